What follows belongs to an exercise in optimizing a design on an open flow for small area; a production flow would make more cautious choices.
In this exercise RTL edits were held to simulation tests only and were not proved equivalent to the original.
Runs are listed by start time; runs that overlapped did not see each other's results, and the first one shown may already differ from the original design.
Some runs may be left out. An edit can pass the tests and still lose a function that they never use.
Power is estimated from default activity; no workload was simulated.

**config.mk**
```make
export PLATFORM = sky130hd
export DESIGN_NAME = k580vi53
export DESIGN_NICKNAME = k580vi53
export VERILOG_FILES = /design/flow/design.v
export SDC_FILE = /design/flow/constraint.sdc
export NUM_CORES = 4
export LEC_CHECK = 0
export CAP_MARGIN = 20
export CORE_MARGIN = 2
export CORE_UTILIZATION = 40
export SLEW_MARGIN = 20
```
**constraint.sdc**
```tcl
create_clock -name core_clock -period 10.0 [get_ports {clk_sys}]
set_input_delay 2.0000 -clock core_clock [delete_from_list [all_inputs] [get_ports {clk_sys}]]
set_output_delay 2.0000 -clock core_clock [all_outputs]
set_load 0.01 [all_outputs]
```
**design.v**
```verilog
module k580vi53
(
	input        reset,
	input        clk_sys,
	input  [1:0] addr,
	input  [7:0] din,
	output [7:0] dout,
	input        wr,
	input        rd,
	input  [2:0] clk_timer,
	input  [2:0] gate,
	output [2:0] out,
	output [2:0] sound_active
);
wire	[7:0] dout0;
wire	[7:0]	dout1;
wire	[7:0]	dout2;
assign dout = (rd) ? dout0 & dout1 & dout2 : 8'hff;
timer t0(reset, clk_sys, clk_timer[0], din, dout0, wr && (addr == 3) && (din[7:6] == 0), wr && (addr == 0), rd && (addr == 0), gate[0], out[0], sound_active[0]);
timer t1(reset, clk_sys, clk_timer[1], din, dout1, wr && (addr == 3) && (din[7:6] == 1), wr && (addr == 1), rd && (addr == 1), gate[1], out[1], sound_active[1]);
timer t2(reset, clk_sys, clk_timer[2], din, dout2, wr && (addr == 3) && (din[7:6] == 2), wr && (addr == 2), rd && (addr == 2), gate[2], out[2], sound_active[2]);
endmodule
module timer
(
	input        reset,
	input        clk_sys,
	input	       clk_timer,
	input	 [7:0] din,
	output [7:0] dout,
	input	       wr_cw,
	input	       wr,
	input	       rd,
	input	       gate,
	output reg   out,
	output reg   sound_active
);
reg  [7:0] q;
reg  [7:0] cw;
reg [15:0] counter;
reg [15:0] ld_count;
reg  [7:0] load;
reg        pause;
reg        stop1;
assign dout = q;
	reg [15:0] l_counter;
	reg msbw, msbr;  
	reg latched;
	reg old_wr_cw, old_wr, old_rd;
always @(posedge clk_sys) begin
	old_wr_cw <= wr_cw;
	old_wr <= wr;
	old_rd <= rd;
	if(!old_wr_cw && wr_cw) begin
		msbw <=0;
		msbr <=0;
		if(!din[5:4]) begin
			if(!latched) begin 
				latched <=1;
				l_counter <= counter;
			end
		end else begin
			cw <= din;
			latched <=0;
			stop1 <=1;
			pause<=1;
		end
	end
	if(!old_wr && wr) begin
		case(cw[5:4]) 
			1: begin  
					ld_count[7:0]  <= check(din);
					ld_count[15:8] <= 0;
					stop1  <=0;
					load  <=load + 1'd1;
					pause <=0;
				end
			2: begin  
					ld_count[7:0]  <= 0;
					ld_count[15:8] <= check(din);
					stop1  <=0;
					load  <=load + 1'd1;
					pause <=0;
				end
			default: begin  
					if(msbw) ld_count[15:8] <= check(din);
						else  ld_count[7:0]  <= check(din);
					msbw  <= ~msbw;
					pause <= ~msbw;
					if(msbw) begin
						stop1  <=0;
						load  <=load + 1'd1;
					end
				end
		endcase
	end
	if(!old_rd && rd) begin
		casex({latched, msbr, cw[5:4]})
			4'b0X01: q <=counter[7:0];
			4'b0X10: q <=counter[15:8];
			4'b0011: q <=counter[7:0];
			4'b0111: q <=counter[15:8];
			4'b1X01: begin q <=l_counter[7:0];  latched <=0; end
			4'b1X10: begin q <=l_counter[15:8]; latched <=0; end
			4'b1011: q <=l_counter[7:0];
			4'b1111: begin q <=l_counter[15:8]; latched <=0; end
		endcase
		msbr <= ~msbr;
	end
	if(!rd || reset) q <= 255;
	if(reset) begin
		stop1 <=1;
		ld_count  <=0;
		cw <= 0;
		old_wr_cw <= 0;
		old_wr <= 0;
		old_rd <= 0;
		msbw <= 0;
		msbr <= 0;
		latched <= 0;
		l_counter <= 0;
		load <= 0;
		pause <= 0;
	end
end
function [15:0] minus1;
	input [15:0] value;
	begin
		if(!cw[0]) minus1 = value-1'd1;
		else begin
			minus1 = value;
			if(!minus1[3:0]) begin
				minus1[3:0] = 9;
				if(!minus1[7:4]) begin
					minus1[7:4] = 9;
					if(!minus1[11:8]) begin
						minus1[11:8] = 9;
						if(!minus1[15:12]) begin
							minus1[15:12] = 9;
						end else minus1[15:12] = minus1[15:12]-1'd1;
					end else minus1[11:8] = minus1[11:8]-1'd1;
				end else minus1[7:4] = minus1[7:4]-1'd1;
			end else minus1[3:0] = minus1[3:0]-1'd1;
		end
	end
endfunction
function [7:0] check;
	input [7:0] value;
	begin
		if(!cw[0]) check = value;
		else begin
			check[3:0] = (value[3:0]>9) ? 4'd9 : value[3:0];
			check[7:4] = (value[7:4]>9) ? 4'd9 : value[7:4];
		end;
	end
endfunction
reg  stop2;
wire stop = stop1 | stop2;
	reg  [7:0] old_load;
	reg        old_gate;
	reg start, count_en, m3state;
	reg  [7:0] stop_delay;
	reg        old_clk;
always @(posedge clk_sys) begin
	old_clk <= clk_timer;
	if(old_clk & ~clk_timer) begin
		stop2 <= stop1;
		old_load <= load;
		old_gate <= gate;
		start <= stop;
		sound_active <= (!cw[3:1] || (cw[2:1] == 2'b11)) && !stop;
		casex(cw[3:1])
			3'b000: 	if(stop) begin out <=0; count_en <=0; end
						else begin
							if(start || (old_load != load)) begin
								counter <= ld_count;
								out <=0;
								count_en <=1;
							end else if(!pause && gate) begin
								counter <= minus1(counter);
								if(counter == 1) begin 
									out <=1;
									count_en <=0;
								end
							end
						end
			3'b001: 	if(stop) begin out <=1; count_en <=0; end
						else begin
							if(!old_gate & gate) begin
								counter <= ld_count;
								out <=0;
								count_en <=1;
							end else begin
								counter <= minus1(counter);
								if((counter == 1) && count_en) begin 
									out <=1;
									count_en <=0;
								end
							end
						end
			3'bX10: 	if(stop || !gate) out <=1;
						else begin
							if(start || (!old_gate & gate) || (counter <= 1)) begin
								counter <=ld_count;
								out <=1;
							end else begin
								counter <= minus1(counter);
								if(counter == 2) out <=0;
							end
						end
			3'bX11: 	if(stop || !gate) begin out <=1; m3state <=1; end
						else begin
							if(start || (!old_gate & gate) || (counter <= 2)) begin
								counter <=ld_count;
								out <= m3state;
								m3state <= ~m3state;
							end else begin 
								counter <= !counter[0] ? minus1(minus1(counter)) : out ? minus1(counter) : minus1(minus1(minus1(counter)));
							end
						end
			3'b100: 	if(stop) begin out <=1; count_en <=0; end
						else begin
							out <=1;
							if(start) begin 
								counter  <=ld_count;
								count_en <=1;
							end else if(gate) begin
								counter <= minus1(counter);
								if((counter == 1) && count_en) begin 
									out <=0;
									count_en <=0;
								end
							end
						end
			3'b101: 	if(stop) begin out <=1; count_en <=0; end
						else begin
							out <=1;
							if(!old_gate & gate) begin
								counter <=ld_count;
								out <=1;
								count_en <=1;
							end else begin
								counter <= minus1(counter);
								if((counter == 1) && count_en) begin 
									out <=0;
									count_en <=0;
								end
							end
						end
		endcase
	end
	if(reset) begin
		old_clk <= 0;
		stop2 <= 1;
		old_load <= 0;
		old_gate <= 0;
		start <= 0;
		sound_active <= 0;
		counter <= 0;
		out <= 0;
		count_en <= 0;
		m3state <= 0;
	end
end
endmodule
```
**run.sh**
```bash
#!/bin/bash
# synth_recipe.tcl (not shown) runs the flow's synth.tcl, then flattens the netlist and writes it again
# the make line also repeats each setting of config.mk as NAME=value (left out here)
make -C /OpenROAD-flow-scripts/flow DESIGN_CONFIG=/design/flow/config.mk WORK_HOME=/design/flow/orfs CLKGATE_MAP_FILE= SYNTH_SCRIPT=/design/flow/synth_recipe.tcl finish
```
==> metrics.cfg, run 1 <==
[run_status]
status=finished clean

[yosys]
synth_area_mm2=0.0196
synth_cell_types=95
synth_top_area_share_pct=28.8
async_flop_share_pct=0
synth_nets=2762
synth_top_cells_by_count=395 x nand2_1, 282 x dfxtp_1, 263 x nor2_1
ys_seq_area_share_pct=28.8
ys_ff_latch=282
ys_warn_count=1
synth_flop_cell=dfxtp_1
netlist.top_cell.by_area=dfxtp_1
synth_cells=2704
yosysMostFrequentCell=nand2_1
netlist_top_cells_area=dfxtp_1 29%, nand2_1 7.6%, a21oi_1 6.1%
syn_avg_cell_area_um2=7.24
synth_edf_count=0

[cts]
cts_buffers=31
clock_sinks=282
cts_root_buf=clkbuf_16
clk_latency_ns=0.59
cts_tree=done
cts_resized=0
post_cts_buffers=0
clockBufferDepth=3
cts-hold-fix-buffers=0
clkTransAtPathRegs_ns=0.07
htreeDepth=1

[hold_path]
hold_class=reg -> reg

[power]
max-vdd-ir-drop_v=0.000119
finalPower_mw=2.49
leakage_nw=7.22
p_per_area_mw_per_mm2=118

[floorplanning]
die_area_mm2=0.0507
die_x_um=225
core_area_mm2=0.0486
start_util_pct=40.3
ios=34
die_h_um=225
num_rows=81

[cells_and_area]
final_cell_area_mm2=0.0211
layout-drive-gt1-share_pct=5.67
utilization_pct=43.4
insertedDiodeCount=0
nNetsFinal=2648
syn2layout_area_growth_pct=7.83
fin_cells=3234

[timing]
hold_slack_ns=0.454
min_period_ns=5.34
fin_skew_ns=0.0246
setup_viol=0
period_share_pct=53.4
fin_ws_ns=4.66
hold_viol=0
relSlewSlack_pct=27.8
slew_viol_final=0
fmax_mhz=187
worst_slew_pin_slew_ns=1.07
rsz0062_at_grt=no
setup_tns_ns=0

[routing]
avgRoutedWirePerCell_um=19.8
first_iter_violations=1765
routed_wl_um=64000
detail-route-antenna-nets=0
viasPerCell=6.17
drc=0
drt_first_pass_iters=6
route.vias.total=20000

[placed_design]
hpwlAfterDp_um=46200
io_buffers=33
dp_cells=3179
place_congestion=0.943
dp_slack_ns=4.71
placedInstanceArea_mm2=0.0201

[grt]
globalRouteOverflowTotal=0
grt_max_degree=89
grt_pass1_wl_um=102000
grt.total_usage_pct=24.5
antenna_found_initial=0
grt_pass1_vias=18300

[worst_setup_path]
critPathRequiredTime_ns=10.45
cp_max_fo=35
critPathLaunchType=register
end_kind=register
arrival_ns=5.79
setup.worst_path.class=reg -> reg

[flow_run]
cap_violations=0

==> sequential cells by signal, indices dropped and copies added, names as in the netlist, 6 cells and up <==
signal	cells
t0.counter	16
t0.cw	6
t0.l_counter	16
t0.ld_count	16
t0.load	8
t0.old_load	8
t0.q	8
t1.counter	16
t1.cw	6
t1.l_counter	16
t1.ld_count	16
t1.load	8
t1.old_load	8
t1.q	8
t2.counter	16
t2.cw	6
t2.l_counter	16
t2.ld_count	16
t2.load	8
t2.old_load	8
t2.q	8
==> routing by layer <==
metal | vias up | wire [µm] | global-route usage (%)
met5 | - | 0 | 0
met3 | 99 | 3730 | 2.23
met4 | 0 | 1500 | 7.09
li1 | 9595 | - | -
met1 | 9563 | 28800 | 33.5
met2 | 709 | 30000 | 41.1
==> layout make-up <==
class	count	area, µm²
Fill cell	4929	27500
Multi-Input combinational cell	2151	12900
Sequential cell	282	5650
Clock buffer	42	887
Tap cell	622	778
Timing Repair Buffer	61	544
Inverter	63	236
Clock inverter	13	130
==> where the power goes <==
part | internal, mW | total (mW) | switching (mW) | leakage [nW]
clock network | 0.669 | 1.15 | 0.482 | 0.498
logic | 0.0592 | 0.185 | 0.126 | 4.44
registers | 1.13 | 1.15 | 0.0155 | 2.28
total | 1.86 | 2.49 | 0.623 | 7.22
==> logic make-up after synthesis <==
family / share of synthesized area (%)
flip-flops: 28.8
buffers and inverters: 5.42
AND/OR/NAND/NOR: 28.7
multiplexers: 4.28
adder cells (fa/ha/maj): 2.43
XOR/XNOR: 4.68
AO/OA/AOI/OAI: 25.6
==> cells in the final DEF (no fill, tap or decap), drive strengths merged, types with 15 or more instances in the layout <==
cell type	count
a211oi	38
a21oi	239
a221oi	47
a311oi	16
a31oi	33
and2	29
and3	15
buf	28
clkbuf	43
clkdlybuf4s50	32
dfxtp	282
ha	38
inv	60
mux2i	71
nand2	395
nand2b	34
nand3	99
nand4	42
nor2	263
nor2b	28
nor3	106
nor4	34
o211ai	54
o21ai	141
o22ai	16
or2	21
or3	24
xnor2	62
xor2	41
==> worst paths after layout <==
kind	slack [ns]	end	cells past startpoint	from
worst max-delay path	4.66	t2.counter[13]	14	t2.counter[0]
worst min-delay path	0.45	t1.ld_count[9]	2	t1.ld_count[9]
worst max register to register	4.66	t2.counter[13]	14	t2.counter[0]
worst min register to register	0.45	t1.ld_count[9]	2	t1.ld_count[9]
==> worst max-delay path, cell delays in order (launching register included) <==
cell      delay (ns)
dfxtp_1         0.31
buf_4           0.35
inv_1           0.33
ha_1            0.48
and2_1          0.28
o311a_1         0.40
or4_4           0.57
or4_1           0.48
o31ai_1         0.15
nand3_1         0.20
nor4b_2         0.84
nand2_1         0.17
o211a_1         0.27
o31ai_1         0.25
a211oi_1        0.12
==> run 2: changes to the inputs <==
==> design.v (replaced) <==
module k580vi53
(
	input        reset,
	input        clk_sys,
	input  [1:0] addr,
	input  [7:0] din,
	output [7:0] dout,
	input        wr,
	input        rd,
	input  [2:0] clk_timer,
	input  [2:0] gate,
	output [2:0] out,
	output [2:0] sound_active
);
reg       old_wr, old_rd;
reg [1:0] old_addr, old_sel;
always @(posedge clk_sys) begin
	old_wr   <= wr & ~reset;
	old_rd   <= rd & ~reset;
	old_addr <= addr;
	old_sel  <= din[7:6];
end
wire old_wr_cw = old_wr && (old_addr == 3);
wire [2:0] cw_edge, wr_edge, rd_edge, rd_sel;
wire [7:0] val0, val1, val2;
genvar i;
generate
	for(i = 0; i < 3; i = i + 1) begin : ch
		assign cw_edge[i] = wr && (addr == 3) && (din[7:6] == i) && !(old_wr_cw && (old_sel == i));
		assign wr_edge[i] = wr && (addr == i) && !(old_wr && (old_addr == i));
		assign rd_edge[i] = rd && (addr == i) && !(old_rd && (old_addr == i));
	end
endgenerate
timer t0(reset, clk_sys, clk_timer[0], din, val0, rd_sel[0], cw_edge[0], wr_edge[0], rd_edge[0], gate[0], out[0], sound_active[0]);
timer t1(reset, clk_sys, clk_timer[1], din, val1, rd_sel[1], cw_edge[1], wr_edge[1], rd_edge[1], gate[1], out[1], sound_active[1]);
timer t2(reset, clk_sys, clk_timer[2], din, val2, rd_sel[2], cw_edge[2], wr_edge[2], rd_edge[2], gate[2], out[2], sound_active[2]);
reg [7:0] q;
assign dout = q;
always @(posedge clk_sys) begin
	if(reset || !rd || addr == 3) q <= 8'hff;
	else if(rd_edge[0]) q <= rd_sel[0] ? val0 : 8'hff;
	else if(rd_edge[1]) q <= rd_sel[1] ? val1 : 8'hff;
	else if(rd_edge[2]) q <= rd_sel[2] ? val2 : 8'hff;
end
endmodule
module timer
(
	input        reset,
	input        clk_sys,
	input        clk_timer,
	input  [7:0] din,
	output [7:0] val,
	output       val_ok,
	input        cw_edge,
	input        wr_edge,
	input        rd_edge,
	input        gate,
	output reg   out,
	output reg   sound_active
);
reg  [5:0] cw;
reg [15:0] counter;
reg [15:0] ld_count;
reg [15:0] l_counter;
reg  [7:0] ldiff;
reg        pause;
reg        stop1, stop2;
reg        msbw, msbr;
reg        latched;
wire [1:0] rw   = cw[5:4];
wire [2:0] mode = cw[3:1];
wire       bcd  = cw[0];
wire [7:0] chk;
assign chk[3:0] = (bcd && din[3:0] > 9) ? 4'd9 : din[3:0];
assign chk[7:4] = (bcd && din[7:4] > 9) ? 4'd9 : din[7:4];
wire ld_inc = wr_edge && ((rw[1] ^ rw[0]) || msbw);
wire [15:0] rsrc = latched ? l_counter : counter;
wire        rhi  = (rw == 2) || ((rw == 3) && msbr);
assign val    = rhi ? rsrc[15:8] : rsrc[7:0];
assign val_ok = (rw != 0);
always @(posedge clk_sys) begin
	if(cw_edge) begin
		msbw <= 0;
		msbr <= 0;
		if(!din[5:4]) begin
			if(!latched) begin
				latched   <= 1;
				l_counter <= counter;
			end
		end else begin
			cw      <= din[5:0];
			latched <= 0;
			stop1   <= 1;
			pause   <= 1;
		end
	end
	if(wr_edge) begin
		case(rw)
			1: begin
					ld_count <= {8'd0, chk};
					stop1 <= 0;
					pause <= 0;
				end
			2: begin
					ld_count <= {chk, 8'd0};
					stop1 <= 0;
					pause <= 0;
				end
			default: begin
					if(msbw) ld_count[15:8] <= chk;
						else  ld_count[7:0]  <= chk;
					msbw  <= ~msbw;
					pause <= ~msbw;
					if(msbw) stop1 <= 0;
				end
		endcase
	end
	if(rd_edge) begin
		if(latched && rw != 0 && (rw != 3 || msbr)) latched <= 0;
		msbr <= ~msbr;
	end
	if(reset) begin
		stop1   <= 1;
		cw      <= 0;
		msbw    <= 0;
		msbr    <= 0;
		latched <= 0;
		pause   <= 0;
	end
end
wire        m3   = (mode[1:0] == 2'b11);
wire  [1:0] k    = (m3 && counter[0]) ? (out ? 2'd1 : 2'd3) : (m3 ? 2'd2 : 2'd1);
wire  [4:0] lo   = {1'b0, counter[3:0]} - {3'b0, k};
wire  [3:0] d0   = (bcd && lo[4]) ? lo[3:0] - 4'd6 : lo[3:0];
wire        b1   = lo[4];
wire        b2   = b1 && (counter[7:4] == 0);
wire        b3   = b2 && (counter[11:8] == 0);
wire  [3:0] d1   = !b1 ? counter[7:4]   : (counter[7:4]   == 0) ? (bcd ? 4'd9 : 4'd15) : counter[7:4]   - 1'd1;
wire  [3:0] d2   = !b2 ? counter[11:8]  : (counter[11:8]  == 0) ? (bcd ? 4'd9 : 4'd15) : counter[11:8]  - 1'd1;
wire  [3:0] d3   = !b3 ? counter[15:12] : (counter[15:12] == 0) ? (bcd ? 4'd9 : 4'd15) : counter[15:12] - 1'd1;
wire [15:0] dec  = {d3, d2, d1, d0};
wire hi_zero = (counter[15:2] == 0);
wire c_eq1 = hi_zero && (counter[1:0] == 1);
wire c_eq2 = hi_zero && (counter[1:0] == 2);
wire c_le1 = hi_zero && !counter[1];
wire c_le2 = hi_zero && (counter[1:0] != 3);
wire stop = stop1 | stop2;
reg old_gate;
reg start, count_en, m3state;
reg old_clk;
wire tedge = old_clk & ~clk_timer;
wire grise = !old_gate & gate;
always @(posedge clk_sys) begin
	old_clk <= clk_timer;
	if(tedge) begin
		stop2 <= stop1;
		old_gate <= gate;
		start <= stop;
		sound_active <= (!mode || (mode[1:0] == 2'b11)) && !stop;
		casex(mode)
			3'b000: 	if(stop) begin out <=0; count_en <=0; end
						else begin
							if(start || ldiff != 0) begin
								counter <= ld_count;
								out <=0;
								count_en <=1;
							end else if(!pause && gate) begin
								counter <= dec;
								if(c_eq1) begin
									out <=1;
									count_en <=0;
								end
							end
						end
			3'b001: 	if(stop) begin out <=1; count_en <=0; end
						else begin
							if(grise) begin
								counter <= ld_count;
								out <=0;
								count_en <=1;
							end else begin
								counter <= dec;
								if(c_eq1 && count_en) begin
									out <=1;
									count_en <=0;
								end
							end
						end
			3'bX10: 	if(stop || !gate) out <=1;
						else begin
							if(start || grise || c_le1) begin
								counter <=ld_count;
								out <=1;
							end else begin
								counter <= dec;
								if(c_eq2) out <=0;
							end
						end
			3'bX11: 	if(stop || !gate) begin out <=1; m3state <=1; end
						else begin
							if(start || grise || c_le2) begin
								counter <=ld_count;
								out <= m3state;
								m3state <= ~m3state;
							end else begin
								counter <= dec;
							end
						end
			3'b100: 	if(stop) begin out <=1; count_en <=0; end
						else begin
							out <=1;
							if(start) begin
								counter  <=ld_count;
								count_en <=1;
							end else if(gate) begin
								counter <= dec;
								if(c_eq1 && count_en) begin
									out <=0;
									count_en <=0;
								end
							end
						end
			3'b101: 	if(stop) begin out <=1; count_en <=0; end
						else begin
							out <=1;
							if(grise) begin
								counter <=ld_count;
								count_en <=1;
							end else begin
								counter <= dec;
								if(c_eq1 && count_en) begin
									out <=0;
									count_en <=0;
								end
							end
						end
		endcase
	end
	ldiff <= (tedge ? 8'd0 : ldiff) + ld_inc;
	if(reset) begin
		old_clk <= 0;
		stop2 <= 1;
		old_gate <= 0;
		start <= 0;
		sound_active <= 0;
		counter <= 0;
		out <= 0;
		count_en <= 0;
		m3state <= 0;
		ldiff <= 0;
	end
end
endmodule
==> run 2 against run 1 <==
Still clean on timing, DRC and antenna. Setup slack gained 0.82 ns. Clock skew grew 0.0089 ns. First-iteration DRC count shrank 58%. Sequential power shrank 9.6%. Die area shrank 31%. Power shrank 11%. Critical path depth shrank 7. Area after synthesis shrank 31%. Register-to-register slack gained 2.1 ns. Combinational power shrank 34%. Final area shrank 29%. Largest power group is now clock.
==> metrics.cfg, run 2 <==
[run_status]
status=finished clean

[routing]
route.vias.total=11000
drt_first_pass_iters=5
first_iter_violations=739
drc=0
detail-route-antenna-nets=0
avgRoutedWirePerCell_um=17.3
routed_wl_um=34000
viasPerCell=5.57

[power]
max-vdd-ir-drop_v=0.000148
leakage_nw=5.50
p_per_area_mw_per_mm2=148

[timing]
fmax_mhz=221
setup_tns_ns=0
fin_skew_ns=0.0335
worst_slew_pin_slew_ns=1.08
setup_viol=0
min_period_ns=4.52
hold_viol=0
relSlewSlack_pct=27.6
rsz0062_at_grt=no
period_share_pct=45.2
slew_viol_final=0

[floorplanning]
die_area_mm2=0.0350
die_x_um=187
start_util_pct=40.3
core_area_mm2=0.0333
num_rows=67
die_h_um=187
ios=34

[yosys]
synth-simple-area-share_pct=22.8
yosysMostFrequentCell=nor2_1
synth_flop_cell=dfxtp_1
synth_top_area_share_pct=21.5
syn_avg_cell_area_um2=8.85
synth_top_family_by_area=simple AND/OR/NAND/NOR gates
synth_cells=1516
synth.area.mux_share_pct=6.74
netlist.top_cell.by_area=edfxtp_1
synth_cell_types=85
ys_warn_count=2
synth_top_cells_by_count=178 x nor2_1, 172 x nand2_1, 143 x dfxtp_1
synth_fa_ha_area_share_pct=4.27
netlist_top_cells_area=edfxtp_1 21%, dfxtp_1 21%, nor2_1 5.0%
ys_ff_latch=239
synth_nets=1580
synth_xor_area_share_pct=1.44
synth-compound-area-share_pct=17.2
async_flop_share_pct=0
synth_area_mm2=0.0134
ys_seq_area_share_pct=42.8
synth_edf_count=96

[cts]
post_cts_buffers=0
cts-hold-fix-buffers=0
cts_tree=done
clk_latency_ns=0.56
cts_buffers=28
clkTransAtPathRegs_ns=0.06
cts_resized=0
clock_sinks=239
clockBufferDepth=3
cts_root_buf=clkbuf_16
htreeDepth=1

[grt]
grt_pass1_wl_um=55000
grt_pass1_vias=10400
grt.total_usage_pct=19.1
globalRouteOverflowTotal=0
grt_max_degree=43
antenna_found_initial=0

[worst_setup_path]
startpoint=clk_timer[0]
r2r-start=t0.cw[1]
setup.worst_path.class=in -> reg
arrival_ns=4.99
end_kind=register
critPathRequiredTime_ns=10.47
rr_worst_depth=9
critPathLaunchType=input port
cp_max_fo=26
ff2ff_setup_slack_ns=6.75

[placed_design]
place_congestion=0.848
hpwlAfterDp_um=24300
dp_cells=1916
io_buffers=33

[cells_and_area]
final_cell_mix=177 x nor2_1, 172 x nand2_1, 143 x dfxtp_1, 96 x edfxtp_1, 87 x a21oi_1
fin_cells=1969
layout-drive-gt1-share_pct=8.95
final_common_cell=nor2_1
nNetsFinal=1562
syn2layout_area_growth_pct=11.8
n_fill_cell=3260

[hold_path]
hold_path_startpoint=t2.count_en
worstHoldPathCells=2
hold_class=reg -> reg

[flow_run]
cap_violations=0

## run 2: layout make-up
cell class / instances / area (µm²) / area share (%)
well taps: 448 / 561 / 3.74
repair buffers: 45 / 418 / 2.79
clock inverters: 15 / 195 / 1.30
flip-flops and latches: 239 / 5750 / 38.3
multi-input cells: 1119 / 7060 / 47.1
clock buffers: 37 / 776 / 5.17
diodes: 1 / 2.50 / 0.0167
inverters: 65 / 244 / 1.63
## run 2: cell families after synthesis
| kind of cell | Yosys count |
|---|---|
| compound gates | 346 |
| xor+xnor | 22 |
| fa+ha+maj | 44 |
| buf+inv | 158 |
| flops | 239 |
| mux | 86 |
| simple gates | 621 |
## run 2: metrics by stage
step	instance area [µm²]	worst slack, ns	hold slack [ns]	utilization (%)	total power, mW
floorplan	13400	5.87	0.445	-	1.14
global placement	14000	5.03	0.460	42.1	1.18
CTS	15000	5.53	0.483	45.1	2.25
finish	15000	5.48	0.477	45.1	2.22
global route	15000	5.05	0.506	45.1	2.30
detailed placement	14000	4.96	0.472	42.1	1.18
## run 2: per-layer routing
layer  track usage, %  share of wire (%)  vias to the layer above
li1                 -                  -                     5451
met4             6.32                3.1                        0
met5                0                  0                        -
met3             2.57                4.5                       51
met1             26.4                 46                     5230
met2             30.8                 46                      241
## run 2: worst max-delay path: stages
cell,delay [ns]
clkdlybuf4s50_1,0.45
nor4b_1,0.56
o21ai_0,0.22
a31oi_1,0.42
o21a_1,0.77
nand2_1,0.26
o32ai_1,0.31
## run 2: path summary, 6_finish.rpt
| kind | endpoint |
|---|---|
| max | t0.counter[5] |
| min reg2reg | t2.count_en |
| min | t2.count_en |
| max reg2reg | t0.counter[9] |
## run 2: where the power goes
group	total (mW)	internal [mW]	switching, mW	leakage (nW)
logic	0.123	0.0438	0.0790	2.96
registers	1.04	1.02	0.0123	2.07
clock network	1.06	0.650	0.412	0.469
==> run 3: changes to the inputs <==
--- a/design.v
+++ b/design.v
@@ -124,7 +124,5 @@
 		cw      <= 0;
 		msbw    <= 0;
-		msbr    <= 0;
 		latched <= 0;
-		pause   <= 0;
 	end
 end
@@ -241,6 +239,4 @@
 		old_clk <= 0;
 		stop2 <= 1;
-		old_gate <= 0;
-		start <= 0;
 		sound_active <= 0;
 		counter <= 0;
@@ -248,5 +244,4 @@
 		count_en <= 0;
 		m3state <= 0;
-		ldiff <= 0;
 	end
 end
==> flow/run.sh (new file) <==
#!/bin/bash
# Own layout flow: the standard synthesis, then the combinational logic
# between the (unchanged) registers is re-mapped by ABC for area, then the
# standard ORFS layout with a lighter clock tree and small port buffers.
set -euo pipefail
W=$PWD
F=$W/flow
R=$W/orfs/results/$FLOW_PLATFORM/k580vi53/base
O=$W/orfs/objects/$FLOW_PLATFORM/k580vi53/base
YOSYS=$(command -v yosys || echo /OpenROAD-flow-scripts/tools/install/yosys/bin/yosys)

# 1. standard synthesis (registers, their names and cell types come from here)
bash standard.sh synth > $W/log_synth_standard.log 2>&1
cp $R/1_2_yosys.v $W/netlist_standard.v

# 2. re-map the logic between the registers for area
export RESYN_LIB=$FLOW_HOME/platforms/$FLOW_PLATFORM/lib/sky130_fd_sc_hd__tt_025C_1v80.lib
export RESYN_DONT_USE="$(sed -n '/DONT_USE_CELLS/,/^$/p' $FLOW_HOME/platforms/$FLOW_PLATFORM/config.mk | grep -o 'sky130_fd_sc_hd__[a-z0-9_]*' | tr '\n' ' ')"
export RESYN_IN=$W/netlist_standard.v
export RESYN_OUT=$W/netlist_resyn.v
export RESYN_SCRIPT=$F/resyn.abc
export RESYN_CONSTR=$O/abc.constr
export RESYN_TOP=$FLOW_TOP
$YOSYS -c $F/resyn.tcl > $W/log_resyn.log 2>&1
cp $W/netlist_resyn.v $R/1_2_yosys.v
rm -f $R/1_synth.odb $R/1_synth.sdc

# 3. layout
export CTS_ARGS="-sink_clustering_enable -repair_clock_nets -dont_use_dummy_load -buf_list sky130_fd_sc_hd__clkbuf_4"
export BUFFER_PORTS_ARGS="-buffer_cell sky130_fd_sc_hd__buf_1"
bash standard.sh finish > $W/log_layout.log 2>&1
==> flow/resyn.abc (new file) <==
strash
&get -n
&deepsyn -T 60
&put
dch -f
map -a
mfs2 -a
strash
dch -f
map -a
==> flow/resyn.tcl (new file) <==
yosys -import
read_liberty -ignore_miss_func $::env(RESYN_LIB)
read_verilog $::env(RESYN_IN)
hierarchy -top $::env(RESYN_TOP)
# sequential cells stay as they are; everything else becomes plain logic
set seqs [list]
foreach c {dfxtp_1 dfxtp_2 dfxtp_4 edfxtp_1 dfrtp_1 dfrtp_2 dfrtp_4 dfstp_1 dfxbp_1 edfxbp_1 sdfxtp_1 sdfxbp_1 dfbbp_1 dfrbp_1 dfsbp_1 dlxtp_1 dlxtn_1} {
  lappend seqs sky130_fd_sc_hd__$c
}
blackbox {*}$seqs
flatten
opt_clean -purge
setundef -zero
set du [list]
foreach c $::env(RESYN_DONT_USE) { lappend du -dont_use $c }
abc -liberty $::env(RESYN_LIB) {*}$du -script $::env(RESYN_SCRIPT) -constr $::env(RESYN_CONSTR) -D 10000
opt_clean -purge
hilomap -singleton -hicell sky130_fd_sc_hd__conb_1 HI -locell sky130_fd_sc_hd__conb_1 LO
splitnets
opt_clean -purge
stat -liberty $::env(RESYN_LIB)
select $::env(RESYN_TOP)
write_verilog -noattr -noexpr -nohex -nodec -selected $::env(RESYN_OUT)
==> standard.sh (new file) <==
#!/bin/bash
# synth_recipe.tcl (not shown) runs the flow's synth.tcl, then flattens the netlist and writes it again
# the make line also repeats each setting of config.mk as NAME=value (left out here)
make -C /OpenROAD-flow-scripts/flow DESIGN_CONFIG=/design/flow/config.mk WORK_HOME=/design/flow/orfs CLKGATE_MAP_FILE= SYNTH_SCRIPT=/design/flow/synth_recipe.tcl "${@:-finish}"
removed: run.sh
==> run 3 against run 2 <==
First-iteration DRC count down 8.4%. Global-route usage up 1.1 points. Power down 19%. Core utilization down 0.079 points. Sequential cell count is the same. Combinational power is 26% lower. Die area fell by 21%. Still clean. Largest power group is now registers. Hold slack worse by 0.047 ns. Clock skew is 0.023 ns higher.
==> metrics.cfg, run 3 <==
[cells_and_area]
syn2layout_area_growth_pct=10.5
final_cell_area_mm2=0.0117
final_common_cell=nand2_1
nNetsFinal=1407
n_fill_cell=2630
layout-drive-gt1-share_pct=6.93
utilization_pct=45.0
final_cell_mix=235 x nand2_1, 215 x nor2_1, 183 x clkinv_1, 132 x o21ai_0, 130 x dfxtp_1
fin_cells=1721

[worst_setup_path]
cp_max_fo=7
timing.rr.end=t0.counter[14]
path_common_cell=clkinv_1
cp_num_buf_inv=5
arrival_ns=5.23
end_kind=register
critPathLaunchType=input port
critPathRequiredTime_ns=10.54
path_cells=buf_1 > clkinv_1 > a211oi_1 > o21ai_0 > a21oi_1 > nand2_1 > nor2_1 > clkinv_1 > nor2_1 > clkinv_1 > nor3_1 > nand3_1 > nor3_1 > nand4_1 > clkinv_1 > nor2_1 > o21ai_0 > nand2_1
max_stage_delay_ns=0.33
setup.worst_path.class=in -> reg
crit_family=simple AND/OR/NAND/NOR gates
crit_slowest_cell=a211oi_1
r2r-start=t0.stop1
ff2ff_setup_slack_ns=6.21
rr_worst_depth=18

[yosys]
ys_warn_count=2
synth_area_mm2=0.0106
syn_avg_cell_area_um2=8.28
synth_nets=1298
synth_cells=1278

[timing]
hold_viol=0
hold_slack_ns=0.430
setup_tns_ns=0
rsz0062_at_grt=no
fin_skew_ns=0.0561
min_period_ns=4.69
relSlewSlack_pct=27.9
slew_viol_final=0
worst_slew_pin_slew_ns=1.08
fmax_mhz=213
period_share_pct=46.9
setup_viol=0
fin_ws_ns=5.31

[hold_path]
holdPathEnd=t0.counter[3]
hold_path_startpoint=t0.ld_count[3]
hold_class=reg -> reg
worstHoldPathCells=2

[floorplanning]
die_h_um=167
core_area_mm2=0.0260
die_x_um=167
start_util_pct=40.7
die_area_mm2=0.0278
ios=34
num_rows=59

[grt]
globalRouteOverflowTotal=0
grt_pass1_wl_um=45300
grt.total_usage_pct=20.2
grt_max_degree=33
grt_pass1_vias=8767
antenna_found_initial=3

[placed_design]
hpwlAfterDp_um=20300
dp_cells=1652
dp_slack_ns=4.80
io_buffers=33
place_congestion=0.904
placedInstanceArea_mm2=0.0112

[routing]
detail-route-antenna-nets=0
route.vias.total=9090
first_iter_violations=677
viasPerCell=5.28
routed_wl_um=27900
avgRoutedWirePerCell_um=16.2
drc=0
drt_first_pass_iters=8

[cts]
htreeDepth=3
cts-hold-fix-buffers=0
clockBufferDepth=3
cts_root_buf=clkbuf_4
clock_sinks=239
cts_buffers=67
cts_tree=done
clk_latency_ns=0.66
post_cts_buffers=0
clkTransAtPathRegs_ns=0.05
cts_resized=0

[power]
internal_power_mw=1.37
switchingPower_mw=0.434
p_per_area_mw_per_mm2=154
max-vdd-ir-drop_v=0.0000934
clockPowerShare_pct=36.4
comb_power_share_pct=5.0
p_seq_share_pct=58.5
finalPower_mw=1.81
leakage_nw=4.25
swShare_pct=24.0

[flow_run]
cap_violations=0

[run_status]
status=finished clean

## run 3: power by group through the flow
stage | Clock (mW) | Sequential (mW) | Combinational, mW
2_1_floorplan | 0 | 1.07 | 0.0569
3_3_place_gp | 0 | 1.08 | 0.0897
3_5_place_dp | 0 | 1.08 | 0.0908
4_1_cts | 0.681 | 1.06 | 0.0910
5_1_grt | 0.726 | 1.06 | 0.102
6_report | 0.658 | 1.06 | 0.0912
## run 3: tightest hold or removal path: stages, from the launching register on
cell and delay (ns):
edfxtp_1 0.31, nand2_1 0.05, nand2_1 0.05
## run 3: metal layers
metal	share of wire [%]	GRT usage [%]	up-vias
li1	-	-	4606
met1	47	28.1	4091
met2	43	30.9	314
met3	6.4	4.25	75
met4	3.1	8.28	4
met5	0.097	0	-
## run 3: how the worst max path moves through the flow
stage / cells after the start / endpoint / start / slack, ns
after global routing: 19 / t2.counter[15] / clk_timer[2] / 4.90
after CTS: 20 / t2.counter[15] / clk_timer[2] / 5.50
final: 18 / t0.counter[14] / gate[0] / 5.31
after floorplan: 17 / t2.counter[14] / clk_timer[2] / 5.48
after detailed placement: 18 / t2.counter[14] / clk_timer[2] / 4.80
after global placement: 19 / t0.ldiff[7] / wr / 4.91
## run 3: area by class of cell
| type | count | area, µm² | share of cell area, % |
|---|---|---|---|
| flip-flops and latches | 239 | 5870 | 50.2 |
| inverters | 183 | 687 | 5.87 |
| multi-input cells | 856 | 4040 | 34.5 |
| repair buffers | 40 | 178 | 1.52 |
| diodes | 1 | 2.50 | 0.0214 |
| well taps | 335 | 419 | 3.58 |
| clock buffers | 67 | 503 | 4.30 |
==> run 4: changes to the inputs <==
--- a/design.v
+++ b/design.v
@@ -62,4 +62,5 @@
 reg [15:0] counter;
 reg [15:0] ld_count;
+wire [15:0] ld_val = {ld_count[15:8] & {8{rw != 1}}, ld_count[7:0] & {8{rw != 2}}};
 reg [15:0] l_counter;
 reg  [7:0] ldiff;
@@ -98,10 +99,10 @@
 		case(rw)
 			1: begin
-					ld_count <= {8'd0, chk};
+					ld_count[7:0] <= chk;
 					stop1 <= 0;
 					pause <= 0;
 				end
 			2: begin
-					ld_count <= {chk, 8'd0};
+					ld_count[15:8] <= chk;
 					stop1 <= 0;
 					pause <= 0;
@@ -160,5 +161,5 @@
 						else begin
 							if(start || ldiff != 0) begin
-								counter <= ld_count;
+								counter <= ld_val;
 								out <=0;
 								count_en <=1;
@@ -174,5 +175,5 @@
 						else begin
 							if(grise) begin
-								counter <= ld_count;
+								counter <= ld_val;
 								out <=0;
 								count_en <=1;
@@ -188,5 +189,5 @@
 						else begin
 							if(start || grise || c_le1) begin
-								counter <=ld_count;
+								counter <=ld_val;
 								out <=1;
 							end else begin
@@ -198,5 +199,5 @@
 						else begin
 							if(start || grise || c_le2) begin
-								counter <=ld_count;
+								counter <=ld_val;
 								out <= m3state;
 								m3state <= ~m3state;
@@ -209,5 +210,5 @@
 							out <=1;
 							if(start) begin
-								counter  <=ld_count;
+								counter  <=ld_val;
 								count_en <=1;
 							end else if(gate) begin
@@ -223,5 +224,5 @@
 							out <=1;
 							if(grise) begin
-								counter <=ld_count;
+								counter <=ld_val;
 								count_en <=1;
 							end else begin
--- a/flow/run.sh
+++ b/flow/run.sh
@@ -27,5 +27,5 @@
 
 # 3. layout
-export CTS_ARGS="-sink_clustering_enable -repair_clock_nets -dont_use_dummy_load -buf_list sky130_fd_sc_hd__clkbuf_4"
+export CTS_ARGS="-sink_clustering_enable -repair_clock_nets -dont_use_dummy_load -buf_list sky130_fd_sc_hd__clkbuf_8 -sink_clustering_size 16 -sink_clustering_max_diameter 70"
 export BUFFER_PORTS_ARGS="-buffer_cell sky130_fd_sc_hd__buf_1"
 bash standard.sh finish > $W/log_layout.log 2>&1
==> run 4 against run 3 <==
Critical path depth is 1 higher. Clock skew is 0.028 ns lower. Core utilization is 1.1 points lower. Final cell count is 4.9% lower. Register-to-register slack better by 0.17 ns. Global-route usage is 1.5 points lower. Routed wire length is 5.9% lower. Non-clock buffer count is 2 lower. Area after synthesis is 0.63% lower. First-iteration DRC count is 31% higher.
==> metrics.cfg, run 4 <==
[hold_path]
hold_path_startpoint=t0.ld_count[3]
worstHoldPathCells=2
hold_class=reg -> reg
holdPathEnd=t0.counter[3]

[cts]
cts_resized=0
cts_tree=done
clk_latency_ns=0.54
cts-hold-fix-buffers=0
cts_root_buf=clkbuf_8
clock_sinks=239
cts_buffers=19
clockBufferDepth=3
post_cts_buffers=0
htreeDepth=1
clkTransAtPathRegs_ns=0.11

[power]
p_seq_share_pct=64.8
clockPowerShare_pct=29.4
comb_power_share_pct=5.8
swShare_pct=24.1
switchingPower_mw=0.394
max-vdd-ir-drop_v=0.000104
internal_power_mw=1.24
p_per_area_mw_per_mm2=144
leakage_nw=3.92
finalPower_mw=1.64

[routing]
drc=0
route.vias.total=8689
routed_wl_um=26300
viasPerCell=5.31
detail-route-antenna-nets=0
first_iter_violations=885
avgRoutedWirePerCell_um=16.1
drt_first_pass_iters=5

[cells_and_area]
nNetsFinal=1323
final_common_cell=clkinv_1
syn2layout_area_growth_pct=8.07
insertedDiodeCount=0
final_cell_mix=197 x clkinv_1, 193 x nand2_1, 179 x nor2_1, 131 x dfxtp_1, 129 x o21ai_0
layout-drive-gt1-share_pct=2.84
n_fill_cell=2584

[timing]
fin_skew_ns=0.0279
setup_tns_ns=0
min_period_ns=4.69
worst_slew_pin_slew_ns=1.06
hold_viol=0
setup_viol=0
rsz0062_at_grt=no
relSlewSlack_pct=28.5
period_share_pct=46.9
slew_viol_final=0
fmax_mhz=213

[grt]
grt_pass1_wl_um=42300
globalRouteOverflowTotal=0
antenna_found_initial=0
grt_max_degree=33
grt_pass1_vias=8045
grt.total_usage_pct=18.8

[floorplanning]
start_util_pct=40.6
num_rows=59
die_area_mm2=0.0276
ios=34
die_x_um=166
die_h_um=166
core_area_mm2=0.0259

[worst_setup_path]
setup.worst_path.class=in -> reg
critPathLaunchType=input port
critPathRequiredTime_ns=10.47
max_stage_delay_ns=0.31
rr_worst_depth=20
path_cells=buf_1 > clkinv_1 > or2_2 > a21oi_1 > clkinv_1 > nor2_1 > clkinv_1 > nor2_1 > clkinv_1 > nor2_1 > nand2_1 > nor2_1 > clkinv_1 > nor2_1 > and2_2 > nand2_1 > a311oi_1 > o21ai_0 > o21ai_0
r2r-start=t2.stop1
cp_num_buf_inv=6
timing.rr.end=t2.counter[14]
end_kind=register
crit_family=simple AND/OR/NAND/NOR gates
cp_max_fo=5
arrival_ns=5.16
crit_slowest_cell=or2_2
ff2ff_setup_slack_ns=6.38

[run_status]
status=finished clean

[yosys]
ys_warn_count=2
synth_cells=1244
synth_nets=1264
syn_avg_cell_area_um2=8.45
synth_area_mm2=0.0105

[placed_design]
io_buffers=33
place_congestion=0.922
hpwlAfterDp_um=19600

[flow_run]
cap_violations=0

[run 4: how the worst max path moves through the flow]
stage / slack, ns / to / cells after the start / from
finish: 5.31 / t2.counter[14] / 19 / gate[2]
global route: 4.88 / t2.counter[14] / 21 / clk_timer[2]
CTS: 5.39 / t2.counter[14] / 21 / clk_timer[2]
detailed placement: 4.83 / t2.counter[14] / 21 / clk_timer[2]
global placement: 4.96 / t2.counter[14] / 21 / clk_timer[2]
floorplan: 5.41 / t2.counter[14] / 20 / clk_timer[2]
[run 4: tightest hold or removal path: cells and delay by family, from the launching register on]
| kind | cells | cell delay [ns] |
|---|---|---|
| flip-flops | 1 | 0.33 |
| AND/OR/NAND/NOR | 2 | 0.09 |
[run 4: stage by stage]
stage | utilization (%) | setup WS [ns] | cell area [µm²] | hold WS, ns | std cells
6_report | 43.9 | 5.31 | 11400 | 0.444 | 1636
5_1_grt | 43.9 | 4.88 | 11400 | 0.473 | 1636
4_1_cts | 43.8 | 5.39 | 11400 | 0.453 | 1636
3_5_place_dp | 42.8 | 4.83 | 11100 | 0.426 | 1617
3_3_place_gp | 42.8 | 4.96 | 11100 | 0.430 | 1617
2_1_floorplan | - | 5.41 | 10500 | 0.412 | 1244
[run 4: cell type report]
type / count / area, µm² / share of cell area (%)
multi-input cells: 808 / 3920 / 34.5
flip-flops and latches: 239 / 5870 / 51.6
clock buffers: 19 / 262 / 2.30
repair buffers: 38 / 163 / 1.43
well taps: 335 / 419 / 3.69
inverters: 197 / 739 / 6.51
[run 4: metal layers]
metal  GRT usage [%]  vias to the layer above  part of all wire, %
li1                -                     4397                    -
met1            26.7                     4024                   47
met2            29.5                      216                   44
met3            2.69                       52                  5.4
met4            6.39                        0                  3.5
met5               0                        -                    0
[run 4: power groups by stage]
stage               clock network (mW)  registers (mW)  logic [mW]
finish                           0.482            1.06      0.0947
global route                     0.526            1.06       0.107
CTS                              0.494            1.06      0.0947
detailed placement                   0            1.08      0.0942
global placement                     0            1.08      0.0931
floorplan                            0            1.08      0.0608
==> run 5: changes to the inputs <==
--- a/design.v
+++ b/design.v
@@ -22,24 +22,32 @@
 end
 wire old_wr_cw = old_wr && (old_addr == 3);
-wire [2:0] cw_edge, wr_edge, rd_edge, rd_sel;
-wire [7:0] val0, val1, val2;
+wire [2:0] cw_edge, wr_edge;
+wire [2:0] asel;
+wire [15:0] cnt0, cnt1, cnt2, lat0, lat1, lat2;
+wire  [4:0] rs0, rs1, rs2;
 genvar i;
 generate
 	for(i = 0; i < 3; i = i + 1) begin : ch
+		assign asel[i]    = (addr == i);
 		assign cw_edge[i] = wr && (addr == 3) && (din[7:6] == i) && !(old_wr_cw && (old_sel == i));
-		assign wr_edge[i] = wr && (addr == i) && !(old_wr && (old_addr == i));
-		assign rd_edge[i] = rd && (addr == i) && !(old_rd && (old_addr == i));
+		assign wr_edge[i] = wr && asel[i] && !(old_wr && (old_addr == i));
 	end
 endgenerate
-timer t0(reset, clk_sys, clk_timer[0], din, val0, rd_sel[0], cw_edge[0], wr_edge[0], rd_edge[0], gate[0], out[0], sound_active[0]);
-timer t1(reset, clk_sys, clk_timer[1], din, val1, rd_sel[1], cw_edge[1], wr_edge[1], rd_edge[1], gate[1], out[1], sound_active[1]);
-timer t2(reset, clk_sys, clk_timer[2], din, val2, rd_sel[2], cw_edge[2], wr_edge[2], rd_edge[2], gate[2], out[2], sound_active[2]);
+wire rd_edge = rd && !(old_rd && (old_addr == addr));
+timer t0(reset, clk_sys, clk_timer[0], din, cnt0, lat0, rs0, cw_edge[0], wr_edge[0], rd_edge && asel[0], gate[0], out[0], sound_active[0]);
+timer t1(reset, clk_sys, clk_timer[1], din, cnt1, lat1, rs1, cw_edge[1], wr_edge[1], rd_edge && asel[1], gate[1], out[1], sound_active[1]);
+timer t2(reset, clk_sys, clk_timer[2], din, cnt2, lat2, rs2, cw_edge[2], wr_edge[2], rd_edge && asel[2], gate[2], out[2], sound_active[2]);
+wire [4:0] s0 = rs0 & {5{asel[0]}};
+wire [4:0] s1 = rs1 & {5{asel[1]}};
+wire [4:0] s2 = rs2 & {5{asel[2]}};
+wire [7:0] rv =
+	({8{s0[0]}} & cnt0[7:0]) | ({8{s0[1]}} & cnt0[15:8]) | ({8{s0[2]}} & lat0[7:0]) | ({8{s0[3]}} & lat0[15:8]) | {8{s0[4]}} |
+	({8{s1[0]}} & cnt1[7:0]) | ({8{s1[1]}} & cnt1[15:8]) | ({8{s1[2]}} & lat1[7:0]) | ({8{s1[3]}} & lat1[15:8]) | {8{s1[4]}} |
+	({8{s2[0]}} & cnt2[7:0]) | ({8{s2[1]}} & cnt2[15:8]) | ({8{s2[2]}} & lat2[7:0]) | ({8{s2[3]}} & lat2[15:8]) | {8{s2[4]}};
 reg [7:0] q;
 assign dout = q;
 always @(posedge clk_sys) begin
 	if(reset || !rd || addr == 3) q <= 8'hff;
-	else if(rd_edge[0]) q <= rd_sel[0] ? val0 : 8'hff;
-	else if(rd_edge[1]) q <= rd_sel[1] ? val1 : 8'hff;
-	else if(rd_edge[2]) q <= rd_sel[2] ? val2 : 8'hff;
+	else if(rd_edge) q <= rv;
 end
 endmodule
@@ -50,6 +58,7 @@
 	input        clk_timer,
 	input  [7:0] din,
-	output [7:0] val,
-	output       val_ok,
+	output [15:0] cnt,
+	output [15:0] lat,
+	output  [4:0] rsel,
 	input        cw_edge,
 	input        wr_edge,
@@ -76,8 +85,9 @@
 assign chk[7:4] = (bcd && din[7:4] > 9) ? 4'd9 : din[7:4];
 wire ld_inc = wr_edge && ((rw[1] ^ rw[0]) || msbw);
-wire [15:0] rsrc = latched ? l_counter : counter;
 wire        rhi  = (rw == 2) || ((rw == 3) && msbr);
-assign val    = rhi ? rsrc[15:8] : rsrc[7:0];
-assign val_ok = (rw != 0);
+wire        rok  = (rw != 0);
+assign cnt  = counter;
+assign lat  = l_counter;
+assign rsel = {!rok, rok && latched && rhi, rok && latched && !rhi, rok && !latched && rhi, rok && !latched && !rhi};
 always @(posedge clk_sys) begin
 	if(cw_edge) begin
==> flow/resyn.abc (replaced) <==
strash
&get -n
&deepsyn -T 60
&st
&dch -f
&nf -p -R 1000 -C 32 -F 8
&put
==> run 5 against run 4 <==
Still clean. Core utilization grew 0.87 points. Combinational power shrank 13%. Power shrank 1.9%. Final area shrank 3.7%. Routed wire length grew 3.5%. Via count shrank 8.5%. Final cell count shrank 16%. Die area shrank 4.5%. Sequential cell count is the same. First-iteration DRC count shrank 10%. Clock-buffer cell count is the same. Fmax shrank 9.1%. Largest cell class unchanged.
==> metrics.cfg, run 5 <==
[power]
finalPower_mw=1.61
leakage_nw=3.74
p_per_area_mw_per_mm2=147
max-vdd-ir-drop_v=0.0000714

[worst_setup_path]
arrival_ns=5.57
cp_max_fo=10
cp_num_buf_inv=2
r2r-start=t1.cw[2]
critPathRequiredTime_ns=10.42
crit_slowest_cell=nor4_1
crit_family=simple AND/OR/NAND/NOR gates
timing.rr.end=t1.counter[15]
path_cells=buf_1 > nand2b_1 > clkinv_1 > nand4_1 > nand2b_1 > or2_0 > nand2b_1 > nor3_1 > nand2_1 > or2_0 > nor4_1 > nand2_1 > nor2_1 > a21oi_1 > o21ai_0 > nand2_1
rr_worst_depth=19
max_stage_delay_ns=0.54
ff2ff_setup_slack_ns=5.58
critPathLaunchType=input port
end_kind=register
setup.worst_path.class=in -> reg

[cells_and_area]
syn2layout_area_growth_pct=9.11
final_common_cell=dfxtp_1
final_cell_mix=131 x dfxtp_1, 125 x nand2_1, 108 x edfxtp_1, 89 x nor2_1, 88 x a21oi_1
fin_cells=1367
nNetsFinal=1064
layout-drive-gt1-share_pct=3.55
n_fill_cell=2348

[cts]
clk_latency_ns=0.54
clockBufferDepth=3
post_cts_buffers=0
clkTransAtPathRegs_ns=0.10
cts_buffers=19
clock_sinks=239
cts-hold-fix-buffers=0
htreeDepth=1
cts_tree=done
cts_root_buf=clkbuf_8
cts_resized=0

[routing]
detail-route-antenna-nets=0
drc=0
route.vias.total=7954
viasPerCell=5.82
avgRoutedWirePerCell_um=19.9
drt_first_pass_iters=5
routed_wl_um=27200
first_iter_violations=796

[grt]
grt_pass1_wl_um=42200
grt_pass1_vias=7380
grt.total_usage_pct=20.5
grt_max_degree=39
globalRouteOverflowTotal=0
antenna_found_initial=4

[hold_path]
worstHoldPathCells=2
hold_class=reg -> reg
hold_path_startpoint=t0.stop2
holdPathEnd=t0.stop2

[timing]
period_share_pct=51.6
slew_viol_final=0
min_period_ns=5.16
fin_ws_ns=4.84
worst_slew_pin_slew_ns=1.03
hold_viol=0
rsz0062_at_grt=no
setup_tns_ns=0
relSlewSlack_pct=31.1
fin_skew_ns=0.0356
fmax_mhz=194
setup_viol=0

[placed_design]
hpwlAfterDp_um=19100
place_congestion=0.902
dp_cells=1347
io_buffers=33
dp_slack_ns=4.36

[yosys]
synth_nets=997
synth_area_mm2=0.0100
syn_avg_cell_area_um2=10.3
synth_cells=977
ys_warn_count=2

[flow_run]
cap_violations=0

[floorplanning]
start_util_pct=41.0
core_area_mm2=0.0245
die_h_um=162
ios=34
num_rows=57
die_x_um=162
die_area_mm2=0.0264

[run_status]
status=finished clean

## run 5: tightest hold or removal path: cells and delay by family, from the launching register on
kind	cells	cell delay, ns
flops	1	0.32
simple gates	2	0.09
## run 5: per-stage QoR
stage / hold WS [ns] / utilization [%] / instance area [µm²]
floorplan: 0.408 / - / 10000
global placement: 0.426 / 43.6 / 10700
detailed placement: 0.432 / 43.6 / 10700
CTS: 0.445 / 44.7 / 10900
global route: 0.462 / 44.7 / 10900
finish: 0.446 / 44.7 / 10900
## run 5: area by class of cell
class | count | area, µm² | share of cell area [%]
sequential | 239 | 5870 | 53.6
multi-input combinational | 716 | 4100 | 37.5
tap | 324 | 405 | 3.70
clock buffer | 19 | 262 | 2.39
timing repair buffer | 46 | 223 | 2.04
inverter | 22 | 82.6 | 0.755
antenna | 1 | 2.50 | 0.0229
## run 5: per-layer routing
| metal | vias to the layer above | part of all wire [%] | GRT usage (%) |
|---|---|---|---|
| li1 | 3814 | - | - |
| met1 | 3797 | 46 | 30.5 |
| met2 | 284 | 44 | 31.7 |
| met3 | 55 | 6.6 | 2.72 |
| met4 | 4 | 2.7 | 5.39 |
| met5 | - | 0.099 | 0 |
## run 5: worst max path at each step
stage                             from        endpoint  slack [ns]  depth (start not counted)
after floorplan           clk_timer[1]  t1.counter[15]        4.98                         15
after global placement    clk_timer[1]  t1.counter[15]        4.50                         16
after detailed placement  clk_timer[1]  t1.counter[15]        4.36                         16
after CTS                 clk_timer[1]  t1.counter[15]        4.91                         16
after global routing      clk_timer[1]  t1.counter[15]        4.42                         16
final                     clk_timer[1]  t1.counter[15]        4.84                         16
## run 5: power breakdown
group	switching [mW]	internal, mW
logic	0.0570	0.0256
registers	0.0133	1.04
clock network	0.303	0.172
total	0.374	1.23
==> run 6: changes to the inputs <==
--- a/design.v
+++ b/design.v
@@ -100,5 +100,5 @@
 			end
 		end else begin
-			cw      <= din[5:0];
+			cw      <= {din[5:4], din[3] & ~din[2], din[2:0]};
 			latched <= 0;
 			stop1   <= 1;
==> flow/resyn.abc (replaced) <==
strash
&get -n
&deepsyn -T 60
&st
&dch -f
&nf -p -R 1000 -C 32 -F 8
&put
mfs2 -a
strash
&get -n
&st
&dch -f
&nf -p -R 1000 -C 32 -F 8
&put
==> run 6 against run 5 <==
Still clean. Sequential power about the same. Final cell count decreased by 1.5%. Synthesized cell count decreased by 1.5%. Routed wire length decreased by 8.1%. Non-clock buffer count decreased by 5. Clock power decreased by 1%. Combinational power increased by 6.7%. Largest power group unchanged.
==> metrics.cfg, run 6 <==
[run_status]
status=finished clean

[worst_setup_path]
end_kind=register
setup.worst_path.class=in -> reg
rr_worst_depth=14
critPathLaunchType=input port
path_cells=buf_1 > nand2b_1 > clkinv_1 > nand2_1 > a211o_1 > o21bai_1 > nand2b_1 > or2_0 > or3_1 > or4_1 > or2_0 > nor3_1 > nand2_1 > nor3_1 > xor2_1 > a22o_1
ff2ff_setup_slack_ns=5.75
crit_slowest_cell=or4_1
critPathRequiredTime_ns=10.41
arrival_ns=5.85
r2r-start=t1.stop1
max_stage_delay_ns=0.46
timing.rr.end=t1.counter[14]
cp_max_fo=9

[grt]
grt.total_usage_pct=19.1
grt_max_degree=47
grt_pass1_vias=7152
globalRouteOverflowTotal=0
grt_pass1_wl_um=39700
antenna_found_initial=1

[routing]
drt_first_pass_iters=8
route.vias.total=7746
viasPerCell=5.75
avgRoutedWirePerCell_um=18.6
drc=0
first_iter_violations=862
detail-route-antenna-nets=0
routed_wl_um=25000

[power]
internal_power_mw=1.24
swShare_pct=23.1
max-vdd-ir-drop_v=0.0000951
p_seq_share_pct=65.6
switchingPower_mw=0.373
comb_power_share_pct=5.4
p_per_area_mw_per_mm2=149
clockPowerShare_pct=29.0
leakage_nw=3.70

[cts]
cts_root_buf=clkbuf_8
cts_tree=done
clockBufferDepth=3
cts_buffers=19
post_cts_buffers=0
clk_latency_ns=0.52
clkTransAtPathRegs_ns=0.10
clock_sinks=239
cts_resized=0
htreeDepth=1
cts-hold-fix-buffers=0

[timing]
fmax_mhz=184
worst_slew_pin_slew_ns=1.13
setup_viol=0
fin_skew_ns=0.0501
setup_tns_ns=0
min_period_ns=5.44
slew_viol_final=0
rsz0062_at_grt=no
relSlewSlack_pct=24.7
period_share_pct=54.4
hold_viol=0

[cells_and_area]
final_common_cell=dfxtp_1
n_fill_cell=2365
syn2layout_area_growth_pct=8.85
nNetsFinal=1044
seqCellArea_mm2=0.00587
multiInputGateArea_mm2=0.00404
insertedDiodeCount=0
layout-drive-gt1-share_pct=3.23
final_cell_mix=131 x dfxtp_1, 116 x nand2_1, 108 x edfxtp_1, 93 x nor2_1, 75 x a21oi_1
fin_cells=1346

[yosys]
synth_cells=962
synth_area_mm2=0.00995
syn_avg_cell_area_um2=10.3
synth_nets=982
ys_warn_count=2

[hold_path]
hold_class=reg -> reg
hold_path_startpoint=t0.stop2
holdPathEnd=t0.stop2
worstHoldPathCells=2

[floorplanning]
ios=34
die_x_um=162
die_h_um=162
num_rows=57
start_util_pct=40.8
die_area_mm2=0.0262
core_area_mm2=0.0244

[placed_design]
hpwlAfterDp_um=17700
dp_cells=1327
io_buffers=33
place_congestion=0.857

[flow_run]
cap_violations=0

==> run 6: metrics by stage <==
step	worst slack (ns)	utilization, %	cell area (µm²)	total power, mW	hold WS, ns
after CTS	4.62	44.4	10800	1.64	0.443
after global placement	4.21	43.3	10600	1.17	0.423
final	4.56	44.4	10800	1.62	0.438
after floorplan	4.61	-	9950	1.13	0.417
after global routing	4.24	44.4	10800	1.69	0.459
after detailed placement	4.08	43.3	10600	1.17	0.428
==> run 6: worst max-delay path by stage <==
stage,start,end,slack (ns),cells past startpoint
6_report,clk_timer[1],t1.counter[14],4.56,16
5_1_grt,clk_timer[1],t1.counter[15],4.24,16
4_1_cts,clk_timer[1],t1.counter[14],4.62,16
3_5_place_dp,clk_timer[1],t1.counter[14],4.08,16
3_3_place_gp,clk_timer[1],t1.counter[14],4.21,16
2_1_floorplan,clk_timer[1],t1.counter[14],4.61,15
==> run 6: metal layers <==
metal  vias to the layer above  track usage [%]  share of wire, %
li1                       3740                -                 -
met1                      3703             27.4                46
met2                       252             30.6                46
met3                        49             2.58               5.9
met4                         2             4.91               2.1
met5                         -                0             0.044
==> run 6: critical path: cells and delay by family <==
family	cells	cell delay, ns
simple gates	10	2.73
buf+inv	2	0.30
xor+xnor	1	0.11
compound gates	3	0.70
==> run 6: area by class of cell <==
type / count / share of cell area (%)
clock buffer: 19 / 2.41
inverter: 20 / 0.693
multi-input combinational: 703 / 37.3
sequential: 239 / 54.2
tap: 324 / 3.74
timing repair buffer: 41 / 1.71
==> run 6: power groups by stage <==
| stage | combinational, mW | sequential [mW] | clock, mW |
|---|---|---|---|
| finish | 0.0880 | 1.06 | 0.468 |
| global route | 0.0988 | 1.06 | 0.524 |
| CTS | 0.0885 | 1.06 | 0.490 |
| detailed placement | 0.0880 | 1.08 | 0 |
| global placement | 0.0871 | 1.08 | 0 |
| floorplan | 0.0537 | 1.08 | 0 |
==> run 7: changes to the inputs <==
--- a/design.v
+++ b/design.v
@@ -165,5 +165,5 @@
 		stop2 <= stop1;
 		old_gate <= gate;
-		start <= stop;
+		start <= stop2;
 		sound_active <= (!mode || (mode[1:0] == 2'b11)) && !stop;
 		casex(mode)
--- a/config.mk
+++ b/config.mk
@@ -8,4 +8,4 @@
 export CAP_MARGIN = 20
 export CORE_MARGIN = 2
-export CORE_UTILIZATION = 40
+export CORE_UTILIZATION = 65
 export SLEW_MARGIN = 20
==> run 7 against run 6 <==
Critical endpoint is now t2.counter[15]. Still clean. Power is 0.32% higher. Combinational power is 9.7% higher. Largest cell class unchanged. Sequential power hardly changed. Critical path type unchanged. Routed wire length hardly changed. Sequential cell count stayed put. First-iteration DRC count is 8.8% lower. Die area is 37% lower. Clock power is 1% lower. Sequential share of layout area is 0.67 points higher.
==> metrics.cfg, run 7 <==
[run_status]
status=finished clean

[yosys]
synth_cells=977
synth_area_mm2=0.0100
ys_warn_count=2
syn_avg_cell_area_um2=10.2
synth_nets=997

[worst_setup_path]
critPathRequiredTime_ns=10.51
path_cells=buf_1 > nand2b_1 > a41oi_1 > o21ai_0 > o31ai_1 > nand2_1 > or3_1 > or2_0 > or3_1 > nor3_1 > nand2b_1 > or3_1 > or3_1 > nor3_1 > o21ai_0 > a21oi_1 > a21o_1
path_common_cell=or3_1
r2r-start=t2.cw[2]
crit_slowest_cell=or3_1
arrival_ns=6.24
end_kind=register
cp_num_buf_inv=1
ff2ff_setup_slack_ns=5.43
rr_worst_depth=16
timing.rr.end=t2.counter[15]
max_stage_delay_ns=0.40
setup.worst_path.class=in -> reg
critPathLaunchType=input port
cp_max_fo=12
crit_family=simple AND/OR/NAND/NOR gates
critical_path_depth=17

[power]
switchingPower_mw=0.384
comb_power_share_pct=6.0
max-vdd-ir-drop_v=0.000136
p_per_area_mw_per_mm2=152
swShare_pct=23.7
clockPowerShare_pct=28.4
leakage_nw=3.75
internal_power_mw=1.24
p_seq_share_pct=65.6

[hold_path]
hold_class=reg -> reg
worstHoldPathCells=1
hold_path_startpoint=t2.ld_count[15]
holdPathEnd=t2.counter[15]

[routing]
first_iter_violations=786
avgRoutedWirePerCell_um=20.4
routed_wl_um=25000
drc=0
drt_first_pass_iters=8
route.vias.total=8090
viasPerCell=6.61
detail-route-antenna-nets=0

[timing]
min_period_ns=5.73
period_share_pct=57.3
fmax_mhz=175
slew_viol_final=0
fin_skew_ns=0.0399
relSlewSlack_pct=31.5
setup_viol=0
hold_viol=0
worst_slew_pin_slew_ns=1.03
setup_tns_ns=0
rsz0062_at_grt=no

[cells_and_area]
final_common_cell=dfxtp_1
final_cell_mix=131 x dfxtp_1, 120 x nand2_1, 108 x edfxtp_1, 105 x nor2_1, 76 x a21oi_1
insertedDiodeCount=0
utilization_pct=70.6
n_fill_cell=1177
syn2layout_area_growth_pct=6.94
layout-drive-gt1-share_pct=3.09
nNetsFinal=1058

[cts]
clock_sinks=239
cts_root_buf=clkbuf_8
htreeDepth=1
cts_buffers=18
clk_latency_ns=0.55
post_cts_buffers=0
cts-hold-fix-buffers=0
cts_resized=0
cts_tree=done
clkTransAtPathRegs_ns=0.11
clockBufferDepth=3

[floorplanning]
num_rows=45
start_util_pct=66.0
core_area_mm2=0.0151
die_x_um=128
ios=34
die_h_um=128
die_area_mm2=0.0164

[grt]
grt_max_degree=45
grt_pass1_wl_um=39700
grt.total_usage_pct=31.0
grt_pass1_vias=7425
antenna_found_initial=0
globalRouteOverflowTotal=0

[placed_design]
io_buffers=33
hpwlAfterDp_um=17400
place_congestion=0.925

[flow_run]
cap_violations=0

-- run 7: cell types whose count changed in the layout (fill, tap and decap cells not counted), sizes merged, moves of 8 or more --
cell / previous run / this run
xnor2: 18 / 8
nand3: 19 / 33
o21ai: 65 / 53
and2: 18 / 8
a22oi: 13 / 21
nor2: 93 / 105
a222oi: 21 / 8
a221oi: 3 / 15
a21boi: 1 / 14
-- run 7: layer usage --
metal	global-route usage, %	up-vias	wire length, µm
met5	0	-	0
met4	10.1	0	728
met3	4.88	69	2130
met2	47.4	395	11100
met1	45.8	3815	11100
li1	-	3811	-
-- run 7: worst reg2reg max path, delay by kind of cell, from the launching register on --
kind | cells | cell delay [ns]
AOI/OAI and AO/OA | 6 | 1.03
DFF | 1 | 0.57
and+or+nand+nor | 10 | 2.93
-- run 7: power by group through the flow --
stage / Clock [mW] / Sequential (mW) / Combinational (mW)
6_report: 0.461 / 1.06 / 0.0965
5_1_grt: 0.496 / 1.07 / 0.107
4_1_cts: 0.462 / 1.06 / 0.0956
3_5_place_dp: 0 / 1.09 / 0.0949
3_3_place_gp: 0 / 1.09 / 0.0933
2_1_floorplan: 0 / 1.08 / 0.0594
-- run 7: worst max path at each step --
stage,slack (ns),to,startpoint
2_1_floorplan,4.36,t2.counter[15],clk_timer[2]
3_3_place_gp,3.96,t2.counter[15],clk_timer[2]
3_5_place_dp,3.80,t2.counter[15],clk_timer[2]
4_1_cts,4.36,t2.counter[15],clk_timer[2]
5_1_grt,3.98,t2.counter[15],clk_timer[2]
6_report,4.27,t2.counter[15],clk_timer[2]
-- run 7: final cells by class --
cell class / instances / area, µm² / area share (%)
clock buffer: 18 / 248 / 2.32
sequential: 239 / 5870 / 54.8
multi-input combinational: 720 / 4100 / 38.3
timing repair buffer: 41 / 185 / 1.73
inverter: 18 / 67.6 / 0.632
tap: 188 / 235 / 2.20
-- run 7: per-stage QoR --
stage / setup WS (ns) / cells / power [mW] / hold WS (ns) / instance area, µm²
4_1_cts: 4.36 / 1224 / 1.62 / 0.450 / 10700
3_5_place_dp: 3.80 / 1206 / 1.18 / 0.426 / 10500
2_1_floorplan: 4.36 / 977 / 1.14 / 0.415 / 10000
3_3_place_gp: 3.96 / 1206 / 1.18 / 0.424 / 10400
5_1_grt: 3.98 / 1224 / 1.67 / 0.472 / 10700
6_report: 4.27 / 1224 / 1.62 / 0.437 / 10700
==> run 8: changes to the inputs <==
--- a/design.v
+++ b/design.v
@@ -24,6 +24,6 @@
 wire [2:0] cw_edge, wr_edge;
 wire [2:0] asel;
-wire [15:0] cnt0, cnt1, cnt2, lat0, lat1, lat2;
-wire  [4:0] rs0, rs1, rs2;
+wire [15:0] lat0, lat1, lat2;
+wire  [1:0] rs0, rs1, rs2;
 genvar i;
 generate
@@ -35,20 +35,12 @@
 endgenerate
 wire rd_edge = rd && !(old_rd && (old_addr == addr));
-timer t0(reset, clk_sys, clk_timer[0], din, cnt0, lat0, rs0, cw_edge[0], wr_edge[0], rd_edge && asel[0], gate[0], out[0], sound_active[0]);
-timer t1(reset, clk_sys, clk_timer[1], din, cnt1, lat1, rs1, cw_edge[1], wr_edge[1], rd_edge && asel[1], gate[1], out[1], sound_active[1]);
-timer t2(reset, clk_sys, clk_timer[2], din, cnt2, lat2, rs2, cw_edge[2], wr_edge[2], rd_edge && asel[2], gate[2], out[2], sound_active[2]);
-wire [4:0] s0 = rs0 & {5{asel[0]}};
-wire [4:0] s1 = rs1 & {5{asel[1]}};
-wire [4:0] s2 = rs2 & {5{asel[2]}};
-wire [7:0] rv =
-	({8{s0[0]}} & cnt0[7:0]) | ({8{s0[1]}} & cnt0[15:8]) | ({8{s0[2]}} & lat0[7:0]) | ({8{s0[3]}} & lat0[15:8]) | {8{s0[4]}} |
-	({8{s1[0]}} & cnt1[7:0]) | ({8{s1[1]}} & cnt1[15:8]) | ({8{s1[2]}} & lat1[7:0]) | ({8{s1[3]}} & lat1[15:8]) | {8{s1[4]}} |
-	({8{s2[0]}} & cnt2[7:0]) | ({8{s2[1]}} & cnt2[15:8]) | ({8{s2[2]}} & lat2[7:0]) | ({8{s2[3]}} & lat2[15:8]) | {8{s2[4]}};
-reg [7:0] q;
-assign dout = q;
-always @(posedge clk_sys) begin
-	if(reset || !rd || addr == 3) q <= 8'hff;
-	else if(rd_edge) q <= rv;
-end
+timer t0(reset, clk_sys, clk_timer[0], din, lat0, rs0, cw_edge[0], wr_edge[0], rd_edge && asel[0], gate[0], out[0], sound_active[0]);
+timer t1(reset, clk_sys, clk_timer[1], din, lat1, rs1, cw_edge[1], wr_edge[1], rd_edge && asel[1], gate[1], out[1], sound_active[1]);
+timer t2(reset, clk_sys, clk_timer[2], din, lat2, rs2, cw_edge[2], wr_edge[2], rd_edge && asel[2], gate[2], out[2], sound_active[2]);
+reg qv;
+always @(posedge clk_sys) qv <= !reset && rd && (addr != 3);
+wire [1:0] rsq  = (old_addr == 0) ? rs0 : (old_addr == 1) ? rs1 : rs2;
+wire [15:0] lq  = (old_addr == 0) ? lat0 : (old_addr == 1) ? lat1 : lat2;
+assign dout = (!qv || rsq[1]) ? 8'hff : rsq[0] ? lq[15:8] : lq[7:0];
 endmodule
 module timer
@@ -58,7 +50,6 @@
 	input        clk_timer,
 	input  [7:0] din,
-	output [15:0] cnt,
 	output [15:0] lat,
-	output  [4:0] rsel,
+	output  [1:0] rsel,
 	input        cw_edge,
 	input        wr_edge,
@@ -85,9 +76,6 @@
 assign chk[7:4] = (bcd && din[7:4] > 9) ? 4'd9 : din[7:4];
 wire ld_inc = wr_edge && ((rw[1] ^ rw[0]) || msbw);
-wire        rhi  = (rw == 2) || ((rw == 3) && msbr);
-wire        rok  = (rw != 0);
-assign cnt  = counter;
 assign lat  = l_counter;
-assign rsel = {!rok, rok && latched && rhi, rok && latched && !rhi, rok && !latched && rhi, rok && !latched && !rhi};
+assign rsel = {rw == 0, (rw == 2) || ((rw == 3) && !msbr)};
 always @(posedge clk_sys) begin
 	if(cw_edge) begin
@@ -128,4 +116,5 @@
 	end
 	if(rd_edge) begin
+		if(!latched) l_counter <= counter;
 		if(latched && rw != 0 && (rw != 3 || msbr)) latched <= 0;
 		msbr <= ~msbr;
--- a/flow/run.sh
+++ b/flow/run.sh
@@ -18,10 +18,20 @@
 export RESYN_DONT_USE="$(sed -n '/DONT_USE_CELLS/,/^$/p' $FLOW_HOME/platforms/$FLOW_PLATFORM/config.mk | grep -o 'sky130_fd_sc_hd__[a-z0-9_]*' | tr '\n' ' ')"
 export RESYN_IN=$W/netlist_standard.v
-export RESYN_OUT=$W/netlist_resyn.v
-export RESYN_SCRIPT=$F/resyn.abc
 export RESYN_CONSTR=$O/abc.constr
 export RESYN_TOP=$FLOW_TOP
-$YOSYS -c $F/resyn.tcl > $W/log_resyn.log 2>&1
-cp $W/netlist_resyn.v $R/1_2_yosys.v
+# deepsyn is a randomised search: run it with four seeds and keep the smallest
+for s in 1 2 3 4; do
+  sed "s/&deepsyn -T 60/\&deepsyn -T 60 -S $s/" $F/resyn.abc > $W/resyn_$s.abc
+  RESYN_SCRIPT=$W/resyn_$s.abc RESYN_OUT=$W/netlist_resyn_$s.v $YOSYS -c $F/resyn.tcl > $W/log_resyn_$s.log 2>&1 &
+done
+wait
+best=$(for s in 1 2 3 4; do
+  a=$(grep "Chip area" $W/log_resyn_$s.log | awk '{print $NF}')
+  if [[ -n "$a" && -s $W/netlist_resyn_$s.v ]]; then echo "$a $s"; fi
+done | sort -g | head -1 | awk '{print $2}')
+echo "resyn areas:" > $W/log_resyn_pick.log
+grep -H "Chip area" $W/log_resyn_*.log >> $W/log_resyn_pick.log || true
+echo "picked seed $best" >> $W/log_resyn_pick.log
+cp $W/netlist_resyn_$best.v $R/1_2_yosys.v
 rm -f $R/1_synth.odb $R/1_synth.sdc
 
==> run 8 against run 7 <==
Final area down 1.1%. Critical endpoint unchanged. Power down 0.36%. First-iteration DRC count down 15%. Clock power fell by 3%. Sequential share of layout area decreased by 0.72 points. Routed wire length decreased by 6.1%. Register-to-register slack better by 0.53 ns. Clock-buffer cell count unchanged. Largest power group unchanged. Synthesized cell count decreased by 1.2%. Final cell count is 1.3% lower. Clock skew fell by 0.0078 ns. Fmax rose by 12%.
==> metrics.cfg, run 8 <==
[run_status]
status=finished clean

[timing]
fin_skew_ns=0.0321
relSlewSlack_pct=27.2
setup_viol=0
setup_tns_ns=0
hold_slack_ns=0.452
hold_viol=0
slew_viol_final=0
worst_slew_pin_slew_ns=1.09
min_period_ns=5.11
period_share_pct=51.1
fin_ws_ns=4.89
rsz0062_at_grt=no
fmax_mhz=196

[flow_run]
cap_violations=0

[routing]
drc=0
viasPerCell=6.51
avgRoutedWirePerCell_um=19.4
routed_wl_um=23500
drt_first_pass_iters=7
route.vias.total=7859
detail-route-antenna-nets=0
first_iter_violations=668

[placed_design]
io_buffers=33
place_congestion=0.911
hpwlAfterDp_um=16500
placedInstanceArea_mm2=0.0103
dp_slack_ns=4.45
dp_cells=1190

[floorplanning]
core_area_mm2=0.0151
num_rows=45
die_x_um=128
start_util_pct=65.9
ios=34
die_area_mm2=0.0163
die_h_um=128

[worst_setup_path]
setup.worst_path.class=in -> reg
critPathRequiredTime_ns=10.37
ff2ff_setup_slack_ns=5.96
cp_max_fo=10
end_kind=register
timing.rr.end=t2.counter[15]
rr_worst_depth=15
arrival_ns=5.48
r2r-start=t2.cw[2]
critPathLaunchType=input port

[hold_path]
worstHoldPathCells=1
hold_class=reg -> reg
hold_path_startpoint=t2.ld_count[3]
holdPathEnd=t2.counter[3]

[power]
max-vdd-ir-drop_v=0.000116
p_per_area_mw_per_mm2=153
leakage_nw=3.74
finalPower_mw=1.62

[cells_and_area]
syn2layout_area_growth_pct=6.44
insertedDiodeCount=0
utilization_pct=70.1
final_cell_mix=125 x nand2_1, 124 x dfxtp_1, 108 x edfxtp_1, 81 x a21oi_1, 76 x a22o_1
nNetsFinal=1042
final_cell_area_mm2=0.0106
fin_cells=1208
layout-drive-gt1-share_pct=2.35
final_common_cell=nand2_1

[cts]
htreeDepth=1
clkTransAtPathRegs_ns=0.10
clock_sinks=232
cts-hold-fix-buffers=0
cts_tree=done
cts_resized=0
clockBufferDepth=3
cts_root_buf=clkbuf_8
clk_latency_ns=0.51
post_cts_buffers=0
cts_buffers=18

[grt]
grt_max_degree=47
antenna_found_initial=0
globalRouteOverflowTotal=0
grt_pass1_wl_um=38300
grt_pass1_vias=7229
grt.total_usage_pct=29.2

[yosys]
synth_cells=965
synth_nets=985
ys_warn_count=2
syn_avg_cell_area_um2=10.3
synth_area_mm2=0.00994

[run 8: changes by cell type in the layout (fill, tap and decap cells not counted), moves of 8 or more]
cell	before	now
o22ai_1	0	8
a22o_1	26	76
a221oi_1	15	0
nor2_1	105	75
a22oi_1	21	6
[run 8: area by class of cell]
type	count	area, µm²
clock buffers	18	248
repair buffers	37	155
flip-flops and latches	232	5730
multi-input cells	715	4150
well taps	188	235
fillers	1198	4510
inverters	18	67.6
[run 8: where the power goes]
part	switching, mW	leakage (nW)	total, mW	internal (mW)
clock	0.286	0.129	0.449	0.163
sequential	0.0299	2.02	1.06	1.03
combinational	0.0713	1.60	0.110	0.0388
total	0.387	3.74	1.62	1.23
[run 8: worst max-delay path by stage]
stage               slack (ns)          from  depth (start not counted)             end
finish                    4.89  clk_timer[2]                         16  t2.counter[15]
global route              4.46  clk_timer[2]                         16  t2.counter[14]
CTS                       4.99  clk_timer[2]                         15  t2.counter[15]
detailed placement        4.45  clk_timer[2]                         16  t2.counter[15]
global placement          4.58  clk_timer[2]                         16  t2.counter[15]
floorplan                 5.07  clk_timer[2]                         14  t2.counter[15]
[run 8: critical path: stages]
cell and delay [ns]:
buf_1 0.07, nand2b_1 0.29, clkinv_1 0.23, nand2_1 0.09
nor2_1 0.14, o21ai_0 0.20, nand2b_1 0.24, or2_0 0.27
nand2b_1 0.24, nor3_1 0.40, nand2_1 0.25, nor3_1 0.42
nand2_1 0.14, nor3_1 0.27, xnor2_1 0.16, o21ai_0 0.08
[run 8: metal layers]
| layer | vias up | wire length (µm) | global-route usage, % |
|---|---|---|---|
| met5 | - | 0 | 0 |
| met4 | 0 | 272 | 4.91 |
| met3 | 25 | 1810 | 4.88 |
| met2 | 305 | 10500 | 44.6 |
| met1 | 3748 | 10800 | 45.0 |
| li1 | 3781 | - | - |
==> run 9: changes to the inputs <==
--- a/design.v
+++ b/design.v
@@ -38,6 +38,5 @@
 timer t1(reset, clk_sys, clk_timer[1], din, lat1, rs1, cw_edge[1], wr_edge[1], rd_edge && asel[1], gate[1], out[1], sound_active[1]);
 timer t2(reset, clk_sys, clk_timer[2], din, lat2, rs2, cw_edge[2], wr_edge[2], rd_edge && asel[2], gate[2], out[2], sound_active[2]);
-reg qv;
-always @(posedge clk_sys) qv <= !reset && rd && (addr != 3);
+wire qv = old_rd && (old_addr != 3);
 wire [1:0] rsq  = (old_addr == 0) ? rs0 : (old_addr == 1) ? rs1 : rs2;
 wire [15:0] lq  = (old_addr == 0) ? lat0 : (old_addr == 1) ? lat1 : lat2;
==> run 9 against run 8 <==
Still clean on timing, DRC and antenna. Core utilization grew 1.1 points. Combinational power shrank 14%. Final area decreased by 1.4%. Register-to-register slack worse by 0.26 ns. Hold slack worse by 0.0036 ns. Routed wire length up 3.7%. Global-route usage increased by 0.92 points. Largest cell class unchanged. Largest power group unchanged.
==> metrics.cfg, run 9 <==
[run_status]
status=finished clean

[placed_design]
io_buffers=33
hpwlAfterDp_um=17500
dp_cells=1157
place_congestion=0.891

[worst_setup_path]
setup.worst_path.class=in -> reg
ff2ff_setup_slack_ns=5.70
path_cells=buf_1 > nand2b_1 > a21oi_1 > o211ai_1 > nand2b_1 > or2_0 > nor3_1 > nand3_1 > nor3_1 > nand2_1 > or2_0 > nor2_1 > xor2_1 > a22o_1
startpoint=clk_timer[1]
arrival_ns=5.45
cp_num_buf_inv=1
end_kind=register
critPathRequiredTime_ns=10.47
max_stage_delay_ns=0.55
rr_worst_depth=16
r2r-start=t1.cw[2]
timing.rr.end=t1.counter[14]
critPathLaunchType=input port
crit_family=simple AND/OR/NAND/NOR gates
cp_max_fo=9
crit_slowest_cell=nor3_1

[power]
leakage_nw=3.74
max-vdd-ir-drop_v=0.000140
p_per_area_mw_per_mm2=152

[timing]
fmax_mhz=201
fin_skew_ns=0.0320
rsz0062_at_grt=no
worst_slew_pin_slew_ns=1.11
min_period_ns=4.98
setup_tns_ns=0
setup_viol=0
hold_viol=0
slew_viol_final=0
period_share_pct=49.8
relSlewSlack_pct=25.7

[cts]
clock_sinks=231
post_cts_buffers=0
cts-hold-fix-buffers=0
cts_resized=0
clockBufferDepth=3
clk_latency_ns=0.52
cts_tree=done
cts_root_buf=clkbuf_8
htreeDepth=1
cts_buffers=18
clkTransAtPathRegs_ns=0.11

[grt]
grt.total_usage_pct=30.1
globalRouteOverflowTotal=0
antenna_found_initial=0
grt_pass1_vias=7341
grt_pass1_wl_um=38600
grt_max_degree=51

[floorplanning]
start_util_pct=66.9
num_rows=44
die_area_mm2=0.0161
core_area_mm2=0.0146
die_x_um=127
die_h_um=127
ios=34

[cells_and_area]
seqCellArea_mm2=0.00571
multiInputGateArea_mm2=0.00403
syn2layout_area_growth_pct=6.56
fin_cells=1176
n_fill_cell=1084
nNetsFinal=1014
insertedDiodeCount=0
final_common_cell=dfxtp_1
final_cell_mix=123 x dfxtp_1, 108 x edfxtp_1, 106 x nand2_1, 94 x nor2_1, 80 x a22o_1
layout-drive-gt1-share_pct=2.42
utilization_pct=71.2

[routing]
detail-route-antenna-nets=0
routed_wl_um=24300
avgRoutedWirePerCell_um=20.7
first_iter_violations=896
route.vias.total=7911
drt_first_pass_iters=5
drc=0
viasPerCell=6.73

[hold_path]
hold_path_startpoint=t2.ld_count[0]
worstHoldPathCells=2
holdPathEnd=t2.counter[0]
hold_class=reg -> reg

[yosys]
ys_warn_count=2
synth_cells=936
synth_nets=956
synth_area_mm2=0.00979
syn_avg_cell_area_um2=10.5

[flow_run]
cap_violations=0

[run 9: worst register-to-register path: cells and delay by family, from the launching register on]
family,cells,cell delay (ns)
AND/OR/NAND/NOR,11,2.95
AO/OA/AOI/OAI,4,0.68
flip-flops,1,0.41
XOR/XNOR,1,0.22
[run 9: layout make-up]
class,count,share of cell area (%)
Inverter,15,0.540
Tap cell,184,2.21
Multi-Input combinational cell,690,38.6
Clock buffer,18,2.37
Sequential cell,231,54.7
Timing Repair Buffer,38,1.56
[run 9: layer usage]
| metal | GRT usage, % | up-vias | share of wire, % |
|---|---|---|---|
| met5 | 0 | - | 0 |
| met4 | 7.30 | 0 | 2.5 |
| met3 | 4.26 | 55 | 9.1 |
| met2 | 47.2 | 416 | 45 |
| met1 | 44.9 | 3770 | 44 |
| li1 | - | 3670 | - |
[run 9: power breakdown]
part	switching, mW	total [mW]	internal [mW]
sequential	0.0224	1.04	1.02
combinational	0.0647	0.0941	0.0294
clock	0.287	0.450	0.163
[run 9: worst max path at each step]
stage,slack [ns],to,depth (start not counted)
4_1_cts,5.11,t1.counter[14],14
3_3_place_gp,4.82,t1.counter[15],14
3_5_place_dp,4.57,t1.counter[14],14
2_1_floorplan,5.21,t1.counter[13],12
6_report,5.02,t1.counter[14],14
5_1_grt,4.73,t1.counter[15],14
[run 9: metrics by stage]
stage / total power [mW] / setup slack, ns / hold slack (ns) / area (µm²)
after global placement: 1.15 / 4.82 / 0.427 / 10200
after CTS: 1.58 / 5.11 / 0.456 / 10400
after floorplan: 1.11 / 5.21 / 0.408 / 9790
after detailed placement: 1.15 / 4.57 / 0.436 / 10200
final: 1.58 / 5.02 / 0.449 / 10400
after global routing: 1.63 / 4.73 / 0.481 / 10400
==> run 10: changes to the inputs <==
--- a/flow/run.sh
+++ b/flow/run.sh
@@ -20,11 +20,14 @@
 export RESYN_CONSTR=$O/abc.constr
 export RESYN_TOP=$FLOW_TOP
-# deepsyn is a randomised search: run it with four seeds and keep the smallest
-for s in 1 2 3 4; do
+# deepsyn is a randomised search: run it with twelve seeds, four at a time,
+# and keep the smallest result
+SEEDS="1 2 3 4 5 6 7 8 9 10 11 12"
+for s in $SEEDS; do
   sed "s/&deepsyn -T 60/\&deepsyn -T 60 -S $s/" $F/resyn.abc > $W/resyn_$s.abc
   RESYN_SCRIPT=$W/resyn_$s.abc RESYN_OUT=$W/netlist_resyn_$s.v $YOSYS -c $F/resyn.tcl > $W/log_resyn_$s.log 2>&1 &
+  if (( s % 4 == 0 )); then wait; fi
 done
 wait
-best=$(for s in 1 2 3 4; do
+best=$(for s in $SEEDS; do
   a=$(grep "Chip area" $W/log_resyn_$s.log | awk '{print $NF}')
   if [[ -n "$a" && -s $W/netlist_resyn_$s.v ]]; then echo "$a $s"; fi
==> run 10 against run 9 <==
Non-clock buffer count shrank 2. Sequential cell count is the same. Via count grew 0.85%. Die area grew 0.42%. Routed wire length shrank 2.1%. Sequential power is essentially flat. Final area grew 0.31%. Clock skew grew 0.0061 ns. First-iteration DRC count shrank 15%. Area after synthesis grew 0.43%. Largest power group unchanged.
==> metrics.cfg, run 10 <==
[cts]
post_cts_buffers=0
cts-hold-fix-buffers=0
cts_root_buf=clkbuf_8
clkTransAtPathRegs_ns=0.10
clock_sinks=231
cts_tree=done
cts_resized=0
cts_buffers=18
clockBufferDepth=3
clk_latency_ns=0.53
htreeDepth=1

[timing]
fin_skew_ns=0.0381
min_period_ns=5.05
setup_viol=0
hold_viol=0
hold_slack_ns=0.440
rsz0062_at_grt=no
slew_viol_final=0
period_share_pct=50.5
worst_slew_pin_slew_ns=1.07
setup_tns_ns=0
fmax_mhz=198
relSlewSlack_pct=28.4

[routing]
viasPerCell=6.73
drt_first_pass_iters=6
route.vias.total=7978
routed_wl_um=23800
first_iter_violations=764
drc=0
detail-route-antenna-nets=0
avgRoutedWirePerCell_um=20.1

[grt]
grt.total_usage_pct=29.6
grt_max_degree=38
grt_pass1_wl_um=38100
grt_pass1_vias=7322
globalRouteOverflowTotal=0
antenna_found_initial=0

[power]
leakage_nw=3.69
p_per_area_mw_per_mm2=150
max-vdd-ir-drop_v=0.000149

[worst_setup_path]
end_kind=register
critPathRequiredTime_ns=10.41
cp_max_fo=9
setup.worst_path.class=in -> reg
arrival_ns=5.47
critPathLaunchType=input port

[placed_design]
dp_cells=1166
place_congestion=0.929
hpwlAfterDp_um=17300
io_buffers=33

[yosys]
synth_area_mm2=0.00983
ys_warn_count=2
syn_avg_cell_area_um2=10.4
synth_cells=947
synth_nets=967

[floorplanning]
die_x_um=127
core_area_mm2=0.0146
die_area_mm2=0.0161
num_rows=44
ios=34
die_h_um=127
start_util_pct=67.1

[hold_path]
hold_class=reg -> reg

[cells_and_area]
utilization_pct=71.5
final_common_cell=dfxtp_1
layout-drive-gt1-share_pct=2.40
final_cell_mix=123 x dfxtp_1, 111 x nand2_1, 108 x edfxtp_1, 83 x nor2_1, 73 x a22o_1
insertedDiodeCount=0
nNetsFinal=1023
syn2layout_area_growth_pct=6.43
fin_cells=1185
n_fill_cell=1060

[flow_run]
cap_violations=0

[run_status]
status=finished clean

## run 10: worst paths after layout
kind                            cells past startpoint       startpoint  slack (ns)              to
worst max-delay path                               12     clk_timer[1]        4.95  t1.counter[15]
worst min-delay path                                1  t1.ld_count[11]        0.44  t1.counter[11]
worst max register to register                     14      t1.ldiff[6]        5.70  t1.counter[15]
worst min register to register                      1  t1.ld_count[11]        0.44  t1.counter[11]
## run 10: cell type report
type | instances | area, µm² | area share [%]
sequential | 231 | 5710 | 54.5
timing repair buffer | 36 | 148 | 1.41
tap | 184 | 230 | 2.20
clock buffer | 18 | 248 | 2.37
inverter | 19 | 71.3 | 0.681
multi-input combinational | 697 | 4060 | 38.8
## run 10: metal layers
layer	wire, µm	global-route usage [%]
met1	10600	44.2
met2	10600	45.8
met3	2050	4.44
met4	603	8.21
met5	0	0
## run 10: worst max-delay path: stages
cell and delay (ns):
buf_1 0.07, nand2b_1 0.28, a21oi_1 0.27, nand3_1 0.20
or3_1 0.50, nor4b_1 0.57, nand2_1 0.21, nor3_1 0.43
nand2_1 0.22, nor4_1 0.40, nand2_1 0.12, a22o_1 0.20
## run 10: where the power goes
part	total (mW)	leakage, nW	internal (mW)	switching (mW)
sequential	1.04	2.00	1.02	0.0216
combinational	0.0897	1.56	0.0276	0.0621
clock	0.446	0.129	0.163	0.283
total	1.57	3.69	1.21	0.367
## run 10: through the flow
stage	power (mW)	area, µm²	setup slack [ns]
5_1_grt	1.62	10500	4.56
4_1_cts	1.58	10500	5.08
3_3_place_gp	1.14	10200	4.73
6_report	1.57	10500	4.95
3_5_place_dp	1.15	10200	4.54
2_1_floorplan	1.11	9830	5.15

separate check: timing with driven ports:
The flow's constraints put no driver on any port. The routed layouts listed below were extracted and timed again, unchanged, in two steps. Step 1: set_driving_cell puts a clkbuf_16 on clk_sys and a buf_2 on each other input, an assumption about the parent block. Step 2 times the ports against the registers' clock, not the clock port: input delays grow and output delays shrink by t, the midpoint of the rising clock arrivals with the driver on. Slacks: ideal / step 1 / step 2; pairs: ideal / step 1.
run	t, ns	setup WS [ns]	hold slack, ns	worst slew at a driven data input, ns	pins driven straight from the clock port
run 1	0.635	4.660 / 4.660 / 4.614	0.454 / 0.454 / 0.454	0.09	1
run 2	0.589	5.479 / 5.507 / 4.918	0.477 / 0.477 / 0.477	0.09	1
run 3	0.674	5.315 / 5.335 / 4.661	0.430 / 0.430 / 0.430	0.06	1
run 4	0.568	5.311 / 5.332 / 4.764	0.444 / 0.444 / 0.444	0.07	1
run 5	0.566	4.844 / 4.868 / 4.302	0.446 / 0.446 / 0.446	0.08	1
run 6	0.530	4.563 / 4.581 / 4.051	0.438 / 0.438 / 0.438	0.06	1
run 7	0.568	4.270 / 4.288 / 3.720	0.437 / 0.437 / 0.437	0.05	1
run 8	0.533	4.886 / 4.903 / 4.370	0.452 / 0.452 / 0.452	0.05	1
run 9	0.550	5.016 / 5.041 / 4.491	0.449 / 0.449 / 0.449	0.03	1
run 10	0.551	4.947 / 4.965 / 4.414	0.440 / 0.440 / 0.440	0.03	1
After both steps setup and hold are still met in every run listed. For run 3, which loses most, drivers alone change the setup slack by +0.020 ns; drivers and shift together by -0.654 ns.
